This is an optimization exercise on Yosys and OpenROAD, whose aim is small area, not a production implementation. RTL that was checked went through simulation tests only; none was proved equivalent to the original. The runs stand in the order in which they began. Some may have run side by side, so a run need not build on the results above it, and the first need not be the original design. Some runs may be left out. An edit can pass the tests and still lose a function that they never use. No functional check of the RTL was part of runs 3 and 8. The clock port is modelled as an ideal driver; clocking choices that lean on that would not hold on a real chip.

--- design/flow/run.sh ---
#!/bin/bash
# synth_recipe.tcl (not shown) runs the flow's synth.tcl, then flattens the netlist and writes it again
# the make line also repeats each setting of config.mk as NAME=value (left out here)
make -C /OpenROAD-flow-scripts/flow DESIGN_CONFIG=/design/flow/config.mk WORK_HOME=/design/flow/orfs CLKGATE_MAP_FILE= SYNTH_SCRIPT=/design/flow/synth_recipe.tcl finish
--- design/flow/config.mk ---
export PLATFORM = sky130hd
export DESIGN_NAME = top
export DESIGN_NICKNAME = top
export VERILOG_FILES = /design/flow/design.v
export SDC_FILE = /design/flow/constraint.sdc
export NUM_CORES = 4
export LEC_CHECK = 0
export CAP_MARGIN = 20
export CORE_MARGIN = 2
export CORE_UTILIZATION = 40
export SLEW_MARGIN = 20
--- design/flow/constraint.sdc ---
create_clock -name core_clock -period 10.0 [get_ports {clk}]
set_input_delay 2.0000 -clock core_clock [delete_from_list [all_inputs] [get_ports {clk}]]
set_output_delay 2.0000 -clock core_clock [all_outputs]
set_load 0.01 [all_outputs]
--- design/flow/design.v ---
`timescale 1ns / 1ps
module uart_rx (
    input clk,
    input rst,
    input in,
    output reg notif,
    output reg [7:0] data,
    output reg send
);
  reg [2:0] state;
  localparam S_IDLE = 3'b000;
  localparam S_START_BIT = 3'b001;
  localparam S_DATA_BIT = 3'b010;
  localparam S_STOP_BIT = 3'b011;
  localparam S_CLEANUP = 3'b100;
  parameter CYCLES = 10416;
  integer clock_count;
  integer bit_index;
  always @(posedge clk) begin
    if (rst) begin
      state <= S_IDLE;
      clock_count <= 0;
      bit_index <= 0;
      notif <= 1'b0;
      send <= 1'b0;
      data <= 8'h00;
    end else
    case (state)
      S_IDLE: begin
        notif <= 1'b0;
        send  <= 1'b0;
        if (in == 1'b0) begin
          state <= S_START_BIT;
        end else begin
          state <= S_IDLE;
        end
      end
      S_START_BIT: begin
        notif <= 1'b1;
        send  <= 1'b0;
        if (clock_count < (CYCLES - 1) / 2) begin
          clock_count <= clock_count + 1;
          state <= S_START_BIT;
        end else begin
          clock_count <= 0;
          state <= S_DATA_BIT;
        end
      end
      S_DATA_BIT: begin
        notif <= 1'b1;
        send <= 1'b0;
        data[bit_index] <= in;
        if (clock_count < CYCLES - 1) begin
          clock_count <= clock_count + 1;
          state <= S_DATA_BIT;
        end else begin
          clock_count <= 0;
          if (bit_index < 7) begin
            bit_index <= bit_index + 1;
            state <= S_DATA_BIT;
          end else begin
            bit_index <= 0;
            state <= S_STOP_BIT;
          end
        end
      end
      S_STOP_BIT: begin
        notif <= 1'b1;
        send  <= 1'b0;
        if (clock_count < CYCLES - 1) begin
          clock_count <= clock_count + 1;
          state <= S_STOP_BIT;
        end else begin
          clock_count <= 0;
          state <= S_CLEANUP;
        end
      end
      S_CLEANUP: begin
        notif <= 1'b1;
        send  <= 1'b1;
        state <= S_IDLE;
      end
      default: state <= S_IDLE;
    endcase
  end
endmodule
`timescale 1ns / 1ps
module uart_tx (
    input clk,
    input rst,
    input send,
    input [7:0] data,
    output reg notif,
    output reg out
);
  reg [2:0] state;
  localparam S_IDLE = 3'b000;
  localparam S_START_BIT = 3'b001;
  localparam S_DATA_BIT = 3'b010;
  localparam S_STOP_BIT = 3'b011;
  localparam S_CLEANUP = 3'b100;
  parameter CYCLES = 10416;
  integer clock_count;
  integer bit_index;
  reg [7:0] shift;
  always @(posedge clk) begin
    if (rst) begin
      state <= S_IDLE;
      clock_count <= 0;
      bit_index <= 0;
      notif <= 1'b0;
      out <= 1'b1;
      shift <= 8'h00;
    end else
    case (state)
      S_IDLE: begin
        notif <= 1'b0;
        out   <= 1'b1;
        if (send == 1'b1) begin
          clock_count <= 0;
          shift <= data;
          state <= S_START_BIT;
        end else begin
          state <= S_IDLE;
        end
      end
      S_START_BIT: begin
        notif <= 1'b1;
        out   <= 1'b0;
        if (clock_count < CYCLES - 1) begin
          clock_count <= clock_count + 1;
          state <= S_START_BIT;
        end else begin
          clock_count <= 0;
          state <= S_DATA_BIT;
        end
      end
      S_DATA_BIT: begin
        notif <= 1'b1;
        out   <= shift[bit_index];
        if (clock_count < CYCLES - 1) begin
          clock_count <= clock_count + 1;
          state <= S_DATA_BIT;
        end else begin
          clock_count <= 0;
          if (bit_index < 7) begin
            bit_index <= bit_index + 1;
            state <= S_DATA_BIT;
          end else begin
            bit_index <= 0;
            state <= S_STOP_BIT;
          end
        end
      end
      S_STOP_BIT: begin
        notif <= 1'b1;
        out   <= 1'b1;
        if (clock_count < CYCLES - 1) begin
          clock_count <= clock_count + 1;
          state <= S_STOP_BIT;
        end else begin
          clock_count <= 0;
          state <= S_CLEANUP;
        end
      end
      S_CLEANUP: begin
        notif <= 1'b1;
        out   <= 1'b1;
        state <= S_IDLE;
      end
      default: state <= S_IDLE;
    endcase
  end
endmodule
`timescale 1ns / 1ps
module top (
    input clk,
    input rst,
    input uart_txd_in,
    output uart_rxd_out,
    output [1:0] led
);
  wire [7:0] data;
  wire send;
  uart_rx uart_rx (
      .clk(clk),
      .rst(rst),
      .in(uart_txd_in),
      .notif(led[0]),
      .data(data),
      .send(send)
  );
  uart_tx uart_tx (
      .clk  (clk),
      .rst  (rst),
      .send (send),
      .data (data),
      .notif(led[1]),
      .out  (uart_rxd_out)
  );
endmodule
==> out/summary.md, run 1 <==
- horizontal die dimension: 150 um
- post-detailed-route DRC marker count: 0
- routed via count: 7557
- total wirelength of the detailed-routed design: 19500 um
- cell area after layout: 9280 um2
- number of max-slew violations in the final report: 0
- post-synth net total: 1100
- post-layout worst setup margin: 5.94 ns
- I/O pin total: 6
- port bufs: 5
- compound-cell area share of the yosys netlist: 15.1%
- number of diodes: 0
- flip-flop and latch count after synthesis: 154
- mux share of post-synthesis cell area: 1.36%
- endpoint required time on the critical path: 10.30 ns
- Fin. Hold Viols: 0
- Post-CTS Repair Setup Buffers: 0
- global-route wire length before repair: 33400 um
- share of synthesized registers carrying an async set or reset: 0%
- routed via count divided by cell count: 5.63
- height of the die: 150 um
- routability cong.: 0.895
- number of buffers inserted during clock tree synthesis: 17
- average wire length per cell after detail routing: 14.5 um
- CP Launch Point: uart_rx.bit_index[0]
- combinational family with the most area after synthesis: simple AND/OR/NAND/NOR gates
- Overflow after GRT: 0
- Initial Util: 40.5%
- number of different library cells in the post-synthesis netlist: 70
- worst slack, placed: 5.80 ns
- FF-to-FF path depth: 11
- number of antenna violations at the first check in global routing: 0
- Die Outline Area: 22400 um2
- Skew-Pair Late Insertion Delay: 0.44 ns
- Final Net Count: 1064
- crit path time final: 4.06 ns
- fraction of the mapped netlist area in simple logic gates: 33.1%
- outcome: finished clean
- endpoint of the most critical setup path: uart_rx.data[5]
- tightest slew margin relative to the limit: 29.9%
- Setup crit start kind: flip-flop
- placed cell area: 8650 um2
- Slew @ Worst Pin: 1.05 ns
- top flip-flop cell by instance count after synthesis: sky130_fd_sc_hd__dfxtp_1
- hpwl dp: 13000 um
- area of the multi-input gates: 5060 um2
- area added between synthesis and finish: 9.28%
- number of buffers on the longest clock path: 2
- maximum number of pins on one net before global-route repair: 51
- arrival time of the worst setup path: 4.36 ns
- H-tree level count: 4
- adder and majority gate portion of the synthesized area: 0.737%
- number of fillers in the final layout: 2161
- setup slack of the worst register-to-register path: 5.94 ns
- clock transition time at the flip-flop clock pins of the worst setup and hold paths: 0.06 ns
- share of final-layout standard cells stronger than drive strength 1: 5.81%
- Yosys Warn Count: 2
- max-cap violations: 0
- Final Skew: 0.0138 ns
- period utilisation layout: 40.6%
- Final TNS setup: 0 ns
- r2r startpoint: uart_rx.bit_index[0]
- via count of the first global-routing pass: 6973
- worst min-delay path class: flip-flop to flip-flop
- Synth Cell Area: 8490 um2
- clk root buf: sky130_fd_sc_hd__clkbuf_16
- Setup-failing EPs final: 0
- cells resized by post-CTS repair: 0
- number of routed nets with antenna violations: 0
- Hold Buf Count CTS: 0
- synthesized instance count: 1092
- reg2reg end: uart_rx.data[5]
- clock sink count: 154
- number of DRC violations after detailed-routing iteration 0: 473
- TritonCTS clock tree: yes
- unrepaired setup endpoints after global routing: no
- Post-Synth XOR/XNOR Area: 9.08%
- area of all sequential standard cells: 3080 um2
- Rows: 53
- Pre-antenna DRT Iters: 7
- critical path endpoint category: flip-flop
- all-layer global routing usage: 18.0%
- number of enable-type register cells in the synthesized netlist: 0
- maximum net fanout on the critical path: 11
- sequential element share of the synthesized area: 36.3%
- average cell area after synthesis: 7.78 um2
- critical path class: flip-flop to flip-flop
- area of the core: 21000 um2
- hold path cells: 2
- achievable clock frequency: 246 MHz
==> worst min path at each step <==
stage / slack (ns) / from / endpoint
detailed placement: 0.45 / uart_rx.data[6] / uart_tx.shift[6]
global placement: 0.44 / uart_tx.shift[7] / uart_tx.shift[7]
global route: 0.48 / uart_rx.data[5] / uart_rx.data[5]
finish: 0.45 / uart_tx.shift[3] / uart_tx.shift[3]
floorplan: 0.43 / uart_rx.data[0] / uart_tx.shift[0]
CTS: 0.46 / uart_tx.shift[3] / uart_tx.shift[3]
==> worst max-delay path, stage by stage (launching register included) <==
cell and delay (ns):
sky130_fd_sc_hd__dfxtp_1 0.41, sky130_fd_sc_hd__inv_1 0.14, sky130_fd_sc_hd__ha_1 0.34, sky130_fd_sc_hd__or3b_1 0.57
sky130_fd_sc_hd__xor2_1 0.88, sky130_fd_sc_hd__nand4_1 0.16, sky130_fd_sc_hd__o311ai_0 0.17, sky130_fd_sc_hd__o2111ai_1 0.19
sky130_fd_sc_hd__nor4b_2 0.40, sky130_fd_sc_hd__and3_4 0.27, sky130_fd_sc_hd__nor4b_1 0.28, sky130_fd_sc_hd__o22ai_1 0.13
==> logic make-up (layout without fill, tap and decap cells) <==
family                   after synthesis  in the layout
flip-flops                           154            154
AND/OR/NAND/NOR                      547            547
buffers and inverters                 88             63
multiplexers                           9              9
XOR/XNOR                              88             88
adder cells (fa/ha/maj)                5              5
AO/OA/AOI/OAI                        201            201
==> stage by stage <==
stage	hold slack, ns	utilization, %	std cells
finish	0.454	44.3	1342
floorplan	0.432	-	1092
global placement	0.441	41.3	1312
CTS	0.460	44.3	1342
global route	0.477	44.3	1342
detailed placement	0.450	41.3	1312
==> flip-flops by register name, indices dropped and copies added, names as in the netlist <==
signal               count
uart_rx.bit_index       32
uart_rx.clock_count     32
uart_tx.bit_index       32
uart_tx.clock_count     32
uart_rx.data             8
uart_tx.shift            8
uart_rx.state            3
uart_tx.state            3
uart_rx.notif            1
uart_rx.send             1
uart_tx.notif            1
uart_tx.out              1
==> metal layers <==
layer | share of wire (%) | up-vias | global-route usage (%) | routed length [um]
met5 | 0 | - | 0 | 0
met4 | 1.1 | 0 | 5.42 | 213
met3 | 3.6 | 19 | 4.36 | 710
met2 | 45 | 130 | 28.6 | 8850
met1 | 50 | 3542 | 24.3 | 9720
li1 | - | 3866 | - | -
==> final cells by class <==
type                            instances  share of cell area [%]
Timing Repair Buffer                   10                   0.890
Clock buffer                           25                    5.56
Multi-Input combinational cell        850                    54.5
Clock inverter                          5                    1.16
Inverter                               23                   0.930
Sequential cell                       154                    33.2
Tap cell                              275                    3.71
==> Yosys cell counts, drive strengths merged (3+ instances only) <==
cell type	instances	area, um2
nor2	163	612
dfxtp	154	3080
nand2	85	319
a21oi	61	305
clkbuf	54	203
nand3	53	265
o21ai	53	265
xor2	47	412
nand4	44	282
xnor2	41	359
nor3	38	200
nor4	36	244
and3	30	193
or3	25	161
inv	23	86.3
nor3b	15	113
and2	11	68.8
buf	11	71.3
or2	9	56.3
a311oi	8	70.1
a31oi	8	50.1
and4	7	61.3
mux2i	7	70.1
nand2b	7	43.8
o211ai	7	52.6
o31ai	7	52.6
a211oi	6	45.0
nor2b	6	37.5
a21o	5	37.5
a41oi	5	43.8
ha	5	62.6
nand3b	5	37.5
nor4b	5	56.3
o2111ai	5	43.8
o22ai	5	31.3
or4	5	37.5
a31o	4	35.0
a21boi	3	22.5
o311ai	3	26.3
o31a	3	26.3
==> layout by cell type, fill, tap and decap left out, types with 29 or more instances in the layout <==
| master | synthesis | layout |
|---|---|---|
| sky130_fd_sc_hd__and3_1 | 29 | 29 |
| sky130_fd_sc_hd__nand2_1 | 85 | 84 |
| sky130_fd_sc_hd__o21ai_0 | 51 | 50 |
| sky130_fd_sc_hd__xor2_1 | 47 | 47 |
| sky130_fd_sc_hd__xnor2_1 | 41 | 41 |
| sky130_fd_sc_hd__nand4_1 | 43 | 43 |
| sky130_fd_sc_hd__nor3_1 | 36 | 36 |
| sky130_fd_sc_hd__a21oi_1 | 61 | 61 |
| sky130_fd_sc_hd__nor4_1 | 33 | 33 |
| sky130_fd_sc_hd__dfxtp_1 | 154 | 154 |
| sky130_fd_sc_hd__nand3_1 | 53 | 53 |
| sky130_fd_sc_hd__nor2_1 | 163 | 163 |
Power of run 1 is not shown: the default activity estimate is doubtful for this run.
==> run 2, diff against run 1 <==
==> design/flow/design.v (replaced) <==
`timescale 1ns / 1ps
module uart_rx (
    input clk,
    input rst,
    input in,
    output notif,
    output reg [7:0] data,
    output send
);
  localparam [13:0] POL = 14'h2aaa;   
  localparam [13:0] J = 14'h3fb9;
  localparam [13:0] M = 14'h34b1;
  localparam [13:0] T = 14'h1150;
  localparam [13:0] TMASK = 14'h1f3f;
  reg [3:0] p;
  reg [13:0] y;
  wire [13:0] c = y ^ POL;
  wire term = (c & TMASK) == (T & TMASK);
  wire load = ~p[3] & ~p[2] & p[1];
  wire [13:0] cn = load ? M : term ? J : {c[12:0], c[13] ^ c[12]};
  always @(posedge clk) y <= cn ^ POL;
  always @(posedge clk) begin
    if (rst) p <= 4'd3;
    else if (p[3:1] == 3'b001) p <= in ? 4'd3 : 4'd6;
    else if (p == 4'd6 || p == 4'd1 || term) p <= p + 4'd1;
  end
  always @(posedge clk) if (term && p[3]) data[p[2:0]] <= in;
  assign notif = ~(p == 4'd3 || p == 4'd6);
  assign send = p == 4'd2;
endmodule
`timescale 1ns / 1ps
module uart_tx (
    input clk,
    input rst,
    input send,
    input [7:0] data,
    output notif,
    output reg out
);
  localparam [13:0] POL = 14'h2aaa;
  localparam [13:0] J = 14'h3fb9;
  localparam [13:0] T = 14'h1150;
  localparam [13:0] TMASK = 14'h1f3f;
  reg [3:0] p;
  reg [13:0] y;
  wire [13:0] c = y ^ POL;
  wire term = (c & TMASK) == (T & TMASK);
  wire load = ~p[3] & (p[2] | p[1]);
  wire [13:0] cn = (load | term) ? J : {c[12:0], c[13] ^ c[12]};
  always @(posedge clk) y <= cn ^ POL;
  always @(posedge clk) begin
    if (rst) p <= 4'd3;
    else if (p[3:1] == 3'b001) p <= send ? 4'd7 : 4'd3;
    else if (p == 4'd7 || term) p <= p + 4'd1;
  end
  always @(posedge clk) begin
    if (rst) out <= 1'b1;
    else if (p == 4'd7) out <= 1'b0;
    else if (term) out <= ~p[3] | data[p[2:0]];
  end
  assign notif = ~(p == 4'd3 || p == 4'd7);
endmodule
`timescale 1ns / 1ps
module top (
    input clk,
    input rst,
    input uart_txd_in,
    output uart_rxd_out,
    output [1:0] led
);
  wire [7:0] data;
  wire send;
  uart_rx uart_rx (
      .clk(clk),
      .rst(rst),
      .in(uart_txd_in),
      .notif(led[0]),
      .data(data),
      .send(send)
  );
  uart_tx uart_tx (
      .clk  (clk),
      .rst  (rst),
      .send (send),
      .data (data),
      .notif(led[1]),
      .out  (uart_rxd_out)
  );
endmodule
==> out/summary.md, run 2 <==
- outcome: finished clean
- Skew-Pair Late Insertion Delay: 0.30 ns, -0.14 ns
- average wire length per cell after detail routing: 13.2 um, -9.1%
- number of different library cells in the post-synthesis netlist: 45, -36%
- r2r startpoint: uart_rx.p[0]
- Setup-failing EPs final: 0, unchanged
- Slew @ Worst Pin: 0.812 ns, -0.236 ns
- TritonCTS clock tree: yes
- number of fillers in the final layout: 439, -80%
- top flip-flop cell by instance count after synthesis: sky130_fd_sc_hd__dfxtp_1
- most common library cell in the layout ignoring fill and taps: sky130_fd_sc_hd__dfxtp_1
- number of buffers on the longest clock path: 2, unchanged
- Die Outline Area: 5330 um2, -76%
- routability cong.: 0.821, -8.3%
- top cell types by occurrence after synthesis: sky130_fd_sc_hd__dfxtp_1, sky130_fd_sc_hd__nand2_1, sky130_fd_sc_hd__nor2_1
- Max stage delay on crit path: 0.54 ns, -0.34 ns
- Hold Buf Count CTS: 0, unchanged
- Initial Util: 40.9%, +0.37 points
- area of all sequential standard cells: 981 um2, -68%
- share of the synthesized area in the top cell type: 38.9%, +2.6 points
- Final Skew: 0.00837 ns, -0.00540 ns
- average cell area after synthesis: 10.3 um2, +32%
- routed via count divided by cell count: 5.23, -7.1%
- critical path endpoint category: output port
- cells resized by post-CTS repair: 0, unchanged
- maximum number of pins on one net before global-route repair: 17, -67%
- I/O pin total: 6, unchanged
- number of DRC violations after detailed-routing iteration 0: 94, -80%
- maximum net fanout on the critical path: 11, unchanged
- flip-flop and latch count after synthesis: 45, -71%
- highest layer used for signal routing: met4
- cell taking the most area after synthesis: sky130_fd_sc_hd__dfxtp_1
- reg2reg end: uart_rx.data[4]
- arrival time of the worst setup path: 1.97 ns, -2.39 ns
- leading post-synthesis cells by cell area: sky130_fd_sc_hd__dfxtp_1, sky130_fd_sc_hd__edfxtp_1, sky130_fd_sc_hd__nand2_1, sky130_fd_sc_hd__nor2_1, sky130_fd_sc_hd__ha_1
- number of max-slew violations in the final report: 0, unchanged
- wire length on met1: 1610 um, -83%
- unrepaired setup endpoints after global routing: no
- FF-to-FF path depth: 5, -6
- endpoint of the most critical setup path: led[0]
- area added between synthesis and finish: 8.01%
- endpoint required time on the critical path: 8.00 ns, -2.30 ns
- Overflow after GRT: 0, unchanged
- number of antenna violations at the first check in global routing: 0, unchanged
- total wirelength of the detailed-routed design: 3210 um, -84%
- worst min-delay path class: flip-flop to flip-flop
- number of buffers inserted during clock tree synthesis: 5, -12
- sequential element share of the synthesized area: 51.5%, +15 points
- height of the die: 73.0 um, -51%
- achievable clock frequency: 252 MHz, +2.3%
- number of diodes: 0, unchanged
- global-route wire length before repair: 5420 um, -84%
- area of the core: 4660 um2, -78%
- Final TNS setup: 0 ns, unchanged
- via count of the first global-routing pass: 1170, -83%
- clk root buf: sky130_fd_sc_hd__clkbuf_8
- launch instance of the worst min-delay path: uart_tx.y[9]
- share of final-layout standard cells stronger than drive strength 1: 12.2%, +6.4 points
- port bufs: 5, unchanged
- Setup crit start kind: flip-flop
- crit path time final: 3.97 ns, -0.0911 ns
- synthesized instance count: 185, -83%
- Fin. Hold Viols: 0, unchanged
- Synth Cell Area: 1910 um2, -78%
- clock transition time at the flip-flop clock pins of the worst setup and hold paths: 0.09 ns, +0.03 ns
- tightest slew margin relative to the limit: 45.6%, +16 points
- area of the multi-input gates: 847 um2, -83%
- Final Net Count: 196, -82%
- critical path class: flip-flop to output port
- all-layer global routing usage: 13.5%, -4.6 points
- max-cap violations: 0, unchanged
- number of routed nets with antenna violations: 0, unchanged
- H-tree level count: 2, -2
- total met3 wirelength after detailed routing: 80 um, -89%
- total met2 wirelength after detailed routing: 1460 um, -84%
- hpwl dp: 2320 um, -82%
- routed via count: 1271, -83%
- share of synthesized registers carrying an async set or reset: 0%, unchanged
- number of enable-type register cells in the synthesized netlist: 8, +8
- period utilisation layout: 39.7%, -0.91 points
- clock sink count: 45, -71%
- most repeated cell in the gate-level netlist after synthesis: sky130_fd_sc_hd__dfxtp_1
- Post-CTS Repair Setup Buffers: 0, unchanged
- most used cells in the layout excluding fill and tap cells: sky130_fd_sc_hd__dfxtp_1, sky130_fd_sc_hd__nand2_1, sky130_fd_sc_hd__nor2_1
- setup slack of the worst register-to-register path: 7.90 ns, +1.96 ns
- Pre-antenna DRT Iters: 4, -3
- post-detailed-route DRC marker count: 0, unchanged
- horizontal die dimension: 73.0 um, -51%
- Rows: 25, -53%
- Yosys Warn Count: 2, unchanged
- sequence of cells on the critical path: inv_1, ha_1, nand2_1, a21o_1, clkdlybuf4s50_1
- library cell contributing the largest single delay on the critical path: sky130_fd_sc_hd__dfxtp_1
- post-synth net total: 193, -82%
- CP Launch Point: uart_rx.p[0]
==> run 2: changes by cell type in the layout (fill, tap and decap cells not counted), moves of 23 or more <==
| cell | change |
|---|---|
| sky130_fd_sc_hd__and3_1 | -27 |
| sky130_fd_sc_hd__nand2_1 | -59 |
| sky130_fd_sc_hd__a21oi_1 | -56 |
| sky130_fd_sc_hd__nor4_1 | -30 |
| sky130_fd_sc_hd__xnor2_1 | -40 |
| sky130_fd_sc_hd__xor2_1 | -43 |
| sky130_fd_sc_hd__nand3_1 | -48 |
| sky130_fd_sc_hd__or3_1 | -23 |
| sky130_fd_sc_hd__o21ai_0 | -43 |
| sky130_fd_sc_hd__dfxtp_1 | -117 |
| sky130_fd_sc_hd__nor3_1 | -30 |
| sky130_fd_sc_hd__nor2_1 | -140 |
| sky130_fd_sc_hd__nand4_1 | -42 |
==> run 2: area by class of cell <==
type | instances | share of cell area, %
multi-input cells | 126 | 41.2
well taps | 54 | 3.28
repair buffers | 5 | 2.43
flip-flops and latches | 45 | 47.7
clock inverters | 3 | 1.22
clock buffers | 5 | 3.34
inverters | 5 | 0.912
==> run 2: how the worst min path moves through the flow <==
stage,end,slack (ns),depth (start not counted)
after floorplan,uart_tx.y[8],0.34,1
after global routing,uart_tx.y[8],0.39,1
final,uart_tx.y[10],0.38,1
after CTS,uart_tx.y[8],0.39,1
after detailed placement,uart_tx.y[8],0.36,1
after global placement,uart_tx.y[8],0.36,1
==> run 2: per-layer routing <==
metal / global-route usage, % / vias to the layer above
met1: 17.5 / 596
met4: 5.56 / 0
met2: 20.7 / 15
met3: 4.14 / 6
met5: 0 / -
li1: - / 654
==> run 2: kinds of logic (layout without fill, tap and decap cells) <==
logic type	after synthesis	after routing	synth area share, %
adder cells (fa/ha/maj)	5	5	3.28
AND/OR/NAND/NOR	83	83	23.4
buffers and inverters	14	18	4.07
AO/OA/AOI/OAI	25	25	9.65
XOR/XNOR	5	5	2.30
multiplexers	8	8	5.78
flip-flops	45	45	51.5
==> run 2: critical path: cells and delay by family (launching register included) <==
family                   cells  cell delay, ns
buffers and inverters        2            0.66
flip-flops                   1            0.54
adder cells (fa/ha/maj)      1            0.25
AO/OA/AOI/OAI                1            0.12
AND/OR/NAND/NOR              1            0.11
==> run 2: stage by stage <==
stage / util [%] / hold WS [ns] / area [um2] / instances / setup WS [ns]
2_1_floorplan: - / 0.343 / 1910 / 185 / 6.80
3_3_place_gp: 42.1 / 0.356 / 1960 / 235 / 6.39
3_5_place_dp: 42.1 / 0.362 / 1960 / 235 / 6.34
4_1_cts: 44.2 / 0.385 / 2060 / 243 / 6.01
5_1_grt: 44.2 / 0.393 / 2060 / 243 / 5.90
6_report: 44.2 / 0.379 / 2060 / 243 / 6.03
Power of run 2 is not shown: the default activity estimate is doubtful for this run.
==> run 3, diff against run 2 <==
==> design/flow/design.v (replaced) <==
`timescale 1ns / 1ps
module uart_rx (
    input clk,
    input rst,
    input in,
    output notif,
    output reg [7:0] data,
    output send
);
  localparam [13:0] POL = 14'h2aaa;
  localparam [13:0] J = 14'h3440;
  localparam [13:0] M = 14'h3e29;
  localparam [13:0] T = 14'h157d;
  localparam [13:0] TMASK = 14'h3fd5;
  localparam [3:0] IDLE = 4'd3;
  localparam [3:0] START0 = 4'd6;
  localparam [3:0] START = 4'd7;
  localparam [3:0] D0 = 4'd8;
  localparam [3:0] D1 = 4'd9;
  localparam [3:0] D2 = 4'd10;
  localparam [3:0] D3 = 4'd11;
  localparam [3:0] D4 = 4'd12;
  localparam [3:0] D5 = 4'd13;
  localparam [3:0] D6 = 4'd14;
  localparam [3:0] D7 = 4'd15;
  localparam [3:0] STOP = 4'd0;
  localparam [3:0] CLEANUP = 4'd1;
  localparam [3:0] POST = 4'd2;
  reg [3:0] p;
  reg [13:0] y;
  wire [13:0] c = y ^ POL;
  wire term = (c & TMASK) == (T & TMASK);
  wire load = p == IDLE || p == POST;
  wire [13:0] cn = load ? M : term ? J : {c[12:0], c[13] ^ c[12]};
  always @(posedge clk) y <= cn ^ POL;
  always @(posedge clk) begin
    if (rst) p <= IDLE;
    else
      case (p)
        IDLE, POST: p <= in ? IDLE : START0;
        START0: p <= START;
        CLEANUP: p <= POST;
        START: if (term) p <= D0;
        D0: if (term) p <= D1;
        D1: if (term) p <= D2;
        D2: if (term) p <= D3;
        D3: if (term) p <= D4;
        D4: if (term) p <= D5;
        D5: if (term) p <= D6;
        D6: if (term) p <= D7;
        D7: if (term) p <= STOP;
        STOP: if (term) p <= CLEANUP;
        default: p <= IDLE;
      endcase
  end
  always @(posedge clk) if (term && p == D0) data[0] <= in;
  always @(posedge clk) if (term && p == D1) data[1] <= in;
  always @(posedge clk) if (term && p == D2) data[2] <= in;
  always @(posedge clk) if (term && p == D3) data[3] <= in;
  always @(posedge clk) if (term && p == D4) data[4] <= in;
  always @(posedge clk) if (term && p == D5) data[5] <= in;
  always @(posedge clk) if (term && p == D6) data[6] <= in;
  always @(posedge clk) if (term && p == D7) data[7] <= in;
  assign notif = !(p == IDLE || p == START0);
  assign send = p == POST;
endmodule
`timescale 1ns / 1ps
module uart_tx (
    input clk,
    input rst,
    input send,
    input [7:0] data,
    output notif,
    output reg out
);
  localparam [13:0] POL = 14'h2aaa;
  localparam [13:0] J = 14'h2a81;
  localparam [13:0] T = 14'h175d;
  localparam [13:0] TMASK = 14'h2df7;
  localparam [3:0] IDLE = 4'd3;
  localparam [3:0] CLEANUP = 4'd2;
  localparam [3:0] PEND = 4'd7;
  localparam [3:0] START = 4'd8;
  localparam [3:0] D0 = 4'd9;
  localparam [3:0] D1 = 4'd10;
  localparam [3:0] D2 = 4'd11;
  localparam [3:0] D3 = 4'd12;
  localparam [3:0] D4 = 4'd13;
  localparam [3:0] D5 = 4'd14;
  localparam [3:0] D6 = 4'd15;
  localparam [3:0] D7 = 4'd0;
  localparam [3:0] STOP = 4'd1;
  reg [3:0] p;
  reg [13:0] y;
  wire [13:0] c = y ^ POL;
  wire term = (c & TMASK) == (T & TMASK);
  wire load = p == IDLE || p == CLEANUP || p == PEND;
  wire [13:0] cn = (load || term) ? J : {c[12:0], c[13] ^ c[12]};
  always @(posedge clk) y <= cn ^ POL;
  always @(posedge clk) begin
    if (rst) p <= IDLE;
    else
      case (p)
        IDLE, CLEANUP: p <= send ? PEND : IDLE;
        PEND: p <= START;
        START: if (term) p <= D0;
        D0: if (term) p <= D1;
        D1: if (term) p <= D2;
        D2: if (term) p <= D3;
        D3: if (term) p <= D4;
        D4: if (term) p <= D5;
        D5: if (term) p <= D6;
        D6: if (term) p <= D7;
        D7: if (term) p <= STOP;
        STOP: if (term) p <= CLEANUP;
        default: p <= IDLE;
      endcase
  end
  always @(posedge clk) begin
    if (rst) out <= 1'b1;
    else if (p == PEND) out <= 1'b0;
    else if (term)
      case (p)
        START: out <= data[0];
        D0: out <= data[1];
        D1: out <= data[2];
        D2: out <= data[3];
        D3: out <= data[4];
        D4: out <= data[5];
        D5: out <= data[6];
        D6: out <= data[7];
        D7: out <= 1'b1;
        default: ;
      endcase
  end
  assign notif = !(p == IDLE || p == PEND);
endmodule
`timescale 1ns / 1ps
module top (
    input clk,
    input rst,
    input uart_txd_in,
    output uart_rxd_out,
    output [1:0] led
);
  wire [7:0] data;
  wire send;
  uart_rx uart_rx (
      .clk(clk),
      .rst(rst),
      .in(uart_txd_in),
      .notif(led[0]),
      .data(data),
      .send(send)
  );
  uart_tx uart_tx (
      .clk  (clk),
      .rst  (rst),
      .send (send),
      .data (data),
      .notif(led[1]),
      .out  (uart_rxd_out)
  );
endmodule
--- a/design/flow/config.mk
+++ b/design/flow/config.mk
@@ -10,2 +10,5 @@
 export CORE_UTILIZATION = 40
+export CTS_BUF_LIST = sky130_fd_sc_hd__clkbuf_8
+export CTS_CLUSTER_DIAMETER = 500
+export CTS_CLUSTER_SIZE = 50
 export SLEW_MARGIN = 20
==> out/summary.md, run 3 <==
- Fin. Hold Viols: 0, unchanged
- clk root buf: sky130_fd_sc_hd__clkbuf_8
- H-tree level count: 2, unchanged
- Post-CTS Repair Setup Buffers: 0, unchanged
- cells resized by post-CTS repair: 0, unchanged
- Hold Buf Count CTS: 0, unchanged
- height of the die: 70.5 um, -3.4%
- horizontal die dimension: 70.5 um, -3.4%
- global-route wire length before repair: 5520 um, +1.8%
- number of buffers inserted during clock tree synthesis: 5, unchanged
- crit path time final: 3.74 ns, -0.232 ns
- number of max-slew violations in the final report: 0, unchanged
- sequential element share of the synthesized area: 55.4%, +3.9 points
- number of buffers on the longest clock path: 2, unchanged
- port bufs: 5, unchanged
- Max stage delay on crit path: 0.58 ns, +0.04 ns
- area added between synthesis and finish: 8.69%
- outcome: finished clean
- Initial Util: 41.2%, +0.34 points
- clock transition time at the flip-flop clock pins of the worst setup and hold paths: 0.08 ns, about the same
- library cell contributing the largest single delay on the critical path: sky130_fd_sc_hd__dfxtp_1
- number of DRC violations after detailed-routing iteration 0: 92, -2.1%
- post-detailed-route DRC marker count: 0, unchanged
- clock sink count: 45, unchanged
- critical path class: flip-flop to output port
- Die Outline Area: 4970 um2, -6.7%
- cell taking the most area after synthesis: sky130_fd_sc_hd__dfxtp_1
- max-cap violations: 0, unchanged
- routed via count: 1272, +0.079%
- TritonCTS clock tree: yes
- synthesized instance count: 181, -2.2%
- number of routed nets with antenna violations: 0, unchanged
- area of the core: 4290 um2, -7.9%
- arrival time of the worst setup path: 1.74 ns, -0.23 ns
- Pre-antenna DRT Iters: 6, +2
- most repeated cell in the gate-level netlist after synthesis: sky130_fd_sc_hd__dfxtp_1
- hpwl dp: 2150 um, -7.3%
- number of different library cells in the post-synthesis netlist: 46, +2.2%
- via count of the first global-routing pass: 1247, +6.6%
- Setup-failing EPs final: 0, unchanged
- Synth Cell Area: 1770 um2, -7.1%
- Final Skew: 0.00655 ns, -0.00182 ns
- endpoint required time on the critical path: 8.00 ns, about the same
- Overflow after GRT: 0, unchanged
- flip-flop and latch count after synthesis: 45, unchanged
- achievable clock frequency: 268 MHz, +6.2%
- Final TNS setup: 0 ns, unchanged
- number of diodes: 0, unchanged
- critical path endpoint category: output port
- share of synthesized registers carrying an async set or reset: 0%, unchanged
- Rows: 24, -4.0%
- most common library cell in the layout ignoring fill and taps: sky130_fd_sc_hd__dfxtp_1
- sequence of cells on the critical path: nor2b_1, nand2_1, clkdlybuf4s50_1
- I/O pin total: 6, unchanged
- share of the synthesized area in the top cell type: 41.8%, +3.0 points
- number of enable-type register cells in the synthesized netlist: 8, unchanged
- routability cong.: 0.760, -7.4%
- all-layer global routing usage: 13.7%, +0.27 points
- tightest slew margin relative to the limit: 45.0%, -0.52 points
- unrepaired setup endpoints after global routing: no
- Setup crit start kind: flip-flop
- area of the multi-input gates: 701 um2, -17%
- leading post-synthesis cells by cell area: sky130_fd_sc_hd__dfxtp_1, sky130_fd_sc_hd__edfxtp_1, sky130_fd_sc_hd__nor2_1, sky130_fd_sc_hd__a21oi_1, sky130_fd_sc_hd__nand2_1
- Slew @ Worst Pin: 0.818 ns, +0.00595 ns
- number of fillers in the final layout: 417, -5.0%
- routed via count divided by cell count: 5.44, +3.9%
- worst min-delay path class: flip-flop to flip-flop
- area of all sequential standard cells: 981 um2, unchanged
- Skew-Pair Late Insertion Delay: 0.29 ns, about the same
- post-synth net total: 184, -4.7%
- number of buffers and inverters on the critical path: 1, -1
- top flip-flop cell by instance count after synthesis: sky130_fd_sc_hd__dfxtp_1
- period utilisation layout: 37.4%, -2.3 points
- total wirelength of the detailed-routed design: 3070 um, -4.5%
- share of final-layout standard cells stronger than drive strength 1: 7.14%, -5.0 points
- maximum number of pins on one net before global-route repair: 16, -1
- Yosys Warn Count: 2, unchanged
- Final Net Count: 184, -6.1%
- cell family with the largest share of critical-path delay: flip-flops
- average wire length per cell after detail routing: 13.1 um, -0.78%
- number of antenna violations at the first check in global routing: 0, unchanged
- top cell types by occurrence after synthesis: sky130_fd_sc_hd__dfxtp_1, sky130_fd_sc_hd__nor2_1, sky130_fd_sc_hd__nand2_1
- average cell area after synthesis: 9.78 um2, -5.0%
- most used cells in the layout excluding fill and tap cells: sky130_fd_sc_hd__dfxtp_1, sky130_fd_sc_hd__nor2_1, sky130_fd_sc_hd__nand2_1
- maximum net fanout on the critical path: 12, +1
[run 3: metal layers]
layer / vias up / GRT usage (%) / wire length (um)
li1: 645 / - / -
met1: 611 / 17.3 / 1510
met2: 11 / 21.6 / 1430
met3: 5 / 4.56 / 90
met4: 0 / 6.08 / 40
met5: - / 0 / 0
[run 3: worst paths after layout]
check                                   start              end  slack (ns)  cells past startpoint
worst min register to register  uart_rx.y[11]    uart_rx.y[12]        0.39                      1
worst max register to register   uart_rx.y[7]  uart_rx.data[0]        8.00                      4
worst max-delay path             uart_tx.p[1]           led[1]        6.26                      3
worst min-delay path            uart_rx.y[11]    uart_rx.y[12]        0.39                      1
[run 3: kinds of logic (layout without fill, tap and decap cells)]
logic type	after synthesis	count (layout)	share of synthesized area [%]
xor+xnor	6	6	2.97
mux	2	2	1.20
flops	45	45	55.4
buf+inv	18	19	5.02
compound gates	37	37	15.1
simple gates	73	73	20.4
[run 3: final cells by class]
cell class | count | area share [%]
repair buffers | 6 | 2.99
multi-input cells | 118 | 36.4
clock buffers | 7 | 5.01
inverters | 5 | 0.975
flip-flops and latches | 45 | 51.0
clock inverters | 1 | 0.260
well taps | 52 | 3.38
[run 3: worst register-to-register path, cell delays in order (launching register included)]
cell                      delay, ns
sky130_fd_sc_hd__dfxtp_1       0.34
sky130_fd_sc_hd__nand4_1       0.15
sky130_fd_sc_hd__nor3_1        0.71
sky130_fd_sc_hd__nand3_1       0.27
sky130_fd_sc_hd__nor3_1        0.24
[run 3: per-stage QoR]
step,cells,cell area (um2),util (%),hold WS (ns),setup WS [ns]
after global routing,234,1920,44.8,0.409,6.10
final,234,1920,44.8,0.388,6.26
after CTS,234,1920,44.8,0.387,6.26
after floorplan,181,1770,-,0.358,7.10
after global placement,226,1820,42.5,0.362,6.49
after detailed placement,226,1820,42.5,0.367,6.43
Power of run 3 is not shown: the default activity estimate is doubtful for this run.
==> run 4, diff against run 3 <==
==> design/flow/design.v (replaced) <==
`timescale 1ns / 1ps
module uart_rx (
    input clk,
    input rst,
    input in,
    output notif,
    output reg [7:0] data,
    output send
);
  localparam [13:0] POL = 14'h2aaa;
  localparam [13:0] J = 14'h3440;
  localparam [13:0] M = 14'h3e29;
  localparam [13:0] T = 14'h157d;
  localparam [13:0] TMASK = 14'h3fd5;
  reg [3:0] p;
  reg [13:0] y;
  wire [13:0] c = y ^ POL;
  wire term = (c & TMASK) == (T & TMASK);
  wire idle = p[3:1] == 3'b001;   
  wire [13:0] cn = idle ? M : term ? J : {c[12:0], c[13] ^ c[12]};
  always @(posedge clk) y <= cn ^ POL;
  wire inc = term | p == 4'd6 | p == 4'd1;
  wire c1 = inc & p[0];
  wire c2 = c1 & p[1];
  wire c3 = c2 & p[2];
  always @(posedge clk) begin
    p[0] <= rst | (idle ? in : p[0] ^ inc);
    p[1] <= rst | idle | (p[1] ^ c1);
    p[2] <= ~rst & (idle ? ~in : p[2] ^ c2);
    p[3] <= ~rst & ~idle & (p[3] ^ c3);
  end
  wire we = term & p[3];
  always @(posedge clk) begin
    if (we && p[2:0] == 3'd0) data[0] <= in;
    if (we && p[2:0] == 3'd1) data[1] <= in;
    if (we && p[2:0] == 3'd2) data[2] <= in;
    if (we && p[2:0] == 3'd3) data[3] <= in;
    if (we && p[2:0] == 3'd4) data[4] <= in;
    if (we && p[2:0] == 3'd5) data[5] <= in;
    if (we && p[2:0] == 3'd6) data[6] <= in;
    if (we && p[2:0] == 3'd7) data[7] <= in;
  end
  assign notif = ~(p == 4'd3 || p == 4'd6);
  assign send = p == 4'd2;
endmodule
`timescale 1ns / 1ps
module uart_tx (
    input clk,
    input rst,
    input send,
    input [7:0] data,
    output notif,
    output reg out
);
  localparam [13:0] POL = 14'h2aaa;
  localparam [13:0] J = 14'h2a81;
  localparam [13:0] T = 14'h175d;
  localparam [13:0] TMASK = 14'h2df7;
  reg [3:0] p;
  reg [13:0] y;
  wire [13:0] c = y ^ POL;
  wire term = (c & TMASK) == (T & TMASK);
  wire idle = p[3:1] == 3'b001;   
  wire pend = p == 4'd7;
  wire [13:0] cn = (idle | pend | term) ? J : {c[12:0], c[13] ^ c[12]};
  always @(posedge clk) y <= cn ^ POL;
  wire inc = term | pend;
  wire c1 = inc & p[0];
  wire c2 = c1 & p[1];
  wire c3 = c2 & p[2];
  always @(posedge clk) begin
    p[0] <= rst | idle | (p[0] ^ inc);
    p[1] <= rst | idle | (p[1] ^ c1);
    p[2] <= ~rst & (idle ? send : p[2] ^ c2);
    p[3] <= ~rst & ~idle & (p[3] ^ c3);
  end
  always @(posedge clk) begin
    if (rst) out <= 1'b1;
    else if (pend) out <= 1'b0;
    else if (term) out <= ~p[3] | data[p[2:0]];
  end
  assign notif = ~(p == 4'd3 || pend);
endmodule
`timescale 1ns / 1ps
module top (
    input clk,
    input rst,
    input uart_txd_in,
    output uart_rxd_out,
    output [1:0] led
);
  wire [7:0] data;
  wire send;
  uart_rx uart_rx (
      .clk(clk),
      .rst(rst),
      .in(uart_txd_in),
      .notif(led[0]),
      .data(data),
      .send(send)
  );
  uart_tx uart_tx (
      .clk  (clk),
      .rst  (rst),
      .send (send),
      .data (data),
      .notif(led[1]),
      .out  (uart_rxd_out)
  );
endmodule
==> design/flow/flow/run.sh (new file) <==
#!/bin/bash
# Standard layout, with the smallest buffer on the ports and a clock tree
# built from one kind of buffer, without dummy loads.
set -euo pipefail
export BUFFER_PORTS_ARGS="-buffer_cell sky130_fd_sc_hd__buf_1"
export CTS_ARGS="-sink_clustering_enable -repair_clock_nets -dont_use_dummy_load -buf_list sky130_fd_sc_hd__clkbuf_16 -root_buf sky130_fd_sc_hd__clkbuf_16 -sink_clustering_size 50 -sink_clustering_max_diameter 500"
bash standard.sh > standard.log 2>&1
==> design/flow/standard.sh (new file) <==
#!/bin/bash
# synth_recipe.tcl (not shown) runs the flow's synth.tcl, then flattens the netlist and writes it again
# the make line also repeats each setting of config.mk as NAME=value (left out here)
make -C /OpenROAD-flow-scripts/flow DESIGN_CONFIG=/design/flow/config.mk WORK_HOME=/design/flow/orfs CLKGATE_MAP_FILE= SYNTH_SCRIPT=/design/flow/synth_recipe.tcl "${@:-finish}"
--- a/design/flow/config.mk
+++ b/design/flow/config.mk
@@ -10,5 +10,2 @@
 export CORE_UTILIZATION = 40
-export CTS_BUF_LIST = sky130_fd_sc_hd__clkbuf_8
-export CTS_CLUSTER_DIAMETER = 500
-export CTS_CLUSTER_SIZE = 50
 export SLEW_MARGIN = 20
removed: design/flow/run.sh
==> out/summary.md, run 4 <==
- outcome: finished clean
- routability cong.: 0.891, +17%
- Skew-Pair Late Insertion Delay: 0.28 ns, about the same
- share of synthesized registers carrying an async set or reset: 0%, unchanged
- synthesized instance count: 158, -13%
- number of buffers on the longest clock path: 2, unchanged
- number of DRC violations after detailed-routing iteration 0: 54, -41%
- reg2reg end: uart_tx.p[3]
- terminating pin of the worst hold path: uart_tx.y[10]
- Synth Cell Area: 1660 um2, -6.3%
- Hold Buf Count CTS: 0, unchanged
- clk root buf: sky130_fd_sc_hd__clkbuf_16
- sequence of cells on the critical path: xor2_1, nand3b_1, buf_1
- critical path endpoint category: output port
- cells resized by post-CTS repair: 0, unchanged
- tightest slew margin relative to the limit: 50.6%, +5.6 points
- cell family with the largest share of critical-path delay: flip-flops
- sequential element share of the synthesized area: 59.1%, +3.7 points
- hold path cells: 1, unchanged
- H-tree level count: 2, unchanged
- Final Net Count: 171, -7.1%
- library cell contributing the largest single delay on the critical path: sky130_fd_sc_hd__dfxtp_1
- clock sink count: 45, unchanged
- arrival time of the worst setup path: 1.21 ns, -0.53 ns
- Final Skew: 0.0184 ns, +0.0119 ns
- number of buffers and inverters on the critical path: 1, unchanged
- Pre-antenna DRT Iters: 4, -2
- Die Outline Area: 4680 um2, -5.9%
- number of routed nets with antenna violations: 0, unchanged
- routed via count divided by cell count: 5.03, -7.4%
- launch instance of the worst min-delay path: uart_tx.y[9]
- I/O pin total: 6, unchanged
- area of the multi-input gates: 609 um2, -13%
- critical path class: flip-flop to output port
- most used cells in the layout excluding fill and tap cells: sky130_fd_sc_hd__dfxtp_1, sky130_fd_sc_hd__nor2_1, sky130_fd_sc_hd__nand2_1
- final hold slack: 0.374 ns, -0.0145 ns
- global-route wire length before repair: 4630 um, -16%
- Rows: 23, -4.2%
- max-cap violations: 0, unchanged
- worst min-delay path class: flip-flop to flip-flop
- area added between synthesis and finish: 8.97%
- height of the die: 68.4 um, -3.0%
- number of fillers in the final layout: 391, -6.2%
- cell taking the most area after synthesis: sky130_fd_sc_hd__dfxtp_1
- share of final-layout standard cells stronger than drive strength 1: 7.50%, +0.36 points
- FF-to-FF path depth: 9, +5
- area of the core: 4000 um2, -6.8%
- Initial Util: 41.5%, +0.25 points
- Final TNS setup: 0 ns, unchanged
- number of buffers inserted during clock tree synthesis: 5, unchanged
- unrepaired setup endpoints after global routing: no
- average cell area after synthesis: 10.5 um2, +7.4%
- number of different library cells in the post-synthesis netlist: 31, -33%
- number of diodes: 0, unchanged
- number of max-slew violations in the final report: 0, unchanged
- maximum net fanout on the critical path: 10, -2
- Overflow after GRT: 0, unchanged
- crit path time final: 3.21 ns, -0.531 ns
- leading post-synthesis cells by cell area: sky130_fd_sc_hd__dfxtp_1, sky130_fd_sc_hd__edfxtp_1, sky130_fd_sc_hd__nor2_1, sky130_fd_sc_hd__ha_1, sky130_fd_sc_hd__nand2_1
- maximum number of pins on one net before global-route repair: 15, -1
- via count of the first global-routing pass: 1002, -20%
- final design utilization: 45.2%, +0.39 points
- most common library cell in the layout ignoring fill and taps: sky130_fd_sc_hd__dfxtp_1
- Max stage delay on crit path: 0.51 ns, -0.07 ns
- clock transition time at the flip-flop clock pins of the worst setup and hold paths: 0.06 ns, -0.02 ns
- worst slack, placed: 7.12 ns, +0.682 ns
- top cell types by occurrence after synthesis: sky130_fd_sc_hd__dfxtp_1, sky130_fd_sc_hd__nor2_1, sky130_fd_sc_hd__nand2_1
- hpwl dp: 1920 um, -11%
- flip-flop and latch count after synthesis: 45, unchanged
- routed via count: 1057, -17%
- horizontal die dimension: 68.4 um, -3.0%
- number of antenna violations at the first check in global routing: 0, unchanged
- achievable clock frequency: 312 MHz, +17%
- post-layout worst setup margin: 6.79 ns, +0.531 ns
- number of enable-type register cells in the synthesized netlist: 8, unchanged
- Setup-failing EPs final: 0, unchanged
- share of the synthesized area in the top cell type: 44.6%, +2.8 points
- post-detailed-route DRC marker count: 0, unchanged
- Post-CTS Repair Setup Buffers: 0, unchanged
- port bufs: 5, unchanged
- post-synth net total: 167, -9.2%
- all-layer global routing usage: 13.9%, +0.12 points
- Yosys Warn Count: 2, unchanged
- top flip-flop cell by instance count after synthesis: sky130_fd_sc_hd__dfxtp_1
- period utilisation layout: 32.1%, -5.3 points
- total wirelength of the detailed-routed design: 2760 um, -10%
- most repeated cell in the gate-level netlist after synthesis: sky130_fd_sc_hd__dfxtp_1
- area of all sequential standard cells: 981 um2, unchanged
- Slew @ Worst Pin: 0.738 ns, -0.0798 ns
- setup slack of the worst register-to-register path: 7.93 ns, -0.07 ns
- average wire length per cell after detail routing: 13.1 um, about the same
- endpoint required time on the critical path: 8.00 ns, about the same
- Fin. Hold Viols: 0, unchanged
- TritonCTS clock tree: yes
- Setup crit start kind: flip-flop
- r2r startpoint: uart_tx.y[13]
## run 4: cell type report
cell class	count	area share [%]
flip-flops and latches	45	54.3
multi-input cells	102	33.7
clock buffers	5	6.92
well taps	50	3.46
repair buffers	5	1.04
inverters	3	0.623
## run 4: worst register-to-register path: cells and delay by family (launching register included)
kind,cells,cell delay [ns]
AOI/OAI and AO/OA,1,0.08
adders and majority gates,3,0.48
DFF,1,0.35
muxes,1,0.27
and+or+nand+nor,4,0.85
## run 4: metrics by stage
step                      cell area [um2]  cells
after floorplan                      1660    158
after global placement               1680    205
after detailed placement             1680    205
after CTS                            1810    210
after global routing                 1810    210
final                                1810    210
## run 4: how the worst max path moves through the flow
stage                     depth (start not counted)  endpoint  slack (ns)    startpoint
after global placement                            3    led[0]        7.14  uart_rx.p[2]
after global routing                              3    led[0]        6.72  uart_rx.p[2]
final                                             3    led[0]        6.79  uart_rx.p[2]
after CTS                                         3    led[0]        6.80  uart_rx.p[2]
after detailed placement                          3    led[0]        7.12  uart_rx.p[2]
after floorplan                                   4    led[0]        7.20  uart_rx.p[2]
## run 4: routing by layer
metal	vias up	share of wire, %	track usage (%)
met5	-	0	0
met4	0	1.7	6.00
met3	5	3.6	4.93
met2	17	48	21.8
met1	492	46	17.1
li1	543	-	-
## run 4: logic make-up (layout without fill, tap and decap cells)
group                      Yosys count  in the layout  synth area share (%)
DFF                                 45             45                  59.1
adders and majority gates            6              6                  4.52
and+or+nand+nor                     72             72                  20.9
xor gates and xnor gates             4              4                  2.11
buffers and inverters               11             13                  4.15
muxes                                6              6                  4.52
AOI/OAI and AO/OA                   14             14                  4.68
Power of run 4 is not shown: the default activity estimate is doubtful for this run.
==> run 5, diff against run 4 <==
==> design/flow/flow/run.sh (replaced) <==
#!/bin/bash
# Standard layout, with the smallest buffer on the ports and a clock tree
# built from one kind of buffer, without dummy loads.
set -euo pipefail
export BUFFER_PORTS_ARGS="-buffer_cell sky130_fd_sc_hd__buf_1"
export CTS_ARGS="-sink_clustering_enable -repair_clock_nets -dont_use_dummy_load -buf_list sky130_fd_sc_hd__clkbuf_8 -root_buf sky130_fd_sc_hd__clkbuf_8 -sink_clustering_size 50 -sink_clustering_max_diameter 500"
bash standard.sh > standard.log 2>&1
==> out/summary.md, run 5 <==
- outcome: finished clean
- Final Skew: 0.0255 ns, +0.00708 ns
- leading post-synthesis cells by cell area: sky130_fd_sc_hd__dfxtp_1, sky130_fd_sc_hd__edfxtp_1, sky130_fd_sc_hd__nor2_1, sky130_fd_sc_hd__ha_1, sky130_fd_sc_hd__nand2_1
- tightest slew margin relative to the limit: 51.0%, +0.41 points
- number of antenna violations at the first check in global routing: 0, unchanged
- maximum net fanout on the critical path: 10, unchanged
- cells resized by post-CTS repair: 0, unchanged
- area of all sequential standard cells: 981 um2, unchanged
- total wirelength of the detailed-routed design: 2640 um, -4.1%
- H-tree level count: 2, unchanged
- TritonCTS clock tree: yes
- all-layer global routing usage: 13.2%, -0.66 points
- max-cap violations: 0, unchanged
- maximum number of pins on one net before global-route repair: 15, unchanged
- Slew @ Worst Pin: 0.732 ns, -0.00607 ns
- most common library cell in the layout ignoring fill and taps: sky130_fd_sc_hd__dfxtp_1
- worst min-delay path class: flip-flop to flip-flop
- library cell contributing the largest single delay on the critical path: sky130_fd_sc_hd__dfxtp_1
- area of the core: 4000 um2, unchanged
- Pre-antenna DRT Iters: 4, unchanged
- Initial Util: 41.5%, unchanged
- height of the die: 68.4 um, unchanged
- number of buffers and inverters on the critical path: 1, unchanged
- number of max-slew violations in the final report: 0, unchanged
- routability cong.: 0.891, unchanged
- number of buffers on the longest clock path: 2, unchanged
- hpwl dp: 1920 um, unchanged
- I/O pin total: 6, unchanged
- area added between synthesis and finish: 5.58%
- Overflow after GRT: 0, unchanged
- Post-CTS Repair Setup Buffers: 0, unchanged
- Fin. Hold Viols: 0, unchanged
- number of DRC violations after detailed-routing iteration 0: 63, +17%
- synthesized instance count: 158, unchanged
- number of routed nets with antenna violations: 0, unchanged
- most used cells in the layout excluding fill and tap cells: sky130_fd_sc_hd__dfxtp_1, sky130_fd_sc_hd__nor2_1, sky130_fd_sc_hd__nand2_1
- number of enable-type register cells in the synthesized netlist: 8, unchanged
- critical path class: flip-flop to output port
- Setup-failing EPs final: 0, unchanged
- Rows: 23, unchanged
- number of buffers inserted during clock tree synthesis: 5, unchanged
- Die Outline Area: 4680 um2, unchanged
- share of synthesized registers carrying an async set or reset: 0%, unchanged
- horizontal die dimension: 68.4 um, unchanged
- unrepaired setup endpoints after global routing: no
- clk root buf: sky130_fd_sc_hd__clkbuf_8
- number of different library cells in the post-synthesis netlist: 31, unchanged
- port bufs: 5, unchanged
- critical path endpoint category: output port
- cell family with the largest share of critical-path delay: flip-flops
- average cell area after synthesis: 10.5 um2, unchanged
- global-route wire length before repair: 4440 um, -4.2%
- flip-flop and latch count after synthesis: 45, unchanged
- share of final-layout standard cells stronger than drive strength 1: 7.50%, unchanged
- post-detailed-route DRC marker count: 0, unchanged
- most repeated cell in the gate-level netlist after synthesis: sky130_fd_sc_hd__dfxtp_1
- crit path time final: 3.21 ns, +0.00573 ns
- share of the synthesized area in the top cell type: 44.6%, unchanged
- Skew-Pair Late Insertion Delay: 0.29 ns, about the same
- period utilisation layout: 32.1%, +0.057 points
- Setup crit start kind: flip-flop
- routed via count divided by cell count: 5.04, about the same
- number of cells in the design after placement: 205, unchanged
- post-synth net total: 167, unchanged
- number of diodes: 0, unchanged
- achievable clock frequency: 311 MHz, -0.18%
- Final Net Count: 171, unchanged
- top cell types by occurrence after synthesis: sky130_fd_sc_hd__dfxtp_1, sky130_fd_sc_hd__nor2_1, sky130_fd_sc_hd__nand2_1
- sequence of cells on the critical path: xor2_1, nand3b_1, buf_1
- final cell count without fillers: 210, unchanged
- Yosys Warn Count: 2, unchanged
- endpoint required time on the critical path: 8.00 ns, about the same
- cell taking the most area after synthesis: sky130_fd_sc_hd__dfxtp_1
- arrival time of the worst setup path: 1.21 ns, about the same
- sequential element share of the synthesized area: 59.1%, unchanged
- Synth Cell Area: 1660 um2, unchanged
- area of the multi-input gates: 609 um2, unchanged
- average wire length per cell after detail routing: 12.6 um, -4.1%
- via count of the first global-routing pass: 967, -3.5%
- Max stage delay on crit path: 0.51 ns, about the same
- top flip-flop cell by instance count after synthesis: sky130_fd_sc_hd__dfxtp_1
- clock sink count: 45, unchanged
- number of fillers in the final layout: 392, +0.26%
- Final TNS setup: 0 ns, unchanged
- clock transition time at the flip-flop clock pins of the worst setup and hold paths: 0.09 ns, +0.03 ns
- Hold Buf Count CTS: 0, unchanged
- routed via count: 1058, +0.095%
-- run 5: layout make-up --
class / count / area share, %
flip-flops and latches: 45 / 56.0
clock buffers: 5 / 3.93
repair buffers: 5 / 1.07
inverters: 3 / 0.643
multi-input cells: 102 / 34.8
well taps: 50 / 3.57
-- run 5: cells by family (layout without fill, tap and decap cells) --
group                      after synthesis  after routing  synth area share (%)
buffers and inverters                   11             13                  4.15
muxes                                    6              6                  4.52
and+or+nand+nor                         72             72                  20.9
AOI/OAI and AO/OA                       14             14                  4.68
adders and majority gates                6              6                  4.52
xor gates and xnor gates                 4              4                  2.11
DFF                                     45             45                  59.1
-- run 5: routing by layer --
layer | GRT usage, % | vias to the layer above | part of all wire (%)
li1 | - | 541 | -
met2 | 20.4 | 14 | 48
met1 | 16.6 | 499 | 47
met5 | 0 | - | 0
met4 | 5.25 | 0 | 1.2
met3 | 4.93 | 4 | 3.9
-- run 5: worst register-to-register path, delay by kind of cell (launching register included) --
family,cells,cell delay [ns]
mux,1,0.27
fa+ha+maj,3,0.47
compound gates,1,0.08
simple gates,4,0.81
flops,1,0.35
-- run 5: path summary, 6_finish.rpt --
check / slack, ns / endpoint / startpoint / cells past startpoint
worst max-delay path: 6.79 / led[0] / uart_rx.p[2] / 3
worst min-delay path: 0.37 / uart_tx.y[10] / uart_tx.y[9] / 1
worst max register to register: 7.98 / uart_tx.p[3] / uart_tx.y[13] / 9
worst min register to register: 0.37 / uart_tx.y[10] / uart_tx.y[9] / 1
-- run 5: through the flow --
stage / utilization, % / worst slack, ns / hold WS [ns] / area (um2)
2_1_floorplan: - / 7.20 / 0.358 / 1660
3_3_place_gp: 42.1 / 7.14 / 0.364 / 1680
3_5_place_dp: 42.1 / 7.12 / 0.369 / 1680
4_1_cts: 43.8 / 6.77 / 0.376 / 1750
5_1_grt: 43.8 / 6.69 / 0.387 / 1750
6_report: 43.8 / 6.79 / 0.371 / 1750
Power of run 5 is not shown: the default activity estimate is doubtful for this run.
==> run 6, diff against run 5 <==
==> design/flow/flow/run.sh (replaced) <==
#!/bin/bash
# Own layout flow: the standard layout (standard.sh), except that
#  - synthesis is the standard flow's synthesis script with an area-oriented ABC script
#    (flow/synth.tcl, flow/abc_area.script); registers are mapped as before,
#  - the ports are buffered with the smallest buffer (buf_1),
#  - the clock tree is CTS_K clock buffers (CTS_BUF), each at the centre of
#    an equal share of the flip-flops (flow/cts.tcl), in place of TritonCTS,
#  - global routing ends with ORFS's power recovery, which downsizes gates
#    that have timing slack to spare.
# Each step's output goes to a log file of its own in this folder.
set -euo pipefail
export BUFFER_PORTS_ARGS="-buffer_cell sky130_fd_sc_hd__buf_1"
export RECOVER_POWER=100
export ABC_SCRIPT=$PWD/flow/abc_area.script
sed "s#SYNTH_SCRIPT=[^ ]*#SYNTH_SCRIPT=$PWD/flow/synth.tcl#" standard.sh > own_synth.sh
bash own_synth.sh synth > own_synth.log 2>&1
bash standard.sh place > standard_place.log 2>&1
R=orfs/results/${FLOW_PLATFORM}/top/base
CTS_BUF=sky130_fd_sc_hd__clkbuf_4 CTS_K=4 \
  CTS_IN=$R/3_place.odb CTS_SDC=$R/3_place.sdc CTS_OUT=$R/4_1_cts.odb CTS_OUT_SDC=$R/4_cts.sdc \
  openroad -no_init -exit flow/cts.tcl > cts.log 2>&1
bash standard.sh > standard_finish.log 2>&1
==> design/flow/flow/abc_area.script (new file) <==
strash
&get -n
&st
&dch -f
&nf -R 1000
&put
==> design/flow/flow/cts.tcl (new file) <==
# Clock tree: the flip-flops are split into CTS_K groups by position
# (equal slices), and each group gets one clock buffer (CTS_BUF) at its centre,
# driven straight from the clock port. Then the placement is legalized.
set plat $::env(FLOW_HOME)/platforms/sky130hd
read_liberty $plat/lib/sky130_fd_sc_hd__tt_025C_1v80.lib
read_db $::env(CTS_IN)
read_sdc $::env(CTS_SDC)
source $plat/setRC.tcl

set block [ord::get_db_block]
set dbu [$block getDbUnitsPerMicron]
set K $::env(CTS_K)
set pts {}
foreach it [[$block findNet clk] getITerms] {
  set bb [[$it getInst] getBBox]
  set x [expr {([$bb xMin] + [$bb xMax]) / 2.0 / $dbu}]
  set y [expr {([$bb yMin] + [$bb yMax]) / 2.0 / $dbu}]
  lappend pts [list [$it getName] $x $y]
}
set n [llength $pts]
# K groups of (nearly) equal size: slices of the flip-flops sorted along the
# longer side of their bounding box
set xs [lsort -real [lmap p $pts {lindex $p 1}]]
set ys [lsort -real [lmap p $pts {lindex $p 2}]]
set idx [expr {([lindex $xs end] - [lindex $xs 0]) >= ([lindex $ys end] - [lindex $ys 0]) ? 1 : 2}]
set sorted [lsort -real -index $idx $pts]
set groups {}
set cs {}
for {set k 0} {$k < $K} {incr k} {
  set g [lrange $sorted [expr {$k * $n / $K}] [expr {($k + 1) * $n / $K - 1}]]
  lappend groups $g
  set sx 0; set sy 0
  foreach p $g { set sx [expr {$sx + [lindex $p 1]}]; set sy [expr {$sy + [lindex $p 2]}] }
  lappend cs [list [expr {$sx / [llength $g]}] [expr {$sy / [llength $g]}]]
}
for {set k 0} {$k < $K} {incr k} {
  set g [lindex $groups $k]
  if {[llength $g] == 0} { continue }
  set pins {}
  foreach p $g { lappend pins [get_pins [lindex $p 0]] }
  set c [lindex $cs $k]
  puts "clock group $k: [llength $g] flip-flops, buffer at ($c)"
  insert_buffer -buffer_cell $::env(CTS_BUF) -net clk -load_pins $pins \
    -location [list [lindex $c 0] [lindex $c 1]] -buffer_name clkbuf_$k -net_name clk_$k
}
set_propagated_clock [all_clocks]
detailed_placement
check_placement -verbose
estimate_parasitics -placement
set mx 0
foreach p [get_pins -hierarchical */CLK] {
  set s [get_property $p slew_max]
  if {$s > $mx} { set mx $s }
}
puts "largest clock pin slew (placement estimate): $mx"
report_clock_skew
report_checks -path_delay min
report_checks -path_delay max
write_db $::env(CTS_OUT)
write_sdc -no_timestamp $::env(CTS_OUT_SDC)
==> design/flow/flow/synth.tcl (new file) <==
# The standard synthesis script (synth_recipe.tcl), except that Yosys's abc
# pass runs the area-oriented ABC script in flow/abc_area.script (path in
# ABC_SCRIPT) instead of ORFS's delay-oriented one.
proc synth {args} { yosys synth -nofsm -noshare {*}$args }
proc abc {args} {
  set i [lsearch -exact $args -script]
  if {$i >= 0} { lset args [expr {$i + 1}] $::env(ABC_SCRIPT) }
  yosys abc {*}$args
}
source $::env(SCRIPTS_DIR)/synth.tcl
# left out here: clear keep_hierarchy, flatten, clean up, hide names made inside functions, write 1_2_yosys.v
--- a/design/flow/config.mk
+++ b/design/flow/config.mk
@@ -9,3 +9,3 @@
 export CORE_MARGIN = 2
-export CORE_UTILIZATION = 40
+export CORE_UTILIZATION = 70
 export SLEW_MARGIN = 20
==> out/summary.md, run 6 <==
- outcome: finished clean
- Setup crit start kind: flip-flop
- achievable clock frequency: 304 MHz, -2.2%
- endpoint required time on the critical path: 8.00 ns, about the same
- Pre-antenna DRT Iters: 5, +1
- maximum net fanout on the critical path: 8, -2
- I/O pin total: 6, unchanged
- arrival time of the worst setup path: 1.28 ns, +0.07 ns
- crit path time final: 3.28 ns, +0.0725 ns
- tightest slew margin relative to the limit: 27.8%, -23 points
- critical path class: flip-flop to output port
- Yosys Warn Count: 2, unchanged
- height of the die: 51.0 um, -25%
- area of all sequential standard cells: 981 um2, unchanged
- unrepaired setup endpoints after global routing: no
- number of routed nets with antenna violations: 0, unchanged
- routed via count divided by cell count: 5.70, +13%
- number of different library cells in the post-synthesis netlist: 26, -16%
- Slew @ Worst Pin: 1.08 ns, +0.343 ns
- Overflow after GRT: 0, unchanged
- Final TNS setup: 0 ns, unchanged
- Rows: 17, -26%
- number of max-slew violations in the final report: 0, unchanged
- max-cap violations: 0, unchanged
- met1 GRT Util: 28.8%, +12 points
- area of the multi-input gates: 542 um2, -11%
- clock transition time at the flip-flop clock pins of the worst setup and hold paths: 0.11 ns, +0.02 ns
- Synth Cell Area: 1550 um2, -6.6%
- cell taking the most area after synthesis: sky130_fd_sc_hd__dfxtp_1
- port bufs: 5, unchanged
- synthesized instance count: 141, -11%
- share of synthesized registers carrying an async set or reset: 0%, unchanged
- Initial Util: 72.1%, +31 points
- Final Skew: 0.00677 ns, -0.0188 ns
- leading post-synthesis cells by cell area: sky130_fd_sc_hd__dfxtp_1, sky130_fd_sc_hd__edfxtp_1, sky130_fd_sc_hd__nor2_1, sky130_fd_sc_hd__ha_1, sky130_fd_sc_hd__nand2_1
- sequential element share of the synthesized area: 63.3%, +4.2 points
- share of the synthesized area in the top cell type: 47.8%, +3.2 points
- routed via count: 1003, -5.2%
- number of DRC violations after detailed-routing iteration 0: 19, -70%
- average wire length per cell after detail routing: 12.9 um, +2.3%
- peak-usage layer in the global routing report: met2
- hpwl dp: 1690 um, -12%
- worst min-delay path class: flip-flop to flip-flop
- Skew-Pair Late Insertion Delay: 0.17 ns, -0.12 ns
- horizontal die dimension: 51.0 um, -25%
- total wirelength of the detailed-routed design: 2270 um, -14%
- average cell area after synthesis: 11.0 um2, +4.6%
- area added between synthesis and finish: 4.44%
- Fin. Hold Viols: 0, unchanged
- Setup-failing EPs final: 0, unchanged
- top flip-flop cell by instance count after synthesis: sky130_fd_sc_hd__dfxtp_1
- Die Outline Area: 2610 um2, -44%
- number of antenna violations at the first check in global routing: 0, unchanged
- all-layer global routing usage: 19.9%, +6.7 points
- via count of the first global-routing pass: 927, -4.1%
- most used cells in the layout excluding fill and tap cells: sky130_fd_sc_hd__dfxtp_1, sky130_fd_sc_hd__nor2_1, sky130_fd_sc_hd__nand2_1
- met2 usage: 33.5%, +13 points
- most repeated cell in the gate-level netlist after synthesis: sky130_fd_sc_hd__dfxtp_1
- post-synth net total: 150, -10%
- maximum number of pins on one net before global-route repair: 13, -2
- most common library cell in the layout ignoring fill and taps: sky130_fd_sc_hd__dfxtp_1
- area of the core: 2150 um2, -46%
- period utilisation layout: 32.8%, +0.73 points
- critical path endpoint category: output port
- share of final-layout standard cells stronger than drive strength 1: 4.05%, -3.4 points
- final design utilization: 75.3%, +32 points
- post-detailed-route DRC marker count: 0, unchanged
- number of diodes: 0, unchanged
- number of enable-type register cells in the synthesized netlist: 8, unchanged
- global-route wire length before repair: 4010 um, -9.6%
- Final Net Count: 159, -7.0%
- grt met3 use: 1.46%, -3.5 points
- flip-flop and latch count after synthesis: 45, unchanged
- routability cong.: 0.826, -7.2%
- number of fillers in the final layout: 147, -63%
- top cell types by occurrence after synthesis: sky130_fd_sc_hd__dfxtp_1, sky130_fd_sc_hd__nor2_1, sky130_fd_sc_hd__nand2_1
[run 6: routing by layer]
| layer | share of wire [%] | up-vias |
|---|---|---|
| met3 | 1.7 | 4 |
| met4 | 1.6 | 0 |
| met1 | 49 | 481 |
| li1 | - | 509 |
| met2 | 48 | 9 |
| met5 | 0 | - |
[run 6: worst paths after layout]
path                 startpoint           end  slack [ns]  depth (start not counted)
hold / removal     uart_tx.y[0]  uart_tx.y[1]        0.39                          1
hold reg to reg    uart_tx.y[0]  uart_tx.y[1]        0.39                          1
setup / recovery   uart_rx.p[1]        led[0]        6.72                          4
setup reg to reg  uart_rx.y[12]  uart_rx.p[2]        7.80                          9
[run 6: metrics by stage]
step / instances / hold slack [ns] / cell area, um2 / worst slack, ns
floorplan: 141 / 0.358 / 1550 / 7.01
global placement: 172 / 0.362 / 1590 / 6.99
detailed placement: 172 / 0.373 / 1590 / 6.92
global route: 176 / 0.406 / 1620 / 6.53
finish: 176 / 0.390 / 1620 / 6.72
[run 6: cell families after synthesis]
logic type | Yosys count | share of synthesized area (%)
simple gates | 64 | 18.6
compound gates | 14 | 5.74
buf+inv | 5 | 1.70
fa+ha+maj | 6 | 4.85
xor+xnor | 4 | 2.26
flops | 45 | 63.3
mux | 3 | 3.55
[run 6: cell type report]
type	count	share of cell area (%)
clock buffer	4	1.86
inverter	3	0.696
multi-input combinational	91	33.5
sequential	45	60.6
tap	28	2.17
timing repair buffer	5	1.16
[run 6: worst max-delay path, cell delays in order, from the launching register on]
cell and delay [ns]:
sky130_fd_sc_hd__dfxtp_1 0.47, sky130_fd_sc_hd__nand2b_1 0.15, sky130_fd_sc_hd__nor3b_1 0.28, sky130_fd_sc_hd__a31oi_1 0.07, sky130_fd_sc_hd__buf_1 0.14
Power of run 6 is not shown: the default activity estimate is doubtful for this run.
==> run 7, diff against run 6 <==
--- a/design/flow/config.mk
+++ b/design/flow/config.mk
@@ -9,3 +9,4 @@
 export CORE_MARGIN = 2
-export CORE_UTILIZATION = 70
+export CORE_UTILIZATION = 45
+export PLACE_DENSITY = 0.9
 export SLEW_MARGIN = 20
==> out/summary.md, run 7 <==
- outcome: finished clean
- via count of the first global-routing pass: 969, +4.5%
- Final Net Count: 159, unchanged
- routability cong.: 0.781, -5.5%
- number of diodes: 0, unchanged
- cell taking the most area after synthesis: sky130_fd_sc_hd__dfxtp_1
- top flip-flop cell by instance count after synthesis: sky130_fd_sc_hd__dfxtp_1
- area of the core: 3310 um2, +54%
- unrepaired setup endpoints after global routing: no
- share of the synthesized area in the top cell type: 47.8%, unchanged
- FF-to-FF path depth: 9, unchanged
- period utilisation layout: 32.5%, -0.32 points
- setup slack of the worst register-to-register path: 7.81 ns, about the same
- number of fillers in the final layout: 322, +120%
- crit path time final: 3.25 ns, -0.0319 ns
- Yosys Warn Count: 2, unchanged
- clock transition time at the flip-flop clock pins of the worst setup and hold paths: 0.10 ns, about the same
- launch instance of the worst min-delay path: uart_rx.y[1]
- share of final-layout standard cells stronger than drive strength 1: 4.05%, unchanged
- terminating pin of the worst hold path: uart_rx.y[2]
- Synth Cell Area: 1550 um2, unchanged
- placed cell area: 1610 um2, +1.4%
- maximum net fanout on the critical path: 8, unchanged
- total wirelength of the detailed-routed design: 2250 um, -0.88%
- horizontal die dimension: 62.7 um, +23%
- most repeated cell in the gate-level netlist after synthesis: sky130_fd_sc_hd__dfxtp_1
- reg2reg end: uart_rx.p[2]
- hold path cells: 1, unchanged
- height of the die: 62.7 um, +23%
- max-cap violations: 0, unchanged
- global-route wire length before repair: 4050 um, +1.0%
- Skew-Pair Late Insertion Delay: 0.17 ns, about the same
- sequential element share of the synthesized area: 63.3%, unchanged
- most used cells in the layout excluding fill and tap cells: sky130_fd_sc_hd__dfxtp_1, sky130_fd_sc_hd__nor2_1, sky130_fd_sc_hd__nand2_1
- arrival time of the worst setup path: 1.25 ns, -0.03 ns
- endpoint required time on the critical path: 8.00 ns, about the same
- number of DRC violations after detailed-routing iteration 0: 51, +32
- leading post-synthesis cells by cell area: sky130_fd_sc_hd__dfxtp_1, sky130_fd_sc_hd__edfxtp_1, sky130_fd_sc_hd__nor2_1, sky130_fd_sc_hd__ha_1, sky130_fd_sc_hd__nand2_1
- number of different library cells in the post-synthesis netlist: 26, unchanged
- average cell area after synthesis: 11.0 um2, unchanged
- number of enable-type register cells in the synthesized netlist: 8, unchanged
- all-layer global routing usage: 11.9%, -8.0 points
- r2r startpoint: uart_rx.y[12]
- Final Skew: 0.00879 ns, +0.00201 ns
- worst min-delay path class: flip-flop to flip-flop
- cell family with the largest share of critical-path delay: flip-flops
- area added between synthesis and finish: 5.90%
- synthesized instance count: 141, unchanged
- hpwl dp: 1670 um, -1.4%
- Overflow after GRT: 0, unchanged
- share of synthesized registers carrying an async set or reset: 0%, unchanged
- Fin. Hold Viols: 0, unchanged
- number of max-slew violations in the final report: 0, unchanged
- Pre-antenna DRT Iters: 4, -1
- achievable clock frequency: 307 MHz, +0.98%
- critical path class: flip-flop to output port
- Max stage delay on crit path: 0.48 ns, about the same
- library cell contributing the largest single delay on the critical path: sky130_fd_sc_hd__dfxtp_1
- Die Outline Area: 3930 um2, +51%
- number of antenna violations at the first check in global routing: 0, unchanged
- sequence of cells on the critical path: nand2b_1, nor3b_1, a31oi_1, buf_1
- flip-flop and latch count after synthesis: 45, unchanged
- tightest slew margin relative to the limit: 28.1%, +0.31 points
- maximum number of pins on one net before global-route repair: 13, unchanged
- Slew @ Worst Pin: 1.07 ns, -0.00461 ns
- Setup crit start kind: flip-flop
- routed via count: 987, -1.6%
- critical path endpoint category: output port
- Final TNS setup: 0 ns, unchanged
- Setup-failing EPs final: 0, unchanged
- number of routed nets with antenna violations: 0, unchanged
- I/O pin total: 6, unchanged
- Initial Util: 46.8%, -25 points
- top cell types by occurrence after synthesis: sky130_fd_sc_hd__dfxtp_1, sky130_fd_sc_hd__nor2_1, sky130_fd_sc_hd__nand2_1
- average wire length per cell after detail routing: 11.6 um, -10%
- cell area after layout: 1640 um2, +1.4%
- post-detailed-route DRC marker count: 0, unchanged
- Rows: 21, +4
- post-synth net total: 150, unchanged
- routed via count divided by cell count: 5.09, -11%
- port bufs: 5, unchanged
- number of buffers and inverters on the critical path: 1, unchanged
- most common library cell in the layout ignoring fill and taps: sky130_fd_sc_hd__dfxtp_1
-- run 7: worst max path at each step --
stage	to	cells after the start	slack, ns	from
global route	led[0]	4	6.58	uart_rx.p[1]
finish	led[0]	4	6.75	uart_rx.p[1]
floorplan	led[0]	4	7.01	uart_rx.p[1]
global placement	led[0]	4	6.97	uart_rx.p[1]
detailed placement	led[0]	4	6.94	uart_rx.p[1]
-- run 7: logic make-up after synthesis --
logic type	count (synthesis)	share of synthesized area, %
AO/OA/AOI/OAI	14	5.74
XOR/XNOR	4	2.26
adder cells (fa/ha/maj)	6	4.85
buffers and inverters	5	1.70
flip-flops	45	63.3
multiplexers	3	3.55
AND/OR/NAND/NOR	64	18.6
-- run 7: through the flow --
step	instances	hold WS, ns	worst slack (ns)	util, %
final	194	0.389	6.75	49.5
after detailed placement	190	0.365	6.94	48.6
after global routing	194	0.402	6.58	49.5
after global placement	190	0.363	6.97	48.6
after floorplan	141	0.358	7.01	-
-- run 7: per-layer routing --
layer,share of wire [%],global-route usage (%),vias to the layer above
met5,0,0,-
met4,2.0,1.94,0
met3,3.6,1.08,5
met2,50,21.5,18
met1,45,15.6,461
li1,-,-,503
-- run 7: area by class of cell --
class	instances	area, um2	area share, %
inverters	3	11.3	0.687
clock buffers	4	30.0	1.83
repair buffers	5	18.8	1.14
multi-input cells	91	542	33.0
flip-flops and latches	45	981	59.8
well taps	46	57.6	3.51
-- run 7: worst register-to-register path: stages (launching register included) --
cell	delay, ns
sky130_fd_sc_hd__dfxtp_1	0.35
sky130_fd_sc_hd__nand4_1	0.10
sky130_fd_sc_hd__nor2_1	0.05
sky130_fd_sc_hd__nand4_1	0.21
sky130_fd_sc_hd__clkinv_1	0.21
sky130_fd_sc_hd__a311o_1	0.31
sky130_fd_sc_hd__ha_1	0.20
sky130_fd_sc_hd__ha_1	0.20
sky130_fd_sc_hd__ha_1	0.28
sky130_fd_sc_hd__o21a_1	0.18
Power of run 7 is not shown: the default activity estimate is doubtful for this run.
==> run 8, diff against run 7 <==
==> design/flow/design.v (replaced) <==
`timescale 1ns / 1ps
module uart_rx (
    input clk,
    input rst,
    input in,
    output notif,
    output reg [7:0] data,
    output send
);
  localparam [13:0] POL = 14'h2aaa;
  localparam [13:0] J = 14'h3440;
  localparam [13:0] M = 14'h3e29;
  localparam [13:0] T = 14'h157d;
  localparam [13:0] TMASK = 14'h3fd5;
  reg [3:0] p;
  reg [13:0] y;
  wire [13:0] c = y ^ POL;
  wire term = (c & TMASK) == (T & TMASK);
  wire idle = (~p[3] & ~p[2] & ~p[1] & ~p[0]) | (p[3] & p[2] & p[0]);
  wire [13:0] cn = idle ? M : term ? J : {c[12:0], c[13] ^ c[12]};
  always @(posedge clk) y <= cn ^ POL;
  wire inc = term | (~p[3] & ~p[2] & ~p[1]) | (p[3] & p[2]);
  always @(posedge clk) begin
    if (rst) p <= 4'd0;
    else if (idle) p <= in ? 4'd0 : 4'd1;
    else p <= p + {3'd0, inc};
  end
  always @(posedge clk) begin
    if (term && ((~p[3] & ~p[2] & p[0]))) data[4] <= in;
    if (term && ((~p[3] & ~p[1] & ~p[0]))) data[5] <= in;
    if (term && ((~p[3] & ~p[1] & p[0]))) data[6] <= in;
    if (term && ((p[2] & p[1] & ~p[0]))) data[7] <= in;
    if (term && ((p[2] & p[1] & p[0]))) data[0] <= in;
    if (term && ((p[3] & ~p[1] & ~p[0]))) data[1] <= in;
    if (term && ((p[3] & ~p[1] & p[0]))) data[2] <= in;
    if (term && ((p[3] & p[1] & ~p[0]))) data[3] <= in;
  end
  assign notif = ~((~p[3] & ~p[2] & ~p[1]));
  assign send = (p[3] & p[2] & p[0]);
endmodule
`timescale 1ns / 1ps
module uart_tx (
    input clk,
    input rst,
    input send,
    input [7:0] data,
    output notif,
    output reg out
);
  localparam [13:0] POL = 14'h2aaa;
  localparam [13:0] J = 14'h2a81;
  localparam [13:0] T = 14'h175d;
  localparam [13:0] TMASK = 14'h2df7;
  reg [3:0] p;
  reg [13:0] y;
  wire [13:0] c = y ^ POL;
  wire term = (c & TMASK) == (T & TMASK);
  wire idle = (p[3] & p[2] & p[1]);
  wire pend = (~p[3] & ~p[2]);
  wire [13:0] cn = (((~p[3] & ~p[2]) | (p[3] & p[2] & p[1])) | term) ? J : {c[12:0], c[13] ^ c[12]};
  always @(posedge clk) y <= cn ^ POL;
  wire inc = term | pend;
  always @(posedge clk) begin
    if (rst) p <= 4'd15;
    else if (idle) p <= send ? 4'd3 : 4'd15;
    else p <= p + {3'd0, inc};
  end
  always @(posedge clk) begin
    if (rst) out <= 1'b1;
    else if ((~p[3] & ~p[2])) out <= 1'b0;
    else if (term) out <= ~((~p[3]) | (~p[2])) | data[p[2:0]];
  end
  assign notif = ~((~p[3] & ~p[2]) | (p[3] & p[2] & p[1] & p[0]));
endmodule
`timescale 1ns / 1ps
module top (
    input clk,
    input rst,
    input uart_txd_in,
    output uart_rxd_out,
    output [1:0] led
);
  wire [7:0] data;
  wire send;
  uart_rx uart_rx (
      .clk(clk),
      .rst(rst),
      .in(uart_txd_in),
      .notif(led[0]),
      .data(data),
      .send(send)
  );
  uart_tx uart_tx (
      .clk  (clk),
      .rst  (rst),
      .send (send),
      .data (data),
      .notif(led[1]),
      .out  (uart_rxd_out)
  );
endmodule
==> out/summary.md, run 8 <==
- number of routed nets with antenna violations: 0, unchanged
- library cell contributing the largest single delay on the critical path: sky130_fd_sc_hd__or3_1
- Yosys Warn Count: 2, unchanged
- Final Net Count: 153, -3.8%
- routed via count divided by cell count: 5.12, +0.55%
- Synth Cell Area: 1510 um2, -2.4%
- unrepaired setup endpoints after global routing: no
- area of the core: 3280 um2, -0.79%
- most used cells in the layout excluding fill and tap cells: sky130_fd_sc_hd__dfxtp_1, sky130_fd_sc_hd__nor2_1, sky130_fd_sc_hd__nand2_1
- share of the synthesized area in the top cell type: 49.0%, +1.2 points
- Final TNS setup: 0 ns, unchanged
- routed via count: 972, -1.5%
- max-cap violations: 0, unchanged
- Overflow after GRT: 0, unchanged
- horizontal die dimension: 62.0 um, -1.1%
- sequence of cells on the critical path: or3_1, buf_1
- total wirelength of the detailed-routed design: 2270 um, +1.2%
- hpwl dp: 1640 um, -2.0%
- height of the die: 62.0 um, -1.1%
- average cell area after synthesis: 11.1 um2, +1.2%
- Setup-failing EPs final: 0, unchanged
- all-layer global routing usage: 12.6%, +0.79 points
- number of DRC violations after detailed-routing iteration 0: 39, -24%
- number of enable-type register cells in the synthesized netlist: 8, unchanged
- period utilisation layout: 31.6%, -0.91 points
- flip-flop and latch count after synthesis: 45, unchanged
- number of diodes: 0, unchanged
- tightest slew margin relative to the limit: 63.2%, +35 points
- port bufs: 5, unchanged
- top cell types by occurrence after synthesis: sky130_fd_sc_hd__dfxtp_1, sky130_fd_sc_hd__nor2_1, sky130_fd_sc_hd__nand2_1
- leading post-synthesis cells by cell area: sky130_fd_sc_hd__dfxtp_1, sky130_fd_sc_hd__edfxtp_1, sky130_fd_sc_hd__nor2_1, sky130_fd_sc_hd__ha_1, sky130_fd_sc_hd__a21oi_1
- crit path time final: 3.16 ns, -0.0913 ns
- number of different library cells in the post-synthesis netlist: 24, -7.7%
- share of synthesized registers carrying an async set or reset: 0%, unchanged
- outcome: finished clean
- Initial Util: 46.0%, -0.77 points
- worst min-delay path class: flip-flop to flip-flop
- Final Skew: 0.0128 ns, +0.00404 ns
- post-layout worst setup margin: 6.84 ns, +0.0913 ns
- maximum number of pins on one net before global-route repair: 15, +2
- achievable clock frequency: 316 MHz, +2.9%
- Die Outline Area: 3840 um2, -2.3%
- arrival time of the worst setup path: 1.16 ns, -0.09 ns
- endpoint required time on the critical path: 8.00 ns, about the same
- I/O pin total: 6, unchanged
- via count of the first global-routing pass: 896, -7.5%
- most common library cell in the layout ignoring fill and taps: sky130_fd_sc_hd__dfxtp_1
- Skew-Pair Late Insertion Delay: 0.17 ns, about the same
- cell taking the most area after synthesis: sky130_fd_sc_hd__dfxtp_1
- number of antenna violations at the first check in global routing: 0, unchanged
- global-route wire length before repair: 3700 um, -8.7%
- maximum net fanout on the critical path: 7, -1
- Pre-antenna DRT Iters: 4, unchanged
- share of final-layout standard cells stronger than drive strength 1: 4.17%, +0.11 points
- Fin. Hold Viols: 0, unchanged
- Slew @ Worst Pin: 0.552 ns, -0.518 ns
- number of max-slew violations in the final report: 0, unchanged
- critical path endpoint category: output port
- average wire length per cell after detail routing: 12.0 um, +3.3%
- Rows: 21, unchanged
- post-synth net total: 143, -4.7%
- clock transition time at the flip-flop clock pins of the worst setup and hold paths: 0.11 ns, about the same
- sequential element share of the synthesized area: 64.9%, +1.6 points
- Setup crit start kind: flip-flop
- top flip-flop cell by instance count after synthesis: sky130_fd_sc_hd__dfxtp_1
- critical path class: flip-flop to output port
- synthesized instance count: 136, -3.5%
- worst slack, placed: 7.06 ns, +0.116 ns
- routability cong.: 0.761, -2.6%
- post-detailed-route DRC marker count: 0, unchanged
- Max stage delay on crit path: 0.44 ns, -0.04 ns
- area added between synthesis and finish: 6.29%
- number of fillers in the final layout: 288, -11%
- most repeated cell in the gate-level netlist after synthesis: sky130_fd_sc_hd__dfxtp_1
run 8: cell count changes after synthesis, sizes merged, moves of 2 or more:
cell / delta
a311o: -2
o31ai: -2
nor3: +2
nand2: -4
ha: -2
a21oi: +3
nor2: -5
o21ai: +3
nor2b: -2
run 8: critical path: cells and delay by family (launching register included):
family                 cells  cell delay [ns]
and+or+nand+nor            1             0.44
buffers and inverters      1             0.15
DFF                        1             0.40
run 8: per-layer routing:
layer / GRT usage, % / vias up / wire length [um]
li1: - / 497 / -
met1: 15.5 / 454 / 1020
met2: 24.7 / 19 / 1140
met3: 1.45 / 2 / 101
met4: 0.608 / 0 / 11
met5: 0 / - / 0
run 8: path summary, 6_finish.rpt:
path / depth (start not counted) / slack, ns / endpoint / start
max: 2 / 6.84 / led[0] / uart_rx.p[2]
min: 1 / 0.39 / uart_rx.y[2] / uart_rx.y[1]
max reg2reg: 7 / 8.09 / uart_rx.p[1] / uart_rx.y[12]
min reg2reg: 1 / 0.39 / uart_rx.y[2] / uart_rx.y[1]
run 8: cell type report:
class | count | area [um2] | share of cell area [%]
timing repair buffer | 6 | 22.5 | 1.40
clock buffer | 4 | 30.0 | 1.87
inverter | 2 | 7.51 | 0.467
tap | 46 | 57.6 | 3.58
multi-input combinational | 87 | 508 | 31.6
sequential | 45 | 981 | 61.1
run 8: cell families after synthesis:
| logic type | after synthesis | synth area share, % |
|---|---|---|
| simple gates | 59 | 18.4 |
| mux | 2 | 2.98 |
| xor+xnor | 5 | 2.90 |
| fa+ha+maj | 4 | 3.31 |
| buf+inv | 4 | 1.49 |
| compound gates | 17 | 6.04 |
| flops | 45 | 64.9 |
run 8: metrics by stage:
stage	utilization (%)	area (um2)	cells	hold slack, ns
6_report	48.9	1610	190	0.388
2_1_floorplan	-	1510	136	0.358
5_1_grt	48.9	1610	190	0.393
3_5_place_dp	48.1	1580	186	0.372
3_3_place_gp	48.1	1580	186	0.363
Power of run 8 is not shown: the default activity estimate is doubtful for this run.
==> run 9, diff against run 8 <==
--- a/design/flow/design.v
+++ b/design/flow/design.v
@@ -18,3 +18,3 @@
   wire term = (c & TMASK) == (T & TMASK);
-  wire idle = (~p[3] & ~p[2] & ~p[1] & ~p[0]) | (p[3] & p[2] & p[0]);
+  wire idle = (~p[3] & ~p[2] & ~p[1] & ~p[0]) | (p[3] & p[2] & p[0]);   
   wire [13:0] cn = idle ? M : term ? J : {c[12:0], c[13] ^ c[12]};
@@ -28,13 +28,13 @@
   always @(posedge clk) begin
-    if (term && ((~p[3] & ~p[2] & p[0]))) data[4] <= in;
-    if (term && ((~p[3] & ~p[1] & ~p[0]))) data[5] <= in;
-    if (term && ((~p[3] & ~p[1] & p[0]))) data[6] <= in;
-    if (term && ((p[2] & p[1] & ~p[0]))) data[7] <= in;
-    if (term && ((p[2] & p[1] & p[0]))) data[0] <= in;
-    if (term && ((p[3] & ~p[1] & ~p[0]))) data[1] <= in;
-    if (term && ((p[3] & ~p[1] & p[0]))) data[2] <= in;
-    if (term && ((p[3] & p[1] & ~p[0]))) data[3] <= in;
+    if (term && (~p[3] & ~p[2] & p[0])) data[4] <= in;   
+    if (term && (~p[3] & ~p[1] & ~p[0])) data[5] <= in;   
+    if (term && (~p[3] & ~p[1] & p[0])) data[6] <= in;   
+    if (term && (p[2] & p[1] & ~p[0])) data[7] <= in;   
+    if (term && (p[2] & p[1] & p[0])) data[0] <= in;   
+    if (term && (p[3] & ~p[1] & ~p[0])) data[1] <= in;   
+    if (term && (p[3] & ~p[1] & p[0])) data[2] <= in;   
+    if (term && (p[3] & p[1] & ~p[0])) data[3] <= in;   
   end
-  assign notif = ~((~p[3] & ~p[2] & ~p[1]));
-  assign send = (p[3] & p[2] & p[0]);
+  assign notif = ~(~p[3] & ~p[2] & ~p[1]);   
+  assign send = p[3] & p[2] & p[0];   
 endmodule
@@ -57,4 +57,4 @@
   wire term = (c & TMASK) == (T & TMASK);
-  wire idle = (p[3] & p[2] & p[1]);
-  wire pend = (~p[3] & ~p[2]);
+  wire idle = (p[3] & p[2] & p[1]);   
+  wire pend = (~p[3] & ~p[2]);   
   wire [13:0] cn = (((~p[3] & ~p[2]) | (p[3] & p[2] & p[1])) | term) ? J : {c[12:0], c[13] ^ c[12]};
@@ -72,3 +72,3 @@
   end
-  assign notif = ~((~p[3] & ~p[2]) | (p[3] & p[2] & p[1] & p[0]));
+  assign notif = ~((~p[3] & ~p[2]) | (p[3] & p[2] & p[1] & p[0]));   
 endmodule
==> out/summary.md, run 9 <==
- critical path endpoint category: output port
- r2r startpoint: uart_rx.y[12]
- Setup-failing EPs final: 0, unchanged
- share of final-layout standard cells stronger than drive strength 1: 4.17%, unchanged
- Final TNS setup: 0 ns, unchanged
- number of DRC violations after detailed-routing iteration 0: 39, unchanged
- number of antenna violations at the first check in global routing: 0, unchanged
- port bufs: 5, unchanged
- number of buffers and inverters on the critical path: 1, unchanged
- number of routed nets with antenna violations: 0, unchanged
- Fin. Hold Viols: 0, unchanged
- hpwl dp: 1640 um, unchanged
- clock transition time at the flip-flop clock pins of the worst setup and hold paths: 0.11 ns, about the same
- height of the die: 62.0 um, unchanged
- max-cap violations: 0, unchanged
- I/O pin total: 6, unchanged
- critical path class: flip-flop to output port
- worst min-delay path class: flip-flop to flip-flop
- maximum net fanout on the critical path: 7, unchanged
- horizontal die dimension: 62.0 um, unchanged
- arrival time of the worst setup path: 1.16 ns, about the same
- most used cells in the layout excluding fill and tap cells: sky130_fd_sc_hd__dfxtp_1, sky130_fd_sc_hd__nor2_1, sky130_fd_sc_hd__nand2_1
- Max stage delay on crit path: 0.44 ns, about the same
- Pre-antenna DRT Iters: 4, unchanged
- Initial Util: 46.0%, unchanged
- post-synth net total: 143, unchanged
- cell family with the largest share of critical-path delay: simple AND/OR/NAND/NOR gates
- Die Outline Area: 3840 um2, unchanged
- sequential element share of the synthesized area: 64.9%, unchanged
- top cell types by occurrence after synthesis: sky130_fd_sc_hd__dfxtp_1, sky130_fd_sc_hd__nor2_1, sky130_fd_sc_hd__nand2_1
- launch instance of the worst min-delay path: uart_rx.y[1]
- number of different library cells in the post-synthesis netlist: 24, unchanged
- Final Skew: 0.0128 ns, unchanged
- routed via count divided by cell count: 5.12, unchanged
- maximum number of pins on one net before global-route repair: 15, unchanged
- average wire length per cell after detail routing: 12.0 um, unchanged
- average cell area after synthesis: 11.1 um2, unchanged
- cell taking the most area after synthesis: sky130_fd_sc_hd__dfxtp_1
- post-detailed-route DRC marker count: 0, unchanged
- library cell contributing the largest single delay on the critical path: sky130_fd_sc_hd__or3_1
- outcome: finished clean
- number of diodes: 0, unchanged
- Final Net Count: 153, unchanged
- routed via count: 972, unchanged
- leading post-synthesis cells by cell area: sky130_fd_sc_hd__dfxtp_1, sky130_fd_sc_hd__edfxtp_1, sky130_fd_sc_hd__nor2_1, sky130_fd_sc_hd__ha_1, sky130_fd_sc_hd__a21oi_1
- number of enable-type register cells in the synthesized netlist: 8, unchanged
- routability cong.: 0.761, unchanged
- area of the core: 3280 um2, unchanged
- Synth Cell Area: 1510 um2, unchanged
- Skew-Pair Late Insertion Delay: 0.17 ns, about the same
- Yosys Warn Count: 2, unchanged
- unrepaired setup endpoints after global routing: no
- synthesized instance count: 136, unchanged
- endpoint required time on the critical path: 8.00 ns, about the same
- via count of the first global-routing pass: 896, unchanged
- total wirelength of the detailed-routed design: 2270 um, unchanged
- number of max-slew violations in the final report: 0, unchanged
- period utilisation layout: 31.6%, unchanged
- share of synthesized registers carrying an async set or reset: 0%, unchanged
- share of the synthesized area in the top cell type: 49.0%, unchanged
- all-layer global routing usage: 12.6%, unchanged
- Setup crit start kind: flip-flop
- achievable clock frequency: 316 MHz, unchanged
- Rows: 21, unchanged
- global-route wire length before repair: 3700 um, unchanged
- flip-flop and latch count after synthesis: 45, unchanged
- CP Launch Point: uart_rx.p[2]
- crit path time final: 3.16 ns, unchanged
- sequence of cells on the critical path: or3_1, buf_1
- area added between synthesis and finish: 6.29%, unchanged
- tightest slew margin relative to the limit: 63.2%, unchanged
- most repeated cell in the gate-level netlist after synthesis: sky130_fd_sc_hd__dfxtp_1
- most common library cell in the layout ignoring fill and taps: sky130_fd_sc_hd__dfxtp_1
- Overflow after GRT: 0, unchanged
- Slew @ Worst Pin: 0.552 ns, unchanged
- top flip-flop cell by instance count after synthesis: sky130_fd_sc_hd__dfxtp_1
==> run 9: metrics by stage <==
stage | utilization, % | cell area, um2 | hold slack [ns] | cells | setup WS (ns)
after detailed placement | 48.1 | 1580 | 0.372 | 186 | 7.06
after floorplan | - | 1510 | 0.358 | 136 | 7.11
final | 48.9 | 1610 | 0.388 | 190 | 6.84
after global routing | 48.9 | 1610 | 0.393 | 190 | 6.78
after global placement | 48.1 | 1580 | 0.363 | 186 | 7.09
==> run 9: cells by family after synthesis <==
family                   count (synthesis)  share of synthesized area, %
AO/OA/AOI/OAI                           17                          6.04
multiplexers                             2                          2.98
AND/OR/NAND/NOR                         59                          18.4
adder cells (fa/ha/maj)                  4                          3.31
buffers and inverters                    4                          1.49
flip-flops                              45                          64.9
XOR/XNOR                                 5                          2.90
==> run 9: routing by layer <==
layer	global-route usage [%]	share of wire (%)	up-vias
li1	-	-	497
met1	15.5	45	454
met2	24.7	50	19
met3	1.45	4.4	2
met4	0.608	0.48	0
met5	0	0	-
==> run 9: final timing paths <==
path,end,slack (ns),cells after the start
worst min-delay path,uart_rx.y[2],0.39,1
worst max register to register,uart_rx.p[1],8.09,7
worst min register to register,uart_rx.y[2],0.39,1
worst max-delay path,led[0],6.84,2
==> run 9: area by class of cell <==
type                            instances  area [um2]
Sequential cell                        45         981
Clock buffer                            4        30.0
Timing Repair Buffer                    6        22.5
Tap cell                               46        57.6
Inverter                                2        7.51
Fill cell                             288        1680
Multi-Input combinational cell         87         508
Power of run 9 is not shown: the default activity estimate is doubtful for this run.
==> run 10, diff against run 9 <==
--- a/design/flow/design.v
+++ b/design/flow/design.v
@@ -49,6 +49,8 @@
 );
-  localparam [13:0] POL = 14'h2aaa;
-  localparam [13:0] J = 14'h2a81;
-  localparam [13:0] T = 14'h175d;
-  localparam [13:0] TMASK = 14'h2df7;
+  localparam [13:0] J = 14'h3fe0;
+  localparam [13:0] T = 14'h1ac4;
+  localparam [13:0] TMASK = 14'h1ffb;
+  localparam [13:0] TLOAD = 14'h0a69;
+  localparam [13:0] HOLD = 14'h0021;
+  localparam [13:0] POL = 14'h39c7;
   reg [3:0] p;
@@ -59,3 +61,4 @@
   wire pend = (~p[3] & ~p[2]);   
-  wire [13:0] cn = (((~p[3] & ~p[2]) | (p[3] & p[2] & p[1])) | term) ? J : {c[12:0], c[13] ^ c[12]};
+  wire [13:0] force_ = (term ? TLOAD : 14'd0) | ((idle | pend) ? HOLD : 14'd0);
+  wire [13:0] cn = ({c[12:0], c[13] ^ c[12]} & ~force_) | (J & force_);
   always @(posedge clk) y <= cn ^ POL;
--- a/design/flow/flow/cts.tcl
+++ b/design/flow/flow/cts.tcl
@@ -1,3 +1,3 @@
 # Clock tree: the flip-flops are split into CTS_K groups by position
-# (equal slices), and each group gets one clock buffer (CTS_BUF) at its centre,
+# (recursive bisection), and each group gets one clock buffer (CTS_BUF) at its centre,
 # driven straight from the clock port. Then the placement is legalized.
@@ -20,13 +20,19 @@
 set n [llength $pts]
-# K groups of (nearly) equal size: slices of the flip-flops sorted along the
-# longer side of their bounding box
-set xs [lsort -real [lmap p $pts {lindex $p 1}]]
-set ys [lsort -real [lmap p $pts {lindex $p 2}]]
-set idx [expr {([lindex $xs end] - [lindex $xs 0]) >= ([lindex $ys end] - [lindex $ys 0]) ? 1 : 2}]
-set sorted [lsort -real -index $idx $pts]
-set groups {}
+# K groups (K a power of two) of equal size by recursive bisection: each
+# group is split in half along the longer side of its bounding box.
+proc bisect {pts levels} {
+  if {$levels == 0} { return [list $pts] }
+  set xs [lsort -real [lmap p $pts {lindex $p 1}]]
+  set ys [lsort -real [lmap p $pts {lindex $p 2}]]
+  set idx [expr {([lindex $xs end] - [lindex $xs 0]) >= ([lindex $ys end] - [lindex $ys 0]) ? 1 : 2}]
+  set sorted [lsort -real -index $idx $pts]
+  set h [expr {[llength $sorted] / 2}]
+  return [concat [bisect [lrange $sorted 0 [expr {$h - 1}]] [expr {$levels - 1}]] \
+    [bisect [lrange $sorted $h end] [expr {$levels - 1}]]]
+}
+set levels [expr {int(round(log($K) / log(2)))}]
+set groups [bisect $pts $levels]
+set K [llength $groups]
 set cs {}
-for {set k 0} {$k < $K} {incr k} {
-  set g [lrange $sorted [expr {$k * $n / $K}] [expr {($k + 1) * $n / $K - 1}]]
-  lappend groups $g
+foreach g $groups {
   set sx 0; set sy 0
==> out/summary.md, run 10 <==
- outcome: finished clean
- hold path cells: 0, -1
- reg2reg end: uart_tx.p[1]
- share of the synthesized area in the top cell type: 49.8%, +0.78 points
- synthesized instance count: 127, -6.6%
- number of cells in the design after placement: 175, -5.9%
- most common library cell in the layout ignoring fill and taps: sky130_fd_sc_hd__dfxtp_1
- port bufs: 5, unchanged
- max-cap violations: 0, unchanged
- number of buffers and inverters on the critical path: 1, unchanged
- maximum net fanout on the critical path: 8, +1
- endpoint required time on the critical path: 8.00 ns, about the same
- FF-to-FF path depth: 8, +1
- crit path time final: 3.17 ns, +0.0112 ns
- routed via count: 949, -2.4%
- top cell types by occurrence after synthesis: sky130_fd_sc_hd__dfxtp_1, sky130_fd_sc_hd__nor2_1, sky130_fd_sc_hd__nand2_1
- Overflow after GRT: 0, unchanged
- number of DRC violations after detailed-routing iteration 0: 113, +190%
- final cell count without fillers: 179, -5.8%
- routed via count divided by cell count: 5.30, +3.6%
- top flip-flop cell by instance count after synthesis: sky130_fd_sc_hd__dfxtp_1
- average wire length per cell after detail routing: 12.8 um, +6.7%
- Setup crit start kind: flip-flop
- Pre-antenna DRT Iters: 4, unchanged
- worst slack, placed: 7.05 ns, -0.00891 ns
- Rows: 20, -4.8%
- post-detailed-route DRC marker count: 0, unchanged
- critical path class: flip-flop to output port
- Setup-failing EPs final: 0, unchanged
- most used cells in the layout excluding fill and tap cells: sky130_fd_sc_hd__dfxtp_1, sky130_fd_sc_hd__nor2_1, sky130_fd_sc_hd__nand2_1
- via count of the first global-routing pass: 812, -9.4%
- Die Outline Area: 3780 um2, -1.5%
- number of routed nets with antenna violations: 0, unchanged
- launch instance of the worst min-delay path: uart_tx.y[9]
- share of synthesized registers carrying an async set or reset: 0%, unchanged
- I/O pin total: 6, unchanged
- average cell area after synthesis: 11.7 um2, +5.4%
- Final TNS setup: 0 ns, unchanged
- unrepaired setup endpoints after global routing: no
- setup slack of the worst register-to-register path: 7.47 ns, -0.62 ns
- cell taking the most area after synthesis: sky130_fd_sc_hd__dfxtp_1
- Final Skew: 0.0132 ns, +0.000413 ns
- arrival time of the worst setup path: 1.17 ns, about the same
- terminating pin of the worst hold path: uart_tx.y[10]
- Final Net Count: 144, -5.9%
- Yosys Warn Count: 2, unchanged
- hpwl dp: 1630 um, -0.67%
- sequence of cells on the critical path: and3_1, a21oi_1, buf_1
- area added between synthesis and finish: 6.22%, about the same
- post-synth net total: 134, -6.3%
- cell family with the largest share of critical-path delay: flip-flops
- achievable clock frequency: 315 MHz, -0.35%
- Initial Util: 47.9%, +1.9 points
- horizontal die dimension: 61.5 um, -0.74%
- Fin. Hold Viols: 0, unchanged
- period utilisation layout: 31.7%, +0.11 points
- final hold slack: 0.344 ns, -0.0431 ns
- tightest slew margin relative to the limit: 48.3%, -15 points
- critical path endpoint category: output port
- global-route wire length before repair: 3640 um, -1.5%
- area of the core: 3100 um2, -5.5%
- r2r startpoint: uart_tx.y[12]
- number of diodes: 0, unchanged
- Max stage delay on crit path: 0.45 ns, about the same
- number of max-slew violations in the final report: 0, unchanged
- number of enable-type register cells in the synthesized netlist: 8, unchanged
- total wirelength of the detailed-routed design: 2290 um, +0.53%
- number of antenna violations at the first check in global routing: 0, unchanged
- all-layer global routing usage: 12.4%, -0.27 points
- library cell contributing the largest single delay on the critical path: sky130_fd_sc_hd__dfxtp_1
- flip-flop and latch count after synthesis: 45, unchanged
- Synth Cell Area: 1490 um2, -1.6%
- number of different library cells in the post-synthesis netlist: 24, unchanged
- worst min-delay path class: flip-flop to flip-flop
- sequential element share of the synthesized area: 65.9%, +1.0 points
- leading post-synthesis cells by cell area: sky130_fd_sc_hd__dfxtp_1, sky130_fd_sc_hd__edfxtp_1, sky130_fd_sc_hd__ha_1, sky130_fd_sc_hd__nor2_1, sky130_fd_sc_hd__a21oi_1
- most repeated cell in the gate-level netlist after synthesis: sky130_fd_sc_hd__dfxtp_1
- share of final-layout standard cells stronger than drive strength 1: 4.44%, +0.28 points
- post-layout worst setup margin: 6.83 ns, -0.0112 ns
- height of the die: 61.5 um, -0.74%
- Skew-Pair Late Insertion Delay: 0.18 ns, about the same
- clock transition time at the flip-flop clock pins of the worst setup and hold paths: 0.12 ns, about the same
- Slew @ Worst Pin: 0.768 ns, +0.216 ns
- maximum number of pins on one net before global-route repair: 15, unchanged
- routability cong.: 0.783, +2.9%
## run 10: cell types whose count changed in the layout (fill, tap and decap cells not counted), sizes merged
cell | previous run | this run
nor2 | 21 | 13
nand2 | 12 | 10
nand4 | 5 | 3
nor4b | 1 | 3
nand2b | 1 | 2
nand3 | 4 | 3
nor3 | 7 | 6
nor4 | 1 | 2
or3 | 4 | 5
xnor2 | 3 | 4
xor2 | 2 | 1
## run 10: worst max path at each step
stage | depth (start not counted) | start | endpoint
after floorplan | 2 | uart_rx.p[3] | led[0]
after global placement | 2 | uart_rx.p[3] | led[0]
after detailed placement | 3 | uart_tx.p[2] | led[1]
after global routing | 3 | uart_tx.p[2] | led[1]
final | 3 | uart_tx.p[2] | led[1]
## run 10: layout make-up
class | instances | area, um2
multi-input combinational | 78 | 484
fill | 289 | 1520
tap | 44 | 55.1
timing repair buffer | 6 | 22.5
clock buffer | 4 | 30.0
inverter | 2 | 7.51
sequential | 45 | 981
## run 10: stage by stage
step	utilization [%]	cell area [um2]
detailed placement	50.1	1550
global placement	50.1	1550
floorplan	-	1490
finish	50.9	1580
global route	50.9	1580
## run 10: metal layers
| layer | wire, um | global-route usage [%] | vias to the layer above |
|---|---|---|---|
| met5 | 0 | 0 | - |
| met2 | 1100 | 20.6 | 17 |
| met4 | 57 | 3.04 | 0 |
| met3 | 78 | 1.26 | 5 |
| met1 | 1050 | 17.4 | 460 |
| li1 | - | - | 467 |
## run 10: cells by family after synthesis
family / after synthesis / synth area share [%]
buf+inv: 4 / 1.51
xor+xnor: 5 / 2.94
simple gates: 50 / 17.1
compound gates: 17 / 6.14
fa+ha+maj: 4 / 3.36
flops: 45 / 65.9
mux: 2 / 3.03
Power of run 10 is not shown: the default activity estimate is doubtful for this run.
==> run 11, diff against run 10 <==
--- a/design/flow/design.v
+++ b/design/flow/design.v
@@ -9,7 +9,9 @@
 );
-  localparam [13:0] POL = 14'h2aaa;
-  localparam [13:0] J = 14'h3440;
-  localparam [13:0] M = 14'h3e29;
-  localparam [13:0] T = 14'h157d;
-  localparam [13:0] TMASK = 14'h3fd5;
+  localparam [13:0] POL = 14'h0c93;
+  localparam [13:0] J = 14'h3310;
+  localparam [13:0] M = 14'h306c;
+  localparam [13:0] T = 14'h3b4a;
+  localparam [13:0] TMASK = 14'h3eb7;
+  localparam [13:0] HOLD = 14'h15b5;
+  localparam [13:0] TLOAD = 14'h0584;
   reg [3:0] p;
@@ -19,3 +21,5 @@
   wire idle = (~p[3] & ~p[2] & ~p[1] & ~p[0]) | (p[3] & p[2] & p[0]);   
-  wire [13:0] cn = idle ? M : term ? J : {c[12:0], c[13] ^ c[12]};
+  wire hold = rst | (~p[3] & ~p[2] & ~p[1] & ~p[0]) | (p[3] & p[2]);   
+  wire [13:0] st = {c[12:0], c[13] ^ c[12]};
+  wire [13:0] cn = hold ? (st & ~HOLD) | (M & HOLD) : term ? (st & ~TLOAD) | (J & TLOAD) : st;
   always @(posedge clk) y <= cn ^ POL;
--- a/design/flow/flow/run.sh
+++ b/design/flow/flow/run.sh
@@ -6,3 +6,4 @@
 #  - the clock tree is CTS_K clock buffers (CTS_BUF), each at the centre of
-#    an equal share of the flip-flops (flow/cts.tcl), in place of TritonCTS,
+#    an equal share of the flip-flops (flow/cts.tcl), in place of TritonCTS;
+#    a group with too slow a clock edge gets a stronger buffer (CTS_BIG_BUF),
 #  - global routing ends with ORFS's power recovery, which downsizes gates
@@ -18,3 +19,3 @@
 R=orfs/results/${FLOW_PLATFORM}/top/base
-CTS_BUF=sky130_fd_sc_hd__clkbuf_4 CTS_K=4 \
+CTS_BUF=sky130_fd_sc_hd__clkbuf_4 CTS_K=4 CTS_BIG_BUF=sky130_fd_sc_hd__clkbuf_8 CTS_SLEW=0.112 \
   CTS_IN=$R/3_place.odb CTS_SDC=$R/3_place.sdc CTS_OUT=$R/4_1_cts.odb CTS_OUT_SDC=$R/4_cts.sdc \
--- a/design/flow/flow/cts.tcl
+++ b/design/flow/flow/cts.tcl
@@ -55,2 +55,23 @@
 estimate_parasitics -placement
+foreach it [[$block findNet clk] getITerms] {
+  set inst [$it getInst]
+  set onet ""
+  foreach o [$inst getITerms] {
+    if {[$o isOutputSignal]} { set onet [$o getNet] }
+  }
+  set mx 0
+  foreach l [$onet getITerms] {
+    if {[$l isOutputSignal]} { continue }
+    set sl [get_property [get_pins [$l getName]] slew_max]
+    if {$sl > $mx} { set mx $sl }
+  }
+  puts "clock buffer [$inst getName]: largest slew $mx"
+  if {$mx > $::env(CTS_SLEW)} {
+    puts "clock buffer [$inst getName]: resized to $::env(CTS_BIG_BUF)"
+    replace_cell [$inst getName] $::env(CTS_BIG_BUF)
+  }
+}
+detailed_placement
+check_placement -verbose
+estimate_parasitics -placement
 set mx 0
==> out/summary.md, run 11 <==
- horizontal die dimension: 61.1 um, -0.59%
- Final TNS setup: 0 ns, unchanged
- worst min-delay path class: flip-flop to flip-flop
- tightest slew margin relative to the limit: 49.0%, +0.72 points
- top flip-flop cell by instance count after synthesis: sky130_fd_sc_hd__dfxtp_1
- average cell area after synthesis: 11.8 um2, +1.1%
- crit path time final: 3.18 ns, +0.00800 ns
- area added between synthesis and finish: 6.47%
- outcome: finished clean
- sequential element share of the synthesized area: 66.8%, +0.84 points
- number of max-slew violations in the final report: 0, unchanged
- leading post-synthesis cells by cell area: sky130_fd_sc_hd__dfxtp_1, sky130_fd_sc_hd__edfxtp_1, sky130_fd_sc_hd__ha_1, sky130_fd_sc_hd__nor2_1, sky130_fd_sc_hd__mux4_2
- Max stage delay on crit path: 0.44 ns, about the same
- Final Skew: 0.0215 ns, +0.00825 ns
- max-cap violations: 0, unchanged
- routed via count: 879, -7.4%
- Setup crit start kind: flip-flop
- Pre-antenna DRT Iters: 4, unchanged
- via count of the first global-routing pass: 845, +4.1%
- number of different library cells in the post-synthesis netlist: 25, +4.2%
- unrepaired setup endpoints after global routing: no
- number of antenna violations at the first check in global routing: 0, unchanged
- number of enable-type register cells in the synthesized netlist: 8, unchanged
- Rows: 20, unchanged
- critical path endpoint category: output port
- number of diodes: 0, unchanged
- average wire length per cell after detail routing: 12.5 um, -2.3%
- share of the synthesized area in the top cell type: 50.4%, +0.64 points
- all-layer global routing usage: 12.4%, +0.015 points
- number of routed nets with antenna violations: 0, unchanged
- Die Outline Area: 3740 um2, -1.2%
- I/O pin total: 6, unchanged
- routed via count divided by cell count: 5.02, -5.3%
- critical path class: flip-flop to output port
- area of the core: 3080 um2, -0.81%
- synthesized instance count: 124, -2.4%
- share of synthesized registers carrying an async set or reset: 0%, unchanged
- flip-flop and latch count after synthesis: 45, unchanged
- height of the die: 61.1 um, -0.59%
- post-synth net total: 131, -2.2%
- clock transition time at the flip-flop clock pins of the worst setup and hold paths: 0.10 ns, -0.02 ns
- most used cells in the layout excluding fill and tap cells: sky130_fd_sc_hd__dfxtp_1, sky130_fd_sc_hd__nor2_1, sky130_fd_sc_hd__nand2_1
- Fin. Hold Viols: 0, unchanged
- maximum net fanout on the critical path: 10, +2
- arrival time of the worst setup path: 1.18 ns, about the same
- hpwl dp: 1650 um, +1.4%
- library cell contributing the largest single delay on the critical path: sky130_fd_sc_hd__or3_1
- number of DRC violations after detailed-routing iteration 0: 31, -73%
- Setup-failing EPs final: 0, unchanged
- most common library cell in the layout ignoring fill and taps: sky130_fd_sc_hd__dfxtp_1
- top cell types by occurrence after synthesis: sky130_fd_sc_hd__dfxtp_1, sky130_fd_sc_hd__nor2_1, sky130_fd_sc_hd__nand2_1
- endpoint required time on the critical path: 8.00 ns, about the same
- post-detailed-route DRC marker count: 0, unchanged
- routability cong.: 0.775, -1.0%
- sequence of cells on the critical path: or3_1, buf_1
- Skew-Pair Late Insertion Delay: 0.16 ns, -0.02 ns
- cell family with the largest share of critical-path delay: simple AND/OR/NAND/NOR gates
- maximum number of pins on one net before global-route repair: 13, -2
- Yosys Warn Count: 2, unchanged
- cell taking the most area after synthesis: sky130_fd_sc_hd__dfxtp_1
- Final Net Count: 140, -2.8%
- port bufs: 5, unchanged
- Initial Util: 47.7%, -0.22 points
- number of buffers and inverters on the critical path: 1, unchanged
- period utilisation layout: 31.8%, +0.080 points
- Synth Cell Area: 1470 um2, -1.3%
- Overflow after GRT: 0, unchanged
- most repeated cell in the gate-level netlist after synthesis: sky130_fd_sc_hd__dfxtp_1
- global-route wire length before repair: 3590 um, -1.5%
- achievable clock frequency: 314 MHz, -0.25%
- share of final-layout standard cells stronger than drive strength 1: 4.58%, +0.14 points
- Slew @ Worst Pin: 0.760 ns, -0.00833 ns
- total wirelength of the detailed-routed design: 2180 um, -4.5%
-- run 11: per-stage QoR --
step / area [um2] / util (%) / hold WS [ns] / worst slack, ns / instances
after floorplan: 1470 / - / 0.310 / 7.08 / 124
after global placement: 1530 / 49.6 / 0.311 / 6.86 / 171
after detailed placement: 1530 / 49.6 / 0.333 / 6.77 / 171
after global routing: 1560 / 50.8 / 0.351 / 6.75 / 175
final: 1560 / 50.8 / 0.343 / 6.82 / 175
-- run 11: worst reg2reg max path: cells and delay by family (launching register included) --
family	cells	cell delay [ns]
AND/OR/NAND/NOR	5	1.47
adder cells (fa/ha/maj)	2	0.40
buffers and inverters	1	0.12
flip-flops	1	0.32
-- run 11: worst paths after layout --
kind                start            to  slack (ns)  cells past startpoint
max          uart_rx.p[3]        led[0]        6.82                      2
min          uart_tx.y[1]  uart_tx.y[2]        0.34                      0
max reg2reg  uart_tx.y[6]  uart_tx.p[1]        7.56                      8
min reg2reg  uart_tx.y[1]  uart_tx.y[2]        0.34                      0
-- run 11: kinds of logic (layout without fill, tap and decap cells) --
family	after synthesis	in the layout	synth area share, %
flip-flops	45	45	66.8
AO/OA/AOI/OAI	14	14	5.37
multiplexers	2	2	3.07
adder cells (fa/ha/maj)	4	4	3.41
XOR/XNOR	5	5	2.98
buffers and inverters	4	11	1.53
AND/OR/NAND/NOR	50	50	16.9
-- run 11: routing by layer --
| metal | wire length, um | GRT usage (%) | up-vias |
|---|---|---|---|
| met2 | 1100 | 23.1 | 19 |
| met4 | 8 | 1.24 | 0 |
| met3 | 100 | 2.10 | 2 |
| li1 | - | - | 450 |
| met5 | 0 | 0 | - |
| met1 | 973 | 15.5 | 408 |
-- run 11: layout make-up --
class,count,area (um2)
Sequential cell,45,981
Timing Repair Buffer,5,18.8
Tap cell,44,55.1
Fill cell,275,1510
Clock buffer,4,36.3
Multi-Input combinational cell,75,465
Inverter,2,7.51
Power of run 11 is not shown: the default activity estimate is doubtful for this run.
==> run 12, diff against run 11 <==
--- a/design/flow/design.v
+++ b/design/flow/design.v
@@ -20,4 +20,4 @@
   wire term = (c & TMASK) == (T & TMASK);
-  wire idle = (~p[3] & ~p[2] & ~p[1] & ~p[0]) | (p[3] & p[2] & p[0]);   
-  wire hold = rst | (~p[3] & ~p[2] & ~p[1] & ~p[0]) | (p[3] & p[2]);   
+  wire idle = (p[3] & p[2] & p[1]) | (p[3] & p[2] & p[0]);   
+  wire hold = rst | (p[3] & p[2]);   
   wire [13:0] st = {c[12:0], c[13] ^ c[12]};
@@ -27,4 +27,4 @@
   always @(posedge clk) begin
-    if (rst) p <= 4'd0;
-    else if (idle) p <= in ? 4'd0 : 4'd1;
+    if (rst) p <= 4'd14;
+    else if (idle) p <= in ? 4'd14 : 4'd1;
     else p <= p + {3'd0, inc};
@@ -32,13 +32,13 @@
   always @(posedge clk) begin
-    if (term && (~p[3] & ~p[2] & p[0])) data[4] <= in;   
-    if (term && (~p[3] & ~p[1] & ~p[0])) data[5] <= in;   
-    if (term && (~p[3] & ~p[1] & p[0])) data[6] <= in;   
-    if (term && (p[2] & p[1] & ~p[0])) data[7] <= in;   
-    if (term && (p[2] & p[1] & p[0])) data[0] <= in;   
-    if (term && (p[3] & ~p[1] & ~p[0])) data[1] <= in;   
-    if (term && (p[3] & ~p[1] & p[0])) data[2] <= in;   
-    if (term && (p[3] & p[1] & ~p[0])) data[3] <= in;   
+    if (term && ((~p[3] & ~p[2] & p[0]))) data[4] <= in;   
+    if (term && ((~p[3] & ~p[1] & ~p[0]))) data[5] <= in;   
+    if (term && ((~p[3] & ~p[1] & p[0]))) data[6] <= in;   
+    if (term && ((p[2] & p[1] & ~p[0]))) data[7] <= in;   
+    if (term && ((p[2] & p[1] & p[0]))) data[0] <= in;   
+    if (term && ((p[3] & ~p[1] & ~p[0]))) data[1] <= in;   
+    if (term && ((p[3] & ~p[1] & p[0]))) data[2] <= in;   
+    if (term && ((p[3] & p[1] & ~p[0]))) data[3] <= in;   
   end
-  assign notif = ~(~p[3] & ~p[2] & ~p[1]);   
-  assign send = p[3] & p[2] & p[0];   
+  assign notif = ~((~p[3] & ~p[2] & ~p[1]) | (p[3] & p[2] & p[1]));   
+  assign send = (p[3] & p[2] & p[0]);   
 endmodule
==> out/summary.md, run 12 <==
- hpwl dp: 1590 um, -3.7%
- CP Launch Point: uart_rx.p[3]
- routability cong.: 0.848, +9.5%
- total wirelength of the detailed-routed design: 2190 um, +0.37%
- arrival time of the worst setup path: 1.19 ns, about the same
- Rows: 20, unchanged
- most repeated cell in the gate-level netlist after synthesis: sky130_fd_sc_hd__dfxtp_1
- via count of the first global-routing pass: 947, +12%
- placed cell area: 1520 um2, -0.33%
- global-route wire length before repair: 3900 um, +8.6%
- adder and majority gate portion of the synthesized area: 3.42%, +0.012 points
- number of fillers in the final layout: 284, +3.3%
- outcome: finished clean
- horizontal die dimension: 61.0 um, -0.16%
- mux share of post-synthesis cell area: 3.08%, +0.010 points
- hold path cells: 0, unchanged
- routed via count divided by cell count: 5.06, +0.68%
- achievable clock frequency: 314 MHz, -0.21%
- area added between synthesis and finish: 6.50%, about the same
- most used cells in the layout excluding fill and tap cells: sky130_fd_sc_hd__dfxtp_1, sky130_fd_sc_hd__nand2_1, sky130_fd_sc_hd__nor2_1
- sequential element share of the synthesized area: 67.0%, +0.23 points
- Die Outline Area: 3730 um2, -0.33%
- Setup crit start kind: flip-flop
- cell taking the most area after synthesis: sky130_fd_sc_hd__dfxtp_1
- Overflow after GRT: 0, unchanged
- launch instance of the worst min-delay path: uart_rx.y[8]
- I/O pin total: 6, unchanged
- number of diodes: 0, unchanged
- most common library cell in the layout ignoring fill and taps: sky130_fd_sc_hd__dfxtp_1
- number of DRC violations after detailed-routing iteration 0: 33, +6.5%
- number of max-slew violations in the final report: 0, unchanged
- critical path class: flip-flop to output port
- post-synth net total: 131, unchanged
- cell area after layout: 1560 um2, -0.32%
- Post-Synth XOR/XNOR Area: 2.39%, -0.59 points
- number of enable-type register cells in the synthesized netlist: 8, unchanged
- Final Net Count: 140, unchanged
- crit path time final: 3.19 ns, +0.00670 ns
- worst min-delay path class: flip-flop to flip-flop
- top cell types by occurrence after synthesis: sky130_fd_sc_hd__dfxtp_1, sky130_fd_sc_hd__nand2_1, sky130_fd_sc_hd__nor2_1
- height of the die: 61.0 um, -0.16%
- tightest slew margin relative to the limit: 50.1%, +1.1 points
- fraction of the mapped netlist area in simple logic gates: 15.6%, -1.2 points
- Setup-failing EPs final: 0, unchanged
- Yosys Warn Count: 2, unchanged
- critical path endpoint category: output port
- setup slack of the worst register-to-register path: 7.44 ns, -0.12 ns
- average cell area after synthesis: 11.8 um2, -0.34%
- Pre-antenna DRT Iters: 4, unchanged
- period utilisation layout: 31.9%, +0.067 points
- synthesized instance count: 124, unchanged
- area of the multi-input gates: 457 um2, -1.9%
- Skew-Pair Late Insertion Delay: 0.17 ns, about the same
- FF-to-FF path depth: 8, unchanged
- leading post-synthesis cells by cell area: sky130_fd_sc_hd__dfxtp_1, sky130_fd_sc_hd__edfxtp_1, sky130_fd_sc_hd__ha_1, sky130_fd_sc_hd__mux4_2, sky130_fd_sc_hd__nand2_1
- Final TNS setup: 0 ns, unchanged
- share of final-layout standard cells stronger than drive strength 1: 4.58%, unchanged
- Fin. Hold Viols: 0, unchanged
- endpoint required time on the critical path: 8.00 ns, about the same
- all-layer global routing usage: 13.3%, +0.88 points
- share of the synthesized area in the top cell type: 50.6%, +0.17 points
- Slew @ Worst Pin: 0.741 ns, -0.0190 ns
- r2r startpoint: uart_tx.y[5]
- combinational family with the most area after synthesis: simple AND/OR/NAND/NOR gates
- number of different library cells in the post-synthesis netlist: 24, -4.0%
- routed via count: 885, +0.68%
- unrepaired setup endpoints after global routing: no
- clock transition time at the flip-flop clock pins of the worst setup and hold paths: 0.10 ns, about the same
- number of routed nets with antenna violations: 0, unchanged
- top flip-flop cell by instance count after synthesis: sky130_fd_sc_hd__dfxtp_1
- average wire length per cell after detail routing: 12.5 um, +0.37%
- maximum net fanout on the critical path: 8, -2
- terminating pin of the worst hold path: uart_rx.y[9]
- port bufs: 5, unchanged
- flip-flop and latch count after synthesis: 45, unchanged
- Final Skew: 0.0322 ns, +0.0107 ns
- Initial Util: 47.6%, -0.16 points
- maximum number of pins on one net before global-route repair: 13, unchanged
- compound-cell area share of the yosys netlist: 6.67%, +1.3 points
- area of the core: 3080 um2, unchanged
- number of antenna violations at the first check in global routing: 0, unchanged
- Synth Cell Area: 1460 um2, -0.34%
- share of synthesized registers carrying an async set or reset: 0%, unchanged
- area of all sequential standard cells: 981 um2, unchanged
- max-cap violations: 0, unchanged
- reg2reg end: uart_tx.p[1]
- post-detailed-route DRC marker count: 0, unchanged
[run 12: stage by stage]
| stage | hold slack (ns) | utilization [%] | cells | setup WS [ns] |
|---|---|---|---|---|
| after global routing | 0.346 | 50.7 | 175 | 6.73 |
| after floorplan | 0.310 | - | 124 | 7.15 |
| final | 0.338 | 50.7 | 175 | 6.81 |
| after detailed placement | 0.318 | 49.5 | 171 | 7.02 |
| after global placement | 0.314 | 49.5 | 171 | 7.11 |
[run 12: kinds of logic (layout without fill, tap and decap cells)]
group,count (synthesis),after routing
adder cells (fa/ha/maj),4,4
multiplexers,2,2
AO/OA/AOI/OAI,18,18
buffers and inverters,5,12
flip-flops,45,45
AND/OR/NAND/NOR,46,46
XOR/XNOR,4,4
[run 12: layout make-up]
cell class                      count  area share, %
Sequential cell                    45           62.9
Multi-Input combinational cell     74           29.3
Tap cell                           44           3.53
Clock buffer                        4           2.33
Timing Repair Buffer                5           1.20
Inverter                            3          0.722
[run 12: worst max-delay path: stages (launching register included)]
cell	delay [ns]
sky130_fd_sc_hd__dfxtp_1	0.39
sky130_fd_sc_hd__and2_0	0.25
sky130_fd_sc_hd__a21oi_1	0.21
sky130_fd_sc_hd__buf_1	0.17
[run 12: worst max-delay path by stage]
stage / to / slack [ns] / cells after the start
after floorplan: led[0] / 7.15 / 3
after global placement: led[1] / 7.11 / 3
after detailed placement: led[0] / 7.02 / 3
after global routing: led[0] / 6.73 / 3
final: led[0] / 6.81 / 3
[run 12: metal layers]
layer / global-route usage, % / share of wire [%] / vias up
met5: 0 / 0 / -
met1: 16.8 / 45 / 408
met3: 1.47 / 6.3 / 5
li1: - / - / 453
met4: 3.42 / 1.6 / 0
met2: 24.0 / 47 / 19
Power of run 12 is not shown: the default activity estimate is doubtful for this run.
==> run 13, diff against run 12 <==
--- a/design/flow/flow/run.sh
+++ b/design/flow/flow/run.sh
@@ -19,3 +19,3 @@
 R=orfs/results/${FLOW_PLATFORM}/top/base
-CTS_BUF=sky130_fd_sc_hd__clkbuf_4 CTS_K=4 CTS_BIG_BUF=sky130_fd_sc_hd__clkbuf_8 CTS_SLEW=0.112 \
+CTS_BUF=sky130_fd_sc_hd__clkbuf_4 CTS_K=4 CTS_BIG_BUF=sky130_fd_sc_hd__buf_6 CTS_SLEW=0.112 \
   CTS_IN=$R/3_place.odb CTS_SDC=$R/3_place.sdc CTS_OUT=$R/4_1_cts.odb CTS_OUT_SDC=$R/4_cts.sdc \
==> out/summary.md, run 13 <==
- number of max-slew violations in the final report: 0, unchanged
- library cell contributing the largest single delay on the critical path: sky130_fd_sc_hd__dfxtp_1
- average wire length per cell after detail routing: 12.5 um, about the same
- outcome: finished clean
- Final TNS setup: 0 ns, unchanged
- tightest slew margin relative to the limit: 50.1%, about the same
- number of antenna violations at the first check in global routing: 0, unchanged
- routed via count divided by cell count: 5.03, -0.45%
- sequential element share of the synthesized area: 67.0%, unchanged
- Max stage delay on crit path: 0.39 ns, about the same
- number of DRC violations after detailed-routing iteration 0: 33, unchanged
- Overflow after GRT: 0, unchanged
- clock transition time at the flip-flop clock pins of the worst setup and hold paths: 0.11 ns, about the same
- share of the synthesized area in the top cell type: 50.6%, unchanged
- Skew-Pair Late Insertion Delay: 0.17 ns, about the same
- share of final-layout standard cells stronger than drive strength 1: 4.58%, unchanged
- Slew @ Worst Pin: 0.741 ns, -0.00000286 ns
- unrepaired setup endpoints after global routing: no
- Synth Cell Area: 1460 um2, unchanged
- maximum number of pins on one net before global-route repair: 13, unchanged
- worst min-delay path class: flip-flop to flip-flop
- Final Skew: 0.0582 ns, +0.0260 ns
- critical path endpoint category: output port
- horizontal die dimension: 61.0 um, unchanged
- number of diodes: 0, unchanged
- routed via count: 881, -0.45%
- share of synthesized registers carrying an async set or reset: 0%, unchanged
- area of the core: 3080 um2, unchanged
- most repeated cell in the gate-level netlist after synthesis: sky130_fd_sc_hd__dfxtp_1
- Pre-antenna DRT Iters: 4, unchanged
- total wirelength of the detailed-routed design: 2190 um, about the same
- number of enable-type register cells in the synthesized netlist: 8, unchanged
- number of routed nets with antenna violations: 0, unchanged
- met2 usage: 24.0%, unchanged
- via count of the first global-routing pass: 947, unchanged
- arrival time of the worst setup path: 1.19 ns, about the same
- final design utilization: 50.6%, -0.081 points
- critical path class: flip-flop to output port
- post-detailed-route DRC marker count: 0, unchanged
- hpwl dp: 1590 um, unchanged
- average cell area after synthesis: 11.8 um2, unchanged
- Rows: 20, unchanged
- top cell types by occurrence after synthesis: sky130_fd_sc_hd__dfxtp_1, sky130_fd_sc_hd__nand2_1, sky130_fd_sc_hd__nor2_1
- cell taking the most area after synthesis: sky130_fd_sc_hd__dfxtp_1
- Final Net Count: 140, unchanged
- peak-usage layer in the global routing report: met2
- Yosys Warn Count: 2, unchanged
- Die Outline Area: 3730 um2, unchanged
- cell family with the largest share of critical-path delay: flip-flops
- crit path time final: 3.19 ns, -0.00220 ns
- Setup crit start kind: flip-flop
- height of the die: 61.0 um, unchanged
- leading post-synthesis cells by cell area: sky130_fd_sc_hd__dfxtp_1, sky130_fd_sc_hd__edfxtp_1, sky130_fd_sc_hd__ha_1, sky130_fd_sc_hd__mux4_2, sky130_fd_sc_hd__nand2_1
- global-route wire length before repair: 3900 um, unchanged
- maximum net fanout on the critical path: 8, unchanged
- final hold slack: 0.332 ns, -0.00648 ns
- Setup-failing EPs final: 0, unchanged
- met1 GRT Util: 16.8%, unchanged
- all-layer global routing usage: 13.3%, unchanged
- I/O pin total: 6, unchanged
- number of buffers and inverters on the critical path: 1, unchanged
- achievable clock frequency: 314 MHz, about the same
- post-synth net total: 131, unchanged
- top flip-flop cell by instance count after synthesis: sky130_fd_sc_hd__dfxtp_1
- flip-flop and latch count after synthesis: 45, unchanged
- sequence of cells on the critical path: and2_0, a21oi_1, buf_1
- period utilisation layout: 31.9%, about the same
- area added between synthesis and finish: 6.32%
- port bufs: 5, unchanged
- synthesized instance count: 124, unchanged
- Fin. Hold Viols: 0, unchanged
- Initial Util: 47.6%, unchanged
- most common library cell in the layout ignoring fill and taps: sky130_fd_sc_hd__dfxtp_1
- endpoint required time on the critical path: 8.00 ns, about the same
- most used cells in the layout excluding fill and tap cells: sky130_fd_sc_hd__dfxtp_1, sky130_fd_sc_hd__nand2_1, sky130_fd_sc_hd__nor2_1
- max-cap violations: 0, unchanged
- grt met3 use: 1.47%, unchanged
- number of different library cells in the post-synthesis netlist: 24, unchanged
- routability cong.: 0.848, unchanged
-- run 13: final timing paths --
path             endpoint  depth (start not counted)  slack (ns)    startpoint
min reg2reg  uart_tx.y[3]                          1        0.33  uart_tx.y[2]
max                led[0]                          3        6.81  uart_rx.p[3]
max reg2reg  uart_tx.p[1]                          8        7.41  uart_tx.y[5]
min          uart_tx.y[3]                          1        0.33  uart_tx.y[2]
-- run 13: area by class of cell --
cell class	instances	area, um2
clock buffers	4	33.8
fillers	283	1520
inverters	3	11.3
multi-input cells	74	457
flip-flops and latches	45	981
well taps	44	55.1
repair buffers	5	18.8
-- run 13: stage by stage --
stage | worst slack (ns) | instances | cell area [um2]
6_report | 6.81 | 175 | 1560
5_1_grt | 6.73 | 175 | 1560
3_5_place_dp | 7.02 | 171 | 1520
3_3_place_gp | 7.11 | 171 | 1520
2_1_floorplan | 7.15 | 124 | 1460
-- run 13: cells by family (layout without fill, tap and decap cells) --
group | Yosys count | after routing | share of synthesized area, %
AOI/OAI and AO/OA | 18 | 18 | 6.67
xor gates and xnor gates | 4 | 4 | 2.39
adders and majority gates | 4 | 4 | 3.42
buffers and inverters | 5 | 12 | 1.79
DFF | 45 | 45 | 67.0
muxes | 2 | 2 | 3.08
and+or+nand+nor | 46 | 46 | 15.6
-- run 13: layer usage --
layer,share of wire (%),up-vias
met5,0,-
met4,1.6,0
met3,3.9,5
met2,47,11
met1,47,411
li1,-,454
Power of run 13 is not shown: the default activity estimate is doubtful for this run.

## what the ideal ports hide
No port has a modelled driver above. Below, the same layouts with a new extraction and two added sets of constraints.
Step 1 assumes that a clkbuf_16 drives the clock port and a buf_2 every other input.
Step 2 moves the port delays by t, midway between the first and last clock arrival at a register: inputs arrive t later, outputs are due t later. That takes back most of the time a late clock gives input paths.
Three values: ideal ports, drivers, drivers and shift; two values: the first two.
run	t, ns	setup WS [ns]	hold slack, ns
run 1	0.474	5.939 / 5.939 / 5.939	0.454 / 0.454 / 0.454
run 2	0.319	6.030 / 6.005 / 6.324	0.379 / 0.379 / 0.379
run 3	0.308	6.262 / 6.237 / 6.436	0.388 / 0.388 / 0.388
run 4	0.302	6.794 / 6.764 / 7.066	0.374 / 0.374 / 0.374
run 5	0.304	6.788 / 6.762 / 7.066	0.371 / 0.371 / 0.371
run 6	0.201	6.715 / 6.680 / 6.880	0.390 / 0.390 / 0.390
run 7	0.205	6.747 / 6.706 / 6.911	0.389 / 0.389 / 0.389
run 8	0.206	6.839 / 6.800 / 7.005	0.388 / 0.388 / 0.388
run 9	0.206	6.839 / 6.800 / 7.005	0.388 / 0.388 / 0.388
run 10	0.217	6.827 / 6.780 / 6.997	0.344 / 0.345 / 0.345
run 11	0.192	6.819 / 6.778 / 6.757	0.343 / 0.343 / 0.343
run 12	0.199	6.813 / 6.764 / 6.963	0.338 / 0.338 / 0.338
run 13	0.185	6.815 / 6.767 / 6.952	0.332 / 0.332 / 0.332
After both steps every run listed still meets setup and hold. For run 11, which loses most, drivers alone change the setup slack by -0.041 ns; drivers and shift together by -0.062 ns.
